Source: an optimization exercise on an open RTL-to-GDS flow (aim: a short achievable clock period and few clock cycles). Production flows keep margins and buffers that such runs may drop.
The RTL was checked by simulation tests, not by an equivalence proof against the original design.
The runs stand in the order in which they began. Some may have run side by side, so a run need not build on the results above it, and the first need not be the original design.
Not every run is shown, and edits may drop behaviour that the tests do not exercise.
No activity file was given, so power comes from the tool's default toggle rates.

==> design.v <==
`timescale 1ns / 1ps
`timescale 1ns / 1ps
 `timescale 1ns / 1ps
module ALU(
    input wire [31:0] Operand1,
    input wire [31:0] Operand2,
    input wire [3:0] AluContrl,
    output reg [31:0] AluOut
    );    
	wire signed [31:0] Operand1_Signed = $signed(Operand1);
    wire signed [31:0] Operand2_Signed = $signed(Operand2);  
    always@(*)
	begin
		case(AluContrl)
			4'd0:
				begin
					AluOut <= Operand1 << (Operand2[4:0]);
				end
			4'd1:
				begin
					AluOut <= Operand1 >> (Operand2[4:0]);
				end
			4'd2:
				begin
					AluOut <= Operand1_Signed >>> (Operand2[4:0]);
				end
			4'd3:
				begin
					AluOut <= Operand1 + Operand2;
				end
			4'd4:
				begin
					AluOut <= Operand1 - Operand2;
				end
			4'd5:
				begin
					AluOut <= Operand1 ^ Operand2;
				end
			4'd6:
				begin
					AluOut <= Operand1 | Operand2;
				end
			4'd7:
				begin
					AluOut <= Operand1 & Operand2;
				end
			4'd8:
				begin
					AluOut <= Operand1_Signed < Operand2_Signed ? 32'b1:32'b0;
				end
			4'd9:
				begin
					AluOut <= Operand1 < Operand2 ? 32'b1:32'b0;
				end
			4'd10:
				begin
					AluOut <= {Operand2[31:12], 12'b0};
				end
			4'd11:
				begin
					AluOut <= Operand1 & (~Operand2);
				end
			default: AluOut <= 32'b0;
		endcase
	end
endmodule
`timescale 1ns / 1ps
 `timescale 1ns / 1ps
module BranchDecisionMaking(
    input wire [2:0] BranchTypeE,
    input wire [31:0] Operand1,Operand2,
    output reg BranchE
    );
	wire signed [31:0] Operand1_Signed = $signed(Operand1);
    wire signed [31:0] Operand2_Signed = $signed(Operand2);
	always@(*)
	begin
		case(BranchTypeE)
			3'd1: BranchE <= (Operand1 == Operand2) ? 1'b1 : 1'b0;
			3'd2: BranchE <= (Operand1 != Operand2) ? 1'b1 : 1'b0;
			3'd3: BranchE <= (Operand1_Signed < Operand2_Signed) ? 1'b1 : 1'b0;
			3'd4: BranchE <= (Operand1 < Operand2) ? 1'b1 : 1'b0;
			3'd5: BranchE <= (Operand1_Signed >= Operand2_Signed) ? 1'b1 : 1'b0;
			3'd6: BranchE <= (Operand1 >= Operand2) ? 1'b1 : 1'b0;
			default: BranchE <= 1'b0;
		endcase
	end
endmodule
module CSR_RegisterFile(
    input wire clk,
    input wire rst,
    input wire WE,
    input wire [4:0] A,
    input wire [4:0] B,
    input wire [31:0] WD,
    output wire [31:0] RD
    );
    reg [31:0] CSR[31:0];
    integer i;
    always@(posedge clk)
    begin
        if(rst)         for(i=0;i<32;i=i+1) CSR[i][31:0]<=32'b0;
        else if(WE)     CSR[B]<=WD;
    end
    assign RD = (WE && (B==A)) ? WD : CSR[A];
endmodule
`timescale 1ns / 1ps
 `timescale 1ns / 1ps
module ControlUnit(
    input wire [6:0] Op,
    input wire [2:0] Fn3,
    input wire [6:0] Fn7,
    output wire JalD,
    output wire JalrD,
    output reg [2:0] RegWriteD,
    output wire MemToRegD,
    output reg [3:0] MemWriteD,
    output wire LoadNpcD,
    output reg [1:0] RegReadD,
    output reg [2:0] BranchTypeD,
    output reg [3:0] AluContrlD,
    output wire [1:0] AluSrc2D,		 
    output wire AluSrc1D, 			 
	output wire ResultCtrlD,
	output reg [2:0] MuxcD,
    output reg [2:0] ImmType,
    output wire CSRWriteD,
    output wire CSRRead        
    ); 
	assign AluSrc1D = (Op == 7'b0010111) ? 1:0;	
	assign AluSrc2D = ((Op == 7'b0010011)&&(Fn3[1:0] == 2'b01)) ? (2'b01) : (((Op == 7'b0110011)||(Op == 7'b1100011)) ? 2'b00 : 2'b10);
	assign JalD = (Op == 7'b1101111) ? 1:0;
    assign JalrD = (Op == 7'b1100111) ? 1:0;
    assign MemToRegD = (Op == 7'b0000011) ? 1:0; 
	assign LoadNpcD = ((Op == 7'b1101111)||(Op == 7'b1100111)) ? 1:0;
	assign ResultCtrlD = (Op == 7'b1110011) ? 1:0;	 
	assign CSRWriteD = (Op == 7'b1110011) ? 1:0;
	assign CSRRead = (Op == 7'b1110011) ? 1:0;
	always@(*)
	begin
		RegWriteD <= 3'b0;
		MemWriteD <= 0;
		AluContrlD <= 4'd3;
		ImmType <= 3'd0;
		RegReadD <= 2'b00;
		BranchTypeD <= 3'd0;
		MuxcD <= 3'b000;
		case(Op)
			7'b0010011:	  
				begin
					RegWriteD <= 3'd3;
					MemWriteD <= 0;
					ImmType <= 3'd1;
					RegReadD <= 2'b10;
					BranchTypeD <= 3'd0;
					MuxcD <= 3'b000;
					case(Fn3)
						3'b000:	 
							AluContrlD <= 4'd3;
						3'b001:	 
							AluContrlD <= 4'd0;
						3'b010:	 
							AluContrlD <= 4'd8;
						3'b011:	 
							AluContrlD <= 4'd9;
						3'b100:	 
							AluContrlD <= 4'd5;
						3'b101:	 
							begin
								if(Fn7 == 7'b0)
									AluContrlD <= 4'd1;	
								else
									AluContrlD <= 4'd2;
							end
						3'b110:	 
							AluContrlD <= 4'd6;
						3'b111:	 
							AluContrlD <= 4'd7;
					endcase	
				end
			7'b0110011:	 
				begin
					RegWriteD <= 3'd3;
					MemWriteD <= 0;
					ImmType <= 3'd0;
					RegReadD <= 2'b11;
					BranchTypeD <= 3'd0;
					MuxcD <= 3'b000;
					case(Fn3)
						3'b000:	 
						  begin
							if(Fn7 == 7'b0)
								AluContrlD <= 4'd3;	
							else
								AluContrlD <= 4'd4;
						  end
						3'b001:	 
							AluContrlD <= 4'd0;
						3'b010:	 
							AluContrlD <= 4'd8;
						3'b011:	 
							AluContrlD <= 4'd9;
						3'b100:	 
							AluContrlD <= 4'd5;
						3'b101:	 
							begin
								if(Fn7 == 7'b0)
									AluContrlD <= 4'd1;
								else
									AluContrlD <= 4'd2;
							end
						3'b110:	 
							AluContrlD <= 4'd6;
						3'b111:	 
							AluContrlD <= 4'd7;
					endcase
				end
			7'b0110111:	 
				begin
					RegWriteD <= 3'd3;
					MemWriteD <= 0;
					AluContrlD <= 4'd10;
					ImmType <= 3'd4;
					RegReadD <= 2'b00;
					BranchTypeD <= 3'd0;
					MuxcD <= 3'b000;
				end
			7'b0010111:	 
				begin
					RegWriteD <= 3'd3;
					MemWriteD <= 0;
					AluContrlD <= 4'd3;
					ImmType <= 3'd4;	
					RegReadD <= 2'b00;
					BranchTypeD <= 3'd0;
					MuxcD <= 3'b000;
				end
			7'b1101111:	 
				begin
					RegWriteD <= 3'd3;
					MemWriteD <= 0;
					AluContrlD <= 4'd3;
					ImmType <= 3'd5;
					RegReadD <= 2'b00;
					BranchTypeD <= 3'd0;
					MuxcD <= 3'b000;
				end
			7'b1100111:  
				begin
					RegWriteD <= 3'd3;
					MemWriteD <= 0;
					AluContrlD <= 4'd3;
					ImmType <= 3'd1;
					RegReadD <= 2'b10;
					BranchTypeD <= 3'd0;
					MuxcD <= 3'b000;
				end
			7'b1100011:	 
				begin
				    RegWriteD <= 3'b0;
					MemWriteD <= 0;
					ImmType <= 3'd3;	
					RegReadD <= 2'b11;
					MuxcD <= 3'b000;
					case(Fn3)
						3'b000:	 
							BranchTypeD <= 3'd1;
						3'b001:	 
							BranchTypeD <= 3'd2;
						3'b100:	 
							BranchTypeD <= 3'd3;
						3'b101:	 
							BranchTypeD <= 3'd5;
						3'b110:	 
							BranchTypeD <= 3'd4;
						3'b111:	 
							BranchTypeD <= 3'd6;
						default:;
					endcase
				end
			7'b0000011:	 
				begin
					MemWriteD <= 0;
					AluContrlD <= 4'd3;
					ImmType <= 3'd1;
					RegReadD <= 2'b10;
					BranchTypeD <= 3'd0;
					MuxcD <= 3'b000;
					case(Fn3)
						3'b000:	 
							RegWriteD <= 3'd1;
						3'b001:	 
							RegWriteD <= 3'd2;
						3'b010:	 
							RegWriteD <= 3'd3;
						3'b100:  
							RegWriteD <= 3'd4;
						3'b101:  
							RegWriteD <= 3'd5;
						default:;
					endcase
				end
			7'b0100011:	 
				begin
					RegWriteD <= 3'b0;
					AluContrlD <= 4'd3;
					ImmType <= 3'd2; 
					RegReadD <= 2'b11;
					BranchTypeD <= 3'd0;
					MuxcD <= 3'b000;
					case(Fn3)
						3'b000:	 
							MemWriteD <= 4'b0001;
						3'b001:	 
							MemWriteD <= 4'b0011;
						3'b010:	 
							MemWriteD <= 4'b1111;
						default:;
					endcase
				end
			7'b1110011:	 
				begin
					RegWriteD <= 3'd3;
					ImmType <= 3'd6;
					MemWriteD <= 0;
					RegReadD <= 2'b10;
					BranchTypeD <= 3'd0;
					case(Fn3)
						3'b001:	 
							begin
								AluContrlD <= 4'd3;
								MuxcD <= 3'b001;
							end
						3'b010:	 
							begin
								AluContrlD <= 4'd6;
								MuxcD <= 3'b011;
							end
						3'b011:	 
							begin
								AluContrlD <= 4'd11;
								MuxcD <= 3'b011;
							end
						3'b101:	 
							begin
								AluContrlD <= 4'd3;
								MuxcD <= 3'b010;
							end
						3'b110:	 
							begin
								AluContrlD <= 4'd6;
								MuxcD <= 3'b100;
							end
						3'b111:	 
							begin
								AluContrlD <= 4'd11;
								MuxcD <= 3'b100;
							end
					endcase
				end
			default:	 
				begin
					RegWriteD <= 3'b0;
					MemWriteD <= 0;
					AluContrlD <= 4'd3;
					ImmType <= 3'd0;
					RegReadD <= 2'b00;
					BranchTypeD <= 3'd0;
					MuxcD <= 3'b000;
				end
		endcase
	end
endmodule
`timescale 1ns / 1ps
 `timescale 1ns / 1ps
module DataExt(
    input wire [31:0] IN,
    input wire [1:0] LoadedBytesSelect,
    input wire [2:0] RegWriteW,
    output reg [31:0] OUT
    );
    wire [31:0] IN_NA;
 	assign IN_NA = IN >> (LoadedBytesSelect * 32'h8);
	always@(*)
	begin
		case(RegWriteW)
			3'd1: OUT <= { {24{IN_NA[7]}}, IN_NA[7:0] };		
			3'd2: OUT <= { {16{IN_NA[15]}}, IN_NA[15:0] };
			3'd3: OUT <= IN;
			3'd4: OUT <= { 24'b0 , IN_NA[7:0] };
			3'd5: OUT <= { 16'b0 , IN_NA[15:0] };
			default: OUT <= 32'hxxxxxxxx;
		endcase
	end
endmodule
`timescale 1ns / 1ps
module EXSegReg(
    input wire clk,
    input wire en,
    input wire clear,
    input wire [31:0] PCD,
    output reg [31:0] PCE, 
    input wire [31:0] JalNPC,
    output reg [31:0] BrNPC, 
    input wire [31:0] ImmD,
    output reg [31:0] ImmE,
    input wire [4:0] RdD,
    output reg [4:0] RdE,
    input wire [4:0] Rs1D,
    output reg [4:0] Rs1E,
    input wire [4:0] Rs2D,
    output reg [4:0] Rs2E,
    input wire [31:0] RegOut1D,
    output reg [31:0] RegOut1E,
    input wire [31:0] RegOut2D,
    output reg [31:0] RegOut2E,
    input wire JalrD,
    output reg JalrE,
    input wire [2:0] RegWriteD,
    output reg [2:0] RegWriteE,
    input wire MemToRegD,
    output reg MemToRegE,
    input wire [3:0] MemWriteD,
    output reg [3:0] MemWriteE,
    input wire LoadNpcD,
    output reg LoadNpcE,
    input wire [1:0] RegReadD,
    output reg [1:0] RegReadE, 
    input wire [2:0] BranchTypeD,
    output reg [2:0] BranchTypeE,
    input wire [3:0] AluContrlD,
    output reg [3:0] AluContrlE,
    input wire AluSrc1D,
    output reg AluSrc1E,
    input wire [1:0] AluSrc2D,
    output reg [1:0] AluSrc2E,
    input wire [31:0] CSROutD,
	output reg [31:0] CSROutE,
	input wire [4:0] CSRD,
	output reg [4:0] CSRE,
	input wire ResultCtrlD,
	output reg ResultCtrlE,
	input wire [2:0] MuxcD,
	output reg [2:0] MuxcE,
	input wire CSRWriteD,
	output reg CSRWriteE
    );
    always@(posedge clk) begin
        if(en)
            if(clear)
                begin
                PCE<=32'b0; 
                BrNPC<=32'b0; 
                ImmE<=32'b0;
                RdE<=32'b0;
                Rs1E<=5'b0;
                Rs2E<=5'b0;
                RegOut1E<=32'b0;
                RegOut2E<=32'b0;
                JalrE<=1'b0;
                RegWriteE<=1'b0;
                MemToRegE<=1'b0;
                MemWriteE<=1'b0;
                LoadNpcE<=1'b0;
                RegReadE<=2'b00;
                BranchTypeE <= 3'b0;
                AluContrlE<=4'b0;
                AluSrc1E<=1'b0; 
                AluSrc2E<=2'b0; 
                CSROutE <= 32'b0;
                CSRE <= 5'b0;
                ResultCtrlE <= 1'b0;
                MuxcE <= 3'b0;  
                CSRWriteE <= 1'b0;  
            end else begin
                PCE<=PCD; 
                BrNPC<=JalNPC; 
                ImmE<=ImmD;
                RdE<=RdD;
                Rs1E<=Rs1D;
                Rs2E<=Rs2D;
                RegOut1E<=RegOut1D;
                RegOut2E<=RegOut2D;
                JalrE<=JalrD;
                RegWriteE<=RegWriteD;
                MemToRegE<=MemToRegD;
                MemWriteE<=MemWriteD;
                LoadNpcE<=LoadNpcD;
                RegReadE<=RegReadD;
                BranchTypeE <= BranchTypeD;
                AluContrlE<=AluContrlD;
                AluSrc1E<=AluSrc1D;
                AluSrc2E<=AluSrc2D; 
                CSROutE <= CSROutD;
                CSRE <= CSRD;
                ResultCtrlE <= ResultCtrlD;
                MuxcE <= MuxcD;   
                CSRWriteE <= CSRWriteD;     
            end
        end
endmodule
`timescale 1ns / 1ps
module HarzardUnit(
    input wire CpuRst, ICacheMiss, DCacheMiss, 
    input wire BranchE, JalrE, JalD, 
    input wire [4:0] Rs1D, Rs2D, Rs1E, Rs2E, RdE, RdM, RdW,
    input wire [1:0] RegReadE,
    input wire MemToRegE,
    input wire [2:0] RegWriteM, RegWriteW,
    output reg StallF, FlushF, StallD, FlushD, StallE, FlushE, StallM, FlushM, StallW, FlushW,
    output reg [1:0] Forward1E, Forward2E
    );
	always@(*)
	begin
		if(CpuRst)
			{StallF, FlushF, StallD, FlushD, StallE, FlushE, StallM, FlushM, StallW, FlushW} <= 10'b0101010101;
		else if(BranchE)
			{StallF, FlushF, StallD, FlushD, StallE, FlushE, StallM, FlushM, StallW, FlushW} <= 10'b0001010000;
		else if(JalrE)
			{StallF, FlushF, StallD, FlushD, StallE, FlushE, StallM, FlushM, StallW, FlushW} <= 10'b0001010000;
		else if(JalD)
			{StallF, FlushF, StallD, FlushD, StallE, FlushE, StallM, FlushM, StallW, FlushW} <= 10'b0001000000;
		else if( MemToRegE && ((RdE == Rs1D)||(RdE == Rs2D)))
			{StallF, FlushF, StallD, FlushD, StallE, FlushE, StallM, FlushM, StallW, FlushW} <= 10'b1010010000;
		else
			{StallF, FlushF, StallD, FlushD, StallE, FlushE, StallM, FlushM, StallW, FlushW} <= 10'b0000000000;
	end
	always@(*)		 
	begin
		if((RegReadE[1])&&(RegWriteM != 0)&&(RdM == Rs1E)&&(RdM != 0))
			Forward1E <= 2'b10;
		else if((RegReadE[1])&&(RegWriteW != 0)&&(RdW == Rs1E)&&(RdW != 0))
			Forward1E <= 2'b01;
		else
			Forward1E <= 2'b00;
	end
	always@(*)		 
	begin
		if((RegReadE[0])&&(RegWriteM != 0)&&(RdM == Rs2E)&&(RdM != 0))
			Forward2E <= 2'b10;
		else if((RegReadE[0])&&(RegWriteW != 0)&&(RdW == Rs2E)&&(RdW != 0))
			Forward2E <= 2'b01;
		else
			Forward2E <= 2'b00;
	end
endmodule
`timescale 1ns / 1ps
module IDSegReg(
    input wire clk,
    input wire clear,
    input wire en,
    input wire [31:0] RD_raw,
    output wire [31:0] RD,
    input wire [31:0] PCF,
    output reg [31:0] PCD 
    );
    always@(posedge clk)
        if(en)
            PCD <= clear ? 0: PCF;
    reg stall_ff;
    reg clear_ff;
    reg [31:0] RD_old;
    always @ (posedge clk)
    begin
        stall_ff<=~en;
        clear_ff<=clear;
        RD_old<=RD_raw;
    end    
    assign RD = stall_ff ? RD_old : (clear_ff ? 32'b0 : RD_raw );
endmodule
`timescale 1ns / 1ps
module IFSegReg(
    input wire clk,
    input wire en, clear,
    input wire [31:0] PC_In,
    output reg [31:0] PCF
    );
    always@(posedge clk)
        if(en) begin
            if(clear)
                PCF <= 0;
            else 
                PCF <= PC_In;
        end
endmodule
`timescale 1ns / 1ps
 `timescale 1ns / 1ps
module ImmOperandUnit(
    input wire [31:7] In,
    input wire [2:0] Type,
    output reg [31:0] Out
    );
    always@(*)
    begin
        case(Type)
            3'd1: Out <= { {21{In[31]}}, In[30:20] };
			3'd2: Out <= { {21{In[31]}}, In[30:25], In[11:7] };
			3'd3:	Out <= { {20{In[31]}}, In[7], In[30:25], In[11:8], 1'b0 };
			3'd4:	Out <= { In[31:12], 12'b0 };
			3'd5:	Out <= { {12{In[31]}}, In[19:12], In[20], In[30:21], 1'b0 };
			3'd6: Out <= { 27'b0, In[19:15] };
            default:Out<=32'hxxxxxxxx;
        endcase
    end
endmodule
`timescale 1ns / 1ps
module MEMSegReg(
    input wire clk,
    input wire en,
    input wire clear,
    input wire [31:0] AluOutE,
    output reg [31:0] AluOutM, 
    input wire [31:0] ForwardData2,
    output reg [31:0] StoreDataM, 
    input wire [4:0] RdE,
    output reg [4:0] RdM,
    input wire [31:0] PCE,
    output reg [31:0] PCM,
    input wire [2:0] RegWriteE,
    output reg [2:0] RegWriteM,
    input wire MemToRegE,
    output reg MemToRegM,
    input wire [3:0] MemWriteE,
    output reg [3:0] MemWriteM,
    input wire LoadNpcE,
    output reg LoadNpcM
    );
    always@(posedge clk)
        if(en) begin
            AluOutM    <= clear ?     0 : AluOutE;
            StoreDataM <= clear ?     0 : ForwardData2;
            RdM        <= clear ?  5'h0 : RdE;
            PCM        <= clear ?     0 : PCE;
            RegWriteM  <= clear ?  3'h0 : RegWriteE;
            MemToRegM  <= clear ?  1'b0 : MemToRegE;
            MemWriteM  <= clear ?  4'b0 : MemWriteE;
            LoadNpcM   <= clear ?     0 : LoadNpcE;
        end
endmodule
`timescale 1ns / 1ps
module NPC_Generator(
    input wire [31:0] PCF,JalrTarget, BranchTarget, JalTarget,
    input wire BranchE,JalD,JalrE,
    output reg [31:0] PC_In
    );
	always@(*)
	begin
		if(JalrE)
			PC_In <= JalrTarget;
		else if(BranchE)
			PC_In <= BranchTarget;
		else if(JalD)
			PC_In <= JalTarget;
		else
			PC_In <= PCF + 4;
	end
endmodule
`timescale 1ns / 1ps
module RegisterFile(
    input wire clk,
    input wire rst,
    input wire WE3,
    input wire [4:0] A1,
    input wire [4:0] A2,
    input wire [4:0] A3,
    input wire [31:0] WD3,
    output wire [31:0] RD1,
    output wire [31:0] RD2
    );
    reg [31:0] RegFile[31:1];
    integer i;
    always@(posedge clk)
    begin
        if(rst)                                 for(i=1;i<32;i=i+1) RegFile[i][31:0]<=32'b0;
        else if( (WE3==1'b1) && (A3!=5'b0) )    RegFile[A3]<=WD3;
    end
    assign RD1= (A1==5'b0)?32'b0:(((WE3==1'b1)&&(A3==A1))?WD3:RegFile[A1]);
    assign RD2= (A2==5'b0)?32'b0:(((WE3==1'b1)&&(A3==A2))?WD3:RegFile[A2]);
endmodule
`timescale 1ns / 1ps
module WBSegReg(
    input wire clk,
    input wire en,
    input wire clear,
    input wire [31:0] A,
    input wire [31:0] WD,
    input wire [3:0] WE,
    output wire [31:0] RD,
    output reg [1:0] LoadedBytesSelect,
    output wire [31:0] MemA,
    output wire [3:0] MemWE,
    output wire [31:0] MemWD,
    input wire [31:0] RD_raw,
    input wire [31:0] ResultM,
    output reg [31:0] ResultW, 
    input wire [4:0] RdM,
    output reg [4:0] RdW,
    input wire [2:0] RegWriteM,
    output reg [2:0] RegWriteW,
    input wire MemToRegM,
    output reg MemToRegW
    );
    always@(posedge clk)
        if(en) begin
            LoadedBytesSelect <= clear ? 2'b00 : A[1:0];
            RegWriteW         <= clear ?  1'b0 : RegWriteM;
            MemToRegW         <= clear ?  1'b0 : MemToRegM;
            ResultW           <= clear ?     0 : ResultM;
            RdW               <= clear ?  5'b0 : RdM;
        end
    assign MemA  = A;
    assign MemWE = WE << A[1:0];
    assign MemWD = WD << (A[1:0]*8);
    reg stall_ff;
    reg clear_ff;
    reg [31:0] RD_old;
    always @ (posedge clk)
    begin
        stall_ff<=~en;
        clear_ff<=clear;
        RD_old<=RD_raw;
    end    
    assign RD = stall_ff ? RD_old : (clear_ff ? 32'b0 : RD_raw );
endmodule
module mux4to2(
	input [31:0] s1,	 
	input [31:0] s2,	 
	input [31:0] s3,	 
	input [31:0] s4,	 
	input [2:0]   s,
	output reg [31:0] out1,
	output reg [31:0] out2
);
	always@(*)
	begin
		case(s)
			3'b000:	 
				begin
					out1 <= s1;
					out2 <= s2;
				end
			3'b001:	 
				begin
					out1 <= s1;
					out2 <= s4;
				end
			3'b010:	 
				begin
					out1 <= s2;
					out2 <= s4;
				end
			3'b011:	 
				begin
					out1 <= s3;
					out2 <= s1;
				end
			3'b100:	 
				begin
					out1 <= s3;
					out2 <= s2;
				end
			default:
				begin
					out1 <= s1;
					out2 <= s2;
				end
		endcase
	end
endmodule
`timescale 1ns / 1ps
module RV32Core(
    input wire CPU_CLK,
    input wire CPU_RST,
    output wire [31:0] CPU_InstRAM_A,
    input wire [31:0] CPU_InstRAM_RD,
    output wire [31:0] CPU_DataRAM_A,
    output wire [3:0] CPU_DataRAM_WE,
    output wire [31:0] CPU_DataRAM_WD,
    input wire [31:0] CPU_DataRAM_RD
    );
    wire StallF, FlushF, StallD, FlushD, StallE, FlushE, StallM, FlushM, StallW, FlushW;
    wire [31:0] PC_In;
    wire [31:0] PCF;
    wire [31:0] Instr, PCD;
    wire JalD, JalrD, LoadNpcD, MemToRegD, AluSrc1D;
    wire [2:0] RegWriteD;
    wire [3:0] MemWriteD;
    wire [1:0] RegReadD;
    wire [2:0] BranchTypeD;
    wire [3:0] AluContrlD;
    wire [1:0] AluSrc2D;
    wire [2:0] RegWriteW;
    wire [4:0] RdW;
    wire [31:0] RegWriteData;
    wire [31:0] DM_RD_Ext;
    wire [2:0] ImmType;
    wire [31:0] ImmD;
    wire [31:0] JalNPC;
    wire [31:0] BrNPC; 
    wire [31:0] ImmE;
    wire [6:0] OpCodeD, Funct7D;
    wire [2:0] Funct3D;
    wire [4:0] Rs1D, Rs2D, RdD;
    wire [4:0] Rs1E, Rs2E, RdE;
    wire [31:0] RegOut1D;
    wire [31:0] RegOut1E;
    wire [31:0] RegOut2D;
    wire [31:0] RegOut2E;
    wire JalrE;
    wire [2:0] RegWriteE;
    wire MemToRegE;
    wire [3:0] MemWriteE;
    wire LoadNpcE;
    wire [1:0] RegReadE;
    wire [2:0] BranchTypeE;
    wire [3:0] AluContrlE;
    wire AluSrc1E;
    wire [1:0] AluSrc2E;
    wire [31:0] Operand1;
    wire [31:0] Operand2;
    wire BranchE;
    wire [31:0] AluOutE;
    wire [31:0] AluOutM; 
    wire [31:0] ForwardData1;
    wire [31:0] ForwardData2;
    wire [31:0] PCE;
    wire [31:0] StoreDataM; 
    wire [4:0] RdM;
    wire [31:0] PCM;
    wire [2:0] RegWriteM;
    wire MemToRegM;
    wire [3:0] MemWriteM;
    wire LoadNpcM;
    wire [31:0] DM_RD;
    wire [31:0] ResultM;
    wire [31:0] ResultW;
    wire MemToRegW;
    wire [1:0] Forward1E;
    wire [1:0] Forward2E;
    wire [1:0] LoadedBytesSelect;
	wire [4:0] CSRD,CSRE;
	wire [2:0] MuxcD,MuxcE;
	wire CSRWriteD, CSRWriteE, CSRWriteEE;
	wire ResultCtrlD,ResultCtrlE;
	wire [31:0] CSROutD,CSROutE;
	wire [31:0] Operand01,Operand02;
	wire [31:0] AluOutEE;
	wire CSRRead,CSRRead0;
    assign {Funct7D, Rs2D, Rs1D, Funct3D, RdD, OpCodeD} = Instr;
    assign JalNPC=ImmD+PCD;
    assign ForwardData1 = Forward1E[1]?(AluOutM):( Forward1E[0]?RegWriteData:RegOut1E );
    assign Operand1 = AluSrc1E?PCE:ForwardData1;
    assign ForwardData2 = Forward2E[1]?(AluOutM):( Forward2E[0]?RegWriteData:RegOut2E );
    assign Operand2 = AluSrc2E[1]?(ImmE):( AluSrc2E[0]?Rs2E:ForwardData2 );
    assign ResultM = LoadNpcM ? (PCM+4) : AluOutM;
    assign RegWriteData = ~MemToRegW?ResultW:DM_RD_Ext;
    assign AluOutE = (ResultCtrlE)? CSROutE:AluOutEE;
    assign CSRRead0 = ((CSRRead && ((MuxcD == 3'b001)||(MuxcD == 3'b0101))&&(RdD == 5'b0))||(CSRRead == 0)) ? 0:1;
    assign CSRWriteEE = CSRWriteE?((((MuxcE == 3'b011)&&(Rs1E == 5'b0))||((MuxcE == 3'b100)&&(ImmE == 32'b0)))? 0 :1):0;
    assign CSRD = Rs2D;
    assign CPU_InstRAM_A = PCF;
    NPC_Generator NPC_Generator1(
        .PCF(PCF),
        .JalrTarget(AluOutE), 
        .BranchTarget(BrNPC), 
        .JalTarget(JalNPC),
        .BranchE(BranchE),
        .JalD(JalD),
        .JalrE(JalrE),
        .PC_In(PC_In)
    );
    IFSegReg IFSegReg1(
        .clk(CPU_CLK),
        .en(~StallF),
        .clear(FlushF), 
        .PC_In(PC_In),
        .PCF(PCF)
    );
    IDSegReg IDSegReg1(
        .clk(CPU_CLK),
        .clear(FlushD),
        .en(~StallD),
        .RD_raw(CPU_InstRAM_RD),
        .RD(Instr),
        .PCF(PCF),
        .PCD(PCD) 
    );
    ControlUnit ControlUnit1(
        .Op(OpCodeD),
        .Fn3(Funct3D),
        .Fn7(Funct7D),
        .JalD(JalD),
        .JalrD(JalrD),
        .RegWriteD(RegWriteD),
        .MemToRegD(MemToRegD),
        .MemWriteD(MemWriteD),
        .LoadNpcD(LoadNpcD),
        .RegReadD(RegReadD),
        .BranchTypeD(BranchTypeD),
        .AluContrlD(AluContrlD),
        .AluSrc1D(AluSrc1D),
        .AluSrc2D(AluSrc2D),
        .ImmType(ImmType),
		.ResultCtrlD(ResultCtrlD),
		.MuxcD(MuxcD),
		.CSRWriteD(CSRWriteD),
		.CSRRead(CSRRead)
    );
    ImmOperandUnit ImmOperandUnit1(
        .In(Instr[31:7]),
        .Type(ImmType),
        .Out(ImmD)
    );
    RegisterFile RegisterFile1(
        .clk(CPU_CLK),
        .rst(CPU_RST),
        .WE3(|RegWriteW),
        .A1(Rs1D),
        .A2(Rs2D),
        .A3(RdW),
        .WD3(RegWriteData),
        .RD1(RegOut1D),
        .RD2(RegOut2D)
    );
	CSR_RegisterFile CSR0(
		.clk(CPU_CLK),
        .rst(CPU_RST),
        .WE(CSRWriteEE),
        .A(Rs2D),
        .B(CSRE),
        .WD(AluOutEE),
        .RD(CSROutD)
	);
    EXSegReg EXSegReg1(
        .clk(CPU_CLK),
        .en(~StallE),
        .clear(FlushE),
        .PCD(PCD),
        .PCE(PCE), 
        .JalNPC(JalNPC),
        .BrNPC(BrNPC), 
        .ImmD(ImmD),
        .ImmE(ImmE),
        .RdD(RdD),
        .RdE(RdE),
        .Rs1D(Rs1D),
        .Rs1E(Rs1E),
        .Rs2D(Rs2D),
        .Rs2E(Rs2E),
        .RegOut1D(RegOut1D),
        .RegOut1E(RegOut1E),
        .RegOut2D(RegOut2D),
        .RegOut2E(RegOut2E),
        .JalrD(JalrD),
        .JalrE(JalrE),
        .RegWriteD(RegWriteD),
        .RegWriteE(RegWriteE),
        .MemToRegD(MemToRegD),
        .MemToRegE(MemToRegE),
        .MemWriteD(MemWriteD),
        .MemWriteE(MemWriteE),
        .LoadNpcD(LoadNpcD),
        .LoadNpcE(LoadNpcE),
        .RegReadD(RegReadD),
        .RegReadE(RegReadE),
        .BranchTypeD(BranchTypeD),
        .BranchTypeE(BranchTypeE),
        .AluContrlD(AluContrlD),
        .AluContrlE(AluContrlE),
        .AluSrc1D(AluSrc1D),
        .AluSrc1E(AluSrc1E),
        .AluSrc2D(AluSrc2D),
        .AluSrc2E(AluSrc2E),
		.CSROutD(CSROutD),
		.CSROutE(CSROutE),
		.CSRD(CSRD),
		.CSRE(CSRE),
		.ResultCtrlD(ResultCtrlD),
		.ResultCtrlE(ResultCtrlE),
		.MuxcD(MuxcD),
		.MuxcE(MuxcE),
		.CSRWriteD(CSRWriteD),
		.CSRWriteE(CSRWriteE)
    	);
	mux4to2 M0(
		.s1(Operand1),
		.s2(Operand2),
		.s3(CSROutE),
		.s4(32'b0),
		.s(MuxcE),
		.out1(Operand01),
		.out2(Operand02)
		);
    ALU ALU1(
        .Operand1(Operand01),
        .Operand2(Operand02),
        .AluContrl(AluContrlE),
        .AluOut(AluOutEE)
    	);
    BranchDecisionMaking BranchDecisionMaking1(
        .BranchTypeE(BranchTypeE),
        .Operand1(Operand1),
        .Operand2(Operand2),
        .BranchE(BranchE)
        );
    MEMSegReg MEMSegReg1(
        .clk(CPU_CLK),
        .en(~StallM),
        .clear(FlushM),
        .AluOutE(AluOutE),
        .AluOutM(AluOutM), 
        .ForwardData2(ForwardData2),
        .StoreDataM(StoreDataM), 
        .RdE(RdE),
        .RdM(RdM),
        .PCE(PCE),
        .PCM(PCM),
        .RegWriteE(RegWriteE),
        .RegWriteM(RegWriteM),
        .MemToRegE(MemToRegE),
        .MemToRegM(MemToRegM),
        .MemWriteE(MemWriteE),
        .MemWriteM(MemWriteM),
        .LoadNpcE(LoadNpcE),
        .LoadNpcM(LoadNpcM)
    );
    WBSegReg WBSegReg1(
        .clk(CPU_CLK),
        .en(~StallW),
        .clear(FlushW),
        .A(AluOutM),
        .WD(StoreDataM),
        .WE(MemWriteM),
        .RD(DM_RD),
        .LoadedBytesSelect(LoadedBytesSelect),
        .MemA(CPU_DataRAM_A),
        .MemWE(CPU_DataRAM_WE),
        .MemWD(CPU_DataRAM_WD),
        .RD_raw(CPU_DataRAM_RD),
        .ResultM(ResultM),
        .ResultW(ResultW), 
        .RdM(RdM),
        .RdW(RdW),
        .RegWriteM(RegWriteM),
        .RegWriteW(RegWriteW),
        .MemToRegM(MemToRegM),
        .MemToRegW(MemToRegW)
    );
    DataExt DataExt1(
        .IN(DM_RD),
        .LoadedBytesSelect(LoadedBytesSelect),
        .RegWriteW(RegWriteW),
        .OUT(DM_RD_Ext)
    );
    HarzardUnit HarzardUnit1(
        .CpuRst(CPU_RST),
        .BranchE(BranchE),
        .JalrE(JalrE),
        .JalD(JalD),
        .Rs1D(Rs1D),
        .Rs2D(Rs2D),
        .Rs1E(Rs1E),
        .Rs2E(Rs2E),
        .RegReadE(RegReadE),
        .MemToRegE(MemToRegE),
        .RdE(RdE),
        .RdM(RdM),
        .RegWriteM(RegWriteM),
        .RdW(RdW),
        .RegWriteW(RegWriteW),
        .ICacheMiss(1'b0),
        .DCacheMiss(1'b0),
        .StallF(StallF),
        .FlushF(FlushF),
        .StallD(StallD),
        .FlushD(FlushD),
        .StallE(StallE),
        .FlushE(FlushE),
        .StallM(StallM),
        .FlushM(FlushM),
        .StallW(StallW),
        .FlushW(FlushW),
        .Forward1E(Forward1E),
        .Forward2E(Forward2E)
    	);    
endmodule
==> run.sh <==
#!/bin/bash
# synth_recipe.tcl (not shown) runs the flow's synth.tcl, then flattens the netlist and writes it again
# the make line also repeats each setting of config.mk as NAME=value (left out here)
make -C /OpenROAD-flow-scripts/flow DESIGN_CONFIG=/design/flow/config.mk WORK_HOME=/design/flow/orfs CLKGATE_MAP_FILE= SYNTH_SCRIPT=/design/flow/synth_recipe.tcl finish
==> config.mk <==
export PLATFORM = sky130hd
export DESIGN_NAME = RV32Core
export DESIGN_NICKNAME = RV32Core
export VERILOG_FILES = /design/flow/design.v
export SDC_FILE = /design/flow/constraint.sdc
export NUM_CORES = 4
export LEC_CHECK = 0
export CAP_MARGIN = 20
export CORE_MARGIN = 2
export CORE_UTILIZATION = 45
export PLACE_DENSITY = 0.6
export SLEW_MARGIN = 20
==> constraint.sdc <==
create_clock -name core_clock -period 12.0 [get_ports {CPU_CLK}]
set_input_delay 2.4000 -clock core_clock [delete_from_list [all_inputs] [get_ports {CPU_CLK}]]
set_output_delay 2.4000 -clock core_clock [all_outputs]
set_load 0.01 [all_outputs]
==> results of run 1 <==
==> worst reg2reg max path: cells and delay by family (launching register included) <==
kind,cells,cell delay [ns]
AOI/OAI and AO/OA,11,4.26
adders and majority gates,1,0.43
DFF,1,0.90
muxes,1,0.36
buffers and inverters,3,1.12
and+or+nand+nor,6,1.51
==> cells by family (layout without fill, tap and decap cells) <==
kind of cell             Yosys count  after routing  share of synthesized area [%]
other                              1             54                        0.00273
XOR/XNOR                         169            169                           1.08
multiplexers                     152            152                           1.17
flip-flops                      2531           2531                           52.3
AND/OR/NAND/NOR                 8118           8118                           25.3
buffers and inverters           1613           1298                           4.81
adder cells (fa/ha/maj)          171            171                           1.58
AO/OA/AOI/OAI                   2507           2507                           13.7
==> power groups by stage <==
stage                     combinational [mW]  clock, mW  sequential, mW
final                                   3.68       8.62            10.1
after global routing                    3.79       8.96            10.1
after CTS                               3.52       8.64            10.1
after detailed placement                3.50          0            10.3
after global placement                  3.51          0            10.3
after floorplan                         2.01          0            10.1
==> layer usage <==
| layer | part of all wire [%] | global-route usage (%) | up-vias |
|---|---|---|---|
| met5 | 0.013 | 0 | - |
| met4 | 6.3 | 21.2 | 12 |
| met3 | 14 | 12.1 | 1610 |
| met2 | 41 | 55.3 | 8939 |
| met1 | 39 | 53.6 | 60200 |
| li1 | - | - | 53200 |
==> cells in the final DEF (no fill, tap or decap), drive strengths merged, types with 118 or more instances in the layout <==
cell type	count
and3	382
edfxtp	2112
xnor2	126
clkdlybuf4s50	164
ha	168
a21oi	368
o21ai	194
dfxtp	419
clkbuf	373
a211oi	422
nor2	2519
and2	124
inv	200
nand3	1057
a311oi	577
nand2	3446
mux2i	118
buf	433
a31oi	233
nor3	183
==> worst min path at each step <==
stage | startpoint | end | slack (ns) | cells past startpoint
after floorplan | EXSegReg1.LoadNpcE$_SDFF_PP0_ | MEMSegReg1.LoadNpcM$_SDFF_PP0_ | 0.41 | 1
after global placement | EXSegReg1.LoadNpcE$_SDFF_PP0_ | MEMSegReg1.LoadNpcM$_SDFF_PP0_ | 0.42 | 1
after detailed placement | EXSegReg1.MemWriteE[0]$_SDFF_PP0_ | MEMSegReg1.MemWriteM[0]$_SDFF_PP0_ | 0.42 | 1
after CTS | EXSegReg1.MemWriteE[0]$_SDFF_PP0_ | MEMSegReg1.MemWriteM[0]$_SDFF_PP0_ | 0.44 | 1
after global routing | EXSegReg1.LoadNpcE$_SDFF_PP0_ | MEMSegReg1.LoadNpcM$_SDFF_PP0_ | 0.45 | 1
final | EXSegReg1.LoadNpcE$_SDFF_PP0_ | MEMSegReg1.LoadNpcM$_SDFF_PP0_ | 0.43 | 1
==> stage by stage <==
stage | setup slack [ns] | total power [mW] | hold slack, ns | instance area, um^2 | utilization (%)
2_1_floorplan | 3.52 | 12.1 | 0.414 | 137000 | -
3_3_place_gp | 1.73 | 13.8 | 0.416 | 143000 | 47.0
3_5_place_dp | 1.60 | 13.8 | 0.424 | 143000 | 47.0
4_1_cts | 2.50 | 22.2 | 0.439 | 152000 | 50.0
5_1_grt | 2.26 | 22.9 | 0.453 | 152000 | 50.1
6_report | 2.34 | 22.4 | 0.433 | 152000 | 50.1
==> cell type report <==
type	count	share of cell area, %
sequential	2531	47.3
clock inverter	139	0.771
inverter	189	0.471
timing repair buffer	598	3.50
tap	3978	3.28
multi-input combinational	11100	39.5
clock buffer	372	5.15
antenna	22	0.0363
==> out/qor.csv, run 1 <==
stage,metric,value,unit
setup_path,Critical Path Sink,EXSegReg1.ImmE[10]$_SDFF_PP0_,
grt,first-pass GRT wire length,868000,um
detailed_routing,final wirelength,626000,um
clocking,clk sinks,2531,
detailed_routing,DR pass1 iterations,7,
setup_path,FF-to-FF setup slack,3.16,ns
sta,max-slew violations,0,
grt,initial antenna violation count,32,
logic_synthesis,Post-synth EDFFs,2112,
detailed_routing,1st-iter DRT viols,19600,
layout,biggest regs,"CSR0.CSR: 1024 flops, RegisterFile1.RegFile: 1024 flops",
clocking,TritonCTS Buffers,287,
logic_synthesis,Synth top area share,46.2,%
setup_path,Worst setup startpoint,CPU_DataRAM_RD[23],
setup_path,Critical Path Slowest Stage Cell,a31oi_2,
setup_path,RR Startpoint,WBSegReg1.RdW[2]$_SDFF_PP0_,
setup_path,CP endpoint kind,register,
logic_synthesis,Cell variety after synth,127,
detailed_routing,Via density,6.53,
placement,placed insts,18400,
clocking,CTS-repair resized insts,0,
power_and_ir_drop,Internal,15.5,mW
sta,RSZ-0062 raised after global routing,no,
sta,fmax,0.104,GHz
detailed_routing,antenna-violating nets left,0,
logic_synthesis,"top cells by area, synth","edfxtp_1, nand2_1, nor2_1, dfxtp_1, nand3_1",
floorplanning,Ports,166,
detailed_routing,DR WL/cell,33.0,um
logic_synthesis,Yosys reg bits,2531,
logic_synthesis,sequential-to-total area share from yosys stat,52.3,%
clocking,"Clk pin slew, worst setup/hold paths",0.06,ns
sta,final hold viol count,0,
logic_synthesis,YS warnings,15,
layout,"Area growth, synth to finish",10.6,%
floorplanning,row cnt,202,
grt,vias in the first global route,112000,
clocking,post-CTS setup repair buffer count,0,
flow_run,Max Cap Viol,0,
placement,post-DP HPWL,395000,um
grt,global route overflow,0,
logic_synthesis,synth cell count leaders,"nand2_1, nor2_1, edfxtp_1, clkbuf_1, nand3_1",
power_and_ir_drop,Switching Share,30.7,%
clocking,TritonCTS clock tree,done,
logic_synthesis,"Top FF cell, synth",edfxtp_1,
setup_path,Slowest Stage Delay on Critical Path,1.06,ns
power_and_ir_drop,Worst VDD drop,0.000107,V
floorplanning,Initial Utilization,45.3,%
setup_path,CP Class,primary input to register,
sta,Slew headroom,10.1,%
setup_path,worst path arrival time,10.48,ns
layout,footprint of the multi-input gates,0.0599,mm^2
layout,"non-filler cells, final",19000,
power_and_ir_drop,share of power burned in registers,45.1,%
clocking,worst skew pair latency,0.96,ns
detailed_routing,drt drc,0,
detailed_routing,via count,124000,
setup_path,Crit path depth,25,
setup_path,Worst Reg-to-Reg Cells,22,
sta,worst slew pin tran,1.34,ns
logic_synthesis,Mean Syn Cell Area,8.99,um^2
logic_synthesis,"count leader, synth",nand2_1,
clocking,Post-CTS Hold Fix Bufs,0,
power_and_ir_drop,Lkg Pwr,54.4,nW
power_and_ir_drop,Clk pwr share,38.5,%
clocking,Clk Tree Root Cell,clkbuf_16,
clocking,Clock Tree Buf Depth,4,
floorplanning,die height,556,um
setup_path,Worst Setup Start Kind,primary input,
floorplanning,die area,0.309,mm^2
placement,port bufs,165,
logic_synthesis,dominant cell type by area after synthesis,edfxtp_1,
logic_synthesis,Mapped Area,0.137,mm^2
setup_path,worst-path fanout max,61,
grt,Total GRT Usage,39.2,%
layout,layout cell share with drive strength beyond 1,8.25,%
setup_path,worst path required time,12.82,ns
setup_path,cell family with most CP delay,compound AO/OA/AOI/OAI gates,
sta,Max Clock Skew,0.0973,ns
power_and_ir_drop,PD cells,148,mW/mm^2
setup_path,Worst R2R End,CSR0.CSR[11][9]$_SDFFCE_PN0P_,
power_and_ir_drop,switching power of the nets,6.87,mW
outcome,status,finished clean,
setup_path,CP bufs+invs,3,
floorplanning,chip width,556,um
sta,min cycle time layout,9.66,ns
sta,"Period Utilization, post-route",80.5,%
setup_path,CP dominant cell by count,nor2_1,
logic_synthesis,async set-reset flop share out of synthesis,0,%
logic_synthesis,post-synthesis instance total,15300,
clocking,H-tree level count,5,
power_and_ir_drop,combinational share of power,16.4,%
grt,largest net degree at the start of global routing,131,
layout,Final nets,15000,
min_path,Hold Path Class,register to register,
layout,Register Area,0.0718,mm^2
sta,setup violators final,0,
sta,Final TNS setup,0,ns
placement,GP Congestion,1.06,
floorplanning,CORE AREA,0.303,mm^2
layout,fill count,28000,
Testbench counts, summed over its fixed seeds: cycles 788,903.
==> run 2: changes to the inputs <==
==> design.v (replaced) <==
`timescale 1ns / 1ps
module RV32Core(
    input wire CPU_CLK,
    input wire CPU_RST,
    output wire [31:0] CPU_InstRAM_A,
    input wire [31:0] CPU_InstRAM_RD,
    output wire [31:0] CPU_DataRAM_A,
    output wire [3:0] CPU_DataRAM_WE,
    output wire [31:0] CPU_DataRAM_WD,
    input wire [31:0] CPU_DataRAM_RD
    );
    localparam IB = 5;               
    localparam NB = 1 << IB;
    localparam TW = 8;               
    localparam TL = IB + 2;          
    wire clk = CPU_CLK;
    wire rst = CPU_RST;
    integer i;
    function [31:0] ksadd;
        input [31:0] a, b;
        input        cin;
        reg   [31:0] g, p, gn, pn, p0;
        integer k, d;
        begin
            p0 = a ^ b;
            g  = a & b;
            p  = p0;
            g[0] = g[0] | (p0[0] & cin);
            for (d = 1; d < 32; d = d * 2) begin
                gn = g;
                pn = p;
                for (k = d; k < 32; k = k + 1) begin
                    gn[k] = g[k] | (p[k] & g[k-d]);
                    pn[k] = p[k] & p[k-d];
                end
                g = gn;
                p = pn;
            end
            ksadd = p0 ^ {g[30:0], cin};
        end
    endfunction
    function ksltu;
        input [31:0] a, b;
        reg   [31:0] g, p, gn, pn;
        integer k, d;
        begin
            g = a & ~b;
            p = ~(a ^ b);
            g[0] = g[0] | p[0];
            for (d = 1; d < 32; d = d * 2) begin
                gn = g;
                pn = p;
                for (k = d; k < 32; k = k + 1) begin
                    gn[k] = g[k] | (p[k] & g[k-d]);
                    pn[k] = p[k] & p[k-d];
                end
                g = gn;
                p = pn;
            end
            ksltu = ~g[31];
        end
    endfunction
    reg  [31:0] pcF;
    reg              btb_v   [0:NB-1];
    reg  [TW-1:0]    btb_tag [0:NB-1];
    reg  [29:0]      btb_tgt [0:NB-1];
    reg  [1:0]       btb_ctr [0:NB-1];
    reg  [1:0]       btb_typ [0:NB-1];   
    reg  [29:0]      ras [0:7];
    reg  [2:0]       rasSp;
    reg              rwE;                
    reg  [2:0]       rwIdx;
    reg  [29:0]      rwVal;
    reg         ivI, svI;
    reg  [31:0] pcI, skidI;
    reg  [29:0] ptgtI;
    reg         predI, hitI;
    reg  [1:0]  ctrI;
    reg  [2:0]  spI;
    reg         pushI, popI;
    reg         vD;
    reg  [31:0] IR, pcD;
    reg  [29:0] ptgtD;
    reg         predD, hitD;
    reg  [1:0]  ctrD;
    reg  [2:0]  spD;
    reg         pushD, popD;
    reg  [31:0] pcE, pc4E, tgtE, constE, aRegE, bRegE, sRegE;
    reg  [2:0]  fAE, fBE, fSE;           
    reg  [29:0] ptgtE;
    reg  [4:0]  rdE, csrIdxE, zimmE;
    reg  [2:0]  f3E;
    reg         wrE, ldE, stE, brE, jalE, jalrE, csrWeE, lateE;
    reg         subE, sAddE, sSllE, sSrlE, sSraE, sSltE, sSltuE, sXorE, sOrE, sAndE, sConstE, sCsrE;
    reg         predE, hitE;
    reg  [1:0]  ctrE;
    reg         lsAE, lsBE;              
    reg         lbrE;                    
    reg  [2:0]  spE;
    reg         pushE, popE;
    reg  [31:0] resM, wdM, redirM, capAM, capBM;
    reg  [31:0] memA;                    
    reg  [3:0]  weM;
    reg  [4:0]  rdM;
    reg  [2:0]  f3M;
    reg         wrM, ldM, misM, lateM, lsAM, lsBM;
    reg  [9:0]  lopM;
    reg         lbrM, predM, tgtOkM, hitM;
    reg  [1:0]  ctrM;
    reg  [31:0] tgtM, pc4M, pcM;
    reg             buWe;
    reg  [IB-1:0]   buIdx;
    reg  [TW-1:0]   buTag;
    reg  [29:0]     buTgt;
    reg  [1:0]      buCtr;
    reg  [31:0] resW, capAW, capBW;
    reg  [4:0]  rdW;
    reg  [2:0]  f3W;
    reg  [1:0]  offW;
    reg         wrW, ldW, lateW, lsAW, lsBW;
    reg  [9:0]  lopW;
    reg         lbrW, predW, tgtOkW, hitW;
    reg  [1:0]  ctrW;
    reg  [31:0] tgtW, pc4W, pcW;
    reg         misX;
    reg  [31:0] redirX;
    reg         brM, misB, jrM;
    reg  [31:0] redirB;
    reg  [29:0] ptgtM;
    reg  [2:0]  spM, spW, spRecM, spRecB, spRecX;
    reg         pushRecM;
    reg  [29:0] pushValM;
    reg  [1:0]  buTyp;
    reg  [31:0] resX;
    reg  [4:0]  rdX;
    reg         wrX;
    reg  [31:0] RF  [1:31];
    reg  [31:0] CSR [0:31];
    wire [IB-1:0] idxF   = pcF[TL-1:2];
    wire          hitF   = btb_v[idxF] && (btb_tag[idxF] == pcF[TL+TW-1:TL]);
    wire [1:0]    ctrF   = btb_ctr[idxF];
    wire          predF  = hitF && ctrF[1];
    wire [1:0]    typF   = btb_typ[idxF];
    wire [29:0]   rasTop = (rwE && rwIdx == rasSp) ? rwVal : ras[rasSp];
    wire [29:0]   ptgtF  = typF[0] ? rasTop : btb_tgt[idxF];
    wire [31:0]   pc4F   = pcF + 32'd4;
    wire [31:0]   npcF   = predF ? {ptgtF, 2'b00} : pc4F;
    wire          pushF  = predF && typF[1];
    wire          popF   = predF && typF[0];
    wire [2:0]    spF    = pushF ? rasSp + 3'd1 : (popF ? rasSp - 3'd1 : rasSp);
    assign CPU_InstRAM_A = pcF;
    wire [31:0] instrI = svI ? skidI : CPU_InstRAM_RD;
    wire [6:0] opD  = IR[6:0];
    wire [4:0] rdD  = IR[11:7];
    wire [2:0] f3D  = IR[14:12];
    wire [4:0] rs1D = IR[19:15];
    wire [4:0] rs2D = IR[24:20];
    wire isLUI   = opD == 7'b0110111;
    wire isAUIPC = opD == 7'b0010111;
    wire isJAL   = opD == 7'b1101111;
    wire isJALR  = opD == 7'b1100111;
    wire isBR    = opD == 7'b1100011;
    wire isLD    = opD == 7'b0000011;
    wire isST    = opD == 7'b0100011;
    wire isOPI   = opD == 7'b0010011;
    wire isOP    = opD == 7'b0110011;
    wire isSYS   = opD == 7'b1110011;
    wire isCSR   = isSYS && (f3D[1:0] != 2'b00);
    wire ldOk    = (f3D == 3'd0) || (f3D == 3'd1) || (f3D == 3'd2) || (f3D == 3'd4) || (f3D == 3'd5);
    wire stOk    = (f3D == 3'd0) || (f3D == 3'd1) || (f3D == 3'd2);
    wire useRs1  = isOP || isOPI || isLD || isST || isBR || isJALR || (isCSR && !f3D[2]);
    wire useRs2  = isOP || isST || isBR;
    wire bIsRs2  = isOP || isBR;
    wire writesRd = isLUI || isAUIPC || isJAL || isJALR || isOP || isOPI || isCSR || (isLD && ldOk);
    wire wrD      = writesRd && (rdD != 5'd0);
    wire [31:0] immI = {{21{IR[31]}}, IR[30:20]};
    wire [31:0] immS = {{21{IR[31]}}, IR[30:25], IR[11:7]};
    wire [31:0] immB = {{20{IR[31]}}, IR[7], IR[30:25], IR[11:8], 1'b0};
    wire [31:0] immU = {IR[31:12], 12'b0};
    wire [31:0] immJ = {{12{IR[31]}}, IR[19:12], IR[20], IR[30:21], 1'b0};
    wire [31:0] immPc = isAUIPC ? immU : (isJAL ? immJ : immB);
    wire [31:0] tgtD  = ksadd(pcD, immPc, 1'b0);
    wire [31:0] pc4D  = pcD + 32'd4;
    wire [31:0] constD = isLUI ? immU : (isAUIPC ? tgtD : pc4D);
    wire [31:0] immAlu = isST ? immS : immI;
    wire opAlu   = isOP || isOPI;
    wire fnAdd   = opAlu && (f3D == 3'd0);
    wire fnSub   = isOP && (f3D == 3'd0) && IR[30];
    wire fnSll   = opAlu && (f3D == 3'd1);
    wire fnSlt   = opAlu && (f3D == 3'd2);
    wire fnSltu  = opAlu && (f3D == 3'd3);
    wire fnXor   = opAlu && (f3D == 3'd4);
    wire fnSrl   = opAlu && (f3D == 3'd5) && !IR[30];
    wire fnSra   = opAlu && (f3D == 3'd5) && IR[30];
    wire fnOr    = opAlu && (f3D == 3'd6);
    wire fnAnd   = opAlu && (f3D == 3'd7);
    wire fnConst = isLUI || isAUIPC || isJAL || isJALR;
    wire [31:0] rf1 = (rs1D == 5'd0) ? 32'd0 : ((wrX && rdX == rs1D) ? resX : RF[rs1D]);
    wire [31:0] rf2 = (rs2D == 5'd0) ? 32'd0 : ((wrX && rdX == rs2D) ? resX : RF[rs2D]);
    wire m1E = wrE && (rdE == rs1D);
    wire m1M = wrM && (rdM == rs1D);
    wire m1W = wrW && (rdW == rs1D);
    wire m2E = wrE && (rdE == rs2D);
    wire m2M = wrM && (rdM == rs2D);
    wire m2W = wrW && (rdW == rs2D);
    wire [2:0] f1D = m1E ? 3'b001 : (m1M ? 3'b010 : (m1W ? 3'b100 : 3'b000));
    wire [2:0] f2D = m2E ? 3'b001 : (m2M ? 3'b010 : (m2W ? 3'b100 : 3'b000));
    wire slowE  = ldE || lateE;
    wire slowM  = ldM || lateM;
    wire late1  = m1E && useRs1 && slowE;
    wire late2  = m2E && useRs2 && slowE;
    wire wait1  = !m1E && m1M && useRs1 && slowM;
    wire wait2  = !m2E && m2M && useRs2 && slowM;
    wire lateD  = (late1 || late2) && opAlu;
    wire lbrD   = (late1 || late2) && isBR;
    wire stall  = vD && (((late1 || late2) && !opAlu && !isBR) || wait1 || wait2 ||
                         (isST && lbrE) || (isCSR && (brE || jalrE || lbrE || lbrM)));
    wire [31:0] A = ({32{fAE[0]}} & resM) | ({32{fAE[1]}} & resW) | ({32{fAE[2]}} & resX) |
                    ({32{fAE == 3'b000}} & aRegE);
    wire [31:0] B = ({32{fBE[0]}} & resM) | ({32{fBE[1]}} & resW) | ({32{fBE[2]}} & resX) |
                    ({32{fBE == 3'b000}} & bRegE);
    wire [31:0] S = ({32{fSE[0]}} & resM) | ({32{fSE[1]}} & resW) | ({32{fSE[2]}} & resX) |
                    ({32{fSE == 3'b000}} & sRegE);
    wire        tgtOkE = (ptgtE == tgtE[31:2]) && (tgtE[1:0] == 2'b00);
    wire [31:0] sum  = ksadd(A, subE ? ~B : B, subE);
    wire        eq   = (A == B);
    wire        ltu  = ksltu(A, B);
    wire        lt   = ltu ^ A[31] ^ B[31];
    wire [31:0] sll  = A << B[4:0];
    wire [31:0] srl  = A >> B[4:0];
    wire [31:0] sra  = $signed(A) >>> B[4:0];
    wire [31:0] csrOld = CSR[csrIdxE];
    wire [31:0] csrSrc = f3E[2] ? {27'd0, zimmE} : A;
    wire [31:0] resE =
        ({32{sAddE}}   & sum) |
        ({32{sSllE}}   & sll) |
        ({32{sSrlE}}   & srl) |
        ({32{sSraE}}   & sra) |
        ({32{sSltE}}   & {31'd0, lt}) |
        ({32{sSltuE}}  & {31'd0, ltu}) |
        ({32{sXorE}}   & (A ^ B)) |
        ({32{sOrE}}    & (A | B)) |
        ({32{sAndE}}   & (A & B)) |
        ({32{sConstE}} & constE) |
        ({32{sCsrE}}   & csrOld);
    wire        killE   = misM || misB || misX;
    wire        misE    = !killE && (jalE ? !(predE && tgtOkE) : (jalrE ? !predE : (predE && !brE && !lbrE)));
    wire        callE   = jalE && (rdE == 5'd1 || rdE == 5'd5);
    wire        retE    = jalrE && (rdE == 5'd0) && (zimmE == 5'd1 || zimmE == 5'd5);
    wire [31:0] redirE  = jalE ? tgtE : (jalrE ? {sum[31:1], 1'b0} : pc4E);
    wire        eqM  = (capAM == capBM);
    wire        ltuM = ksltu(capAM, capBM);
    wire        ltM  = ltuM ^ capAM[31] ^ capBM[31];
    reg         condM;
    always @(*) begin
        case (f3M)
            3'b000: condM = eqM;
            3'b001: condM = !eqM;
            3'b100: condM = ltM;
            3'b101: condM = !ltM;
            3'b110: condM = ltuM;
            3'b111: condM = !ltuM;
            default: condM = 1'b0;
        endcase
    end
    wire        takenB = brM && condM;
    wire        jrBad  = (redirM[31:2] != ptgtM) || (redirM[1:0] != 2'b00);
    wire        misBc  = !misB && !misX && ((brM && (predM ? (!tgtOkM || !takenB) : takenB)) ||
                                            (jrM && jrBad));
    wire [31:0] redirBc = jrM ? redirM : (!predM ? tgtM : (tgtOkM ? pc4M : pcM));
    wire [3:0]  maskE = (f3E[1:0] == 2'b00) ? 4'b0001 : ((f3E[1:0] == 2'b01) ? 4'b0011 : 4'b1111);
    wire [3:0]  weE   = (stE && !killE) ? (maskE << sum[1:0]) : 4'b0000;
    wire [31:0] wdE   = S << {sum[1:0], 3'b000};
    wire [9:0]  lopE = {sAndE, sOrE, sXorE, sSltuE, sSltE, sSraE, sSrlE, sSllE, sAddE, subE};
    wire [31:0] ldSh = CPU_DataRAM_RD >> {offW, 3'b000};
    reg  [31:0] ldExt;
    always @(*) begin
        case (f3W)
            3'd0:    ldExt = {{24{ldSh[7]}}, ldSh[7:0]};
            3'd1:    ldExt = {{16{ldSh[15]}}, ldSh[15:0]};
            3'd4:    ldExt = {24'd0, ldSh[7:0]};
            3'd5:    ldExt = {16'd0, ldSh[15:0]};
            default: ldExt = CPU_DataRAM_RD;
        endcase
    end
    wire [31:0] LA   = lsAW ? resX : capAW;
    wire [31:0] LB   = lsBW ? resX : capBW;
    wire [31:0] lSum = ksadd(LA, lopW[0] ? ~LB : LB, lopW[0]);
    wire        lLtu = ksltu(LA, LB);
    wire        lLt  = lLtu ^ LA[31] ^ LB[31];
    wire [31:0] lSll = LA << LB[4:0];
    wire [31:0] lSrl = LA >> LB[4:0];
    wire [31:0] lSra = $signed(LA) >>> LB[4:0];
    wire [31:0] lateRes =
        ({32{lopW[1]}} & lSum) |
        ({32{lopW[2]}} & lSll) |
        ({32{lopW[3]}} & lSrl) |
        ({32{lopW[4]}} & lSra) |
        ({32{lopW[5]}} & {31'd0, lLt}) |
        ({32{lopW[6]}} & {31'd0, lLtu}) |
        ({32{lopW[7]}} & (LA ^ LB)) |
        ({32{lopW[8]}} & (LA | LB)) |
        ({32{lopW[9]}} & (LA & LB));
    wire [31:0] wdataW = ldW ? ldExt : (lateW ? lateRes : resW);
    wire        lEq = (LA == LB);
    reg         condL;
    always @(*) begin
        case (f3W)
            3'b000: condL = lEq;
            3'b001: condL = !lEq;
            3'b100: condL = lLt;
            3'b101: condL = !lLt;
            3'b110: condL = lLtu;
            3'b111: condL = !lLtu;
            default: condL = 1'b0;
        endcase
    end
    wire        takenL = lbrW && condL;
    wire        misL   = lbrW && !misX && (predW ? (!takenL || !tgtOkW) : takenL);
    wire [31:0] redirL = !predW ? tgtW : (tgtOkW ? pc4W : pcW);
    assign CPU_DataRAM_A  = memA;
    assign CPU_DataRAM_WE = (misB || misX) ? 4'b0000 : weM;
    assign CPU_DataRAM_WD = wdM;
    wire goD = vD && !stall && !killE;    
    always @(posedge clk) begin
        if (rst) begin
            pcF <= 32'd0;
            ivI <= 1'b0;
            svI <= 1'b0;
        end else if (misX) begin
            pcF <= redirX;
            ivI <= 1'b0;
            svI <= 1'b0;
        end else if (misB) begin
            pcF <= redirB;
            ivI <= 1'b0;
            svI <= 1'b0;
        end else if (misM) begin
            pcF <= redirM;
            ivI <= 1'b0;
            svI <= 1'b0;
        end else if (stall) begin
            if (ivI)
                svI <= 1'b1;
        end else begin
            pcF   <= npcF;
            ivI   <= 1'b1;
            svI   <= 1'b0;
        end
        if (!stall) begin
            pcI   <= pcF;
            ptgtI <= ptgtF;
            predI <= predF;
            hitI  <= hitF;
            ctrI  <= ctrF;
            spI   <= spF;
            pushI <= pushF;
            popI  <= popF;
        end
    end
    always @(posedge clk) begin
        if (rst)
            rasSp <= 3'd0;
        else if (misX)
            rasSp <= spRecX;
        else if (misB)
            rasSp <= spRecB;
        else if (misM)
            rasSp <= spRecM;
        else if (!stall)
            rasSp <= spF;
        rwE   <= !rst && !misX && !misB && (misM ? pushRecM : (!stall && pushF));
        rwIdx <= misM ? spRecM : spF;
        rwVal <= misM ? pushValM : pc4F[31:2];
        if (rwE)
            ras[rwIdx] <= rwVal;
    end
    always @(posedge clk)
        if (stall && !svI)
            skidI <= CPU_InstRAM_RD;
    always @(posedge clk) begin
        if (rst || killE)
            vD <= 1'b0;
        else if (!stall)
            vD <= ivI;
        if (!stall) begin
            IR    <= instrI;
            pcD   <= pcI;
            ptgtD <= ptgtI;
            predD <= predI;
            hitD  <= hitI;
            ctrD  <= ctrI;
            spD   <= spI;
            pushD <= pushI;
            popD  <= popI;
        end
    end
    always @(posedge clk) begin
        pcE     <= pcD;
        pc4E    <= pc4D;
        tgtE    <= tgtD;
        ptgtE   <= ptgtD;
        constE  <= constD;
        aRegE   <= rf1;
        bRegE   <= bIsRs2 ? rf2 : immAlu;
        sRegE   <= rf2;
        fAE     <= f1D;
        fBE     <= bIsRs2 ? f2D : 3'b000;
        fSE     <= f2D;
        rdE     <= rdD;
        csrIdxE <= IR[24:20];
        zimmE   <= rs1D;
        f3E     <= f3D;
        subE    <= fnSub;
        sAddE   <= fnAdd || isLD || isST;
        sSllE   <= fnSll;
        sSrlE   <= fnSrl;
        sSraE   <= fnSra;
        sSltE   <= fnSlt;
        sSltuE  <= fnSltu;
        sXorE   <= fnXor;
        sOrE    <= fnOr;
        sAndE   <= fnAnd;
        sConstE <= fnConst;
        sCsrE   <= isCSR;
        hitE    <= hitD;
        ctrE    <= ctrD;
        spE     <= spD;
        pushE   <= pushD;
        popE    <= popD;
        lsAE    <= late1;
        lsBE    <= late2;
        if (rst || !goD) begin
            wrE    <= 1'b0;
            ldE    <= 1'b0;
            stE    <= 1'b0;
            brE    <= 1'b0;
            jalE   <= 1'b0;
            jalrE  <= 1'b0;
            csrWeE <= 1'b0;
            predE  <= 1'b0;
            lateE  <= 1'b0;
            lbrE   <= 1'b0;
        end else begin
            wrE    <= wrD;
            ldE    <= isLD && ldOk;
            stE    <= isST && stOk;
            brE    <= isBR && !lbrD;
            jalE   <= isJAL;
            jalrE  <= isJALR;
            csrWeE <= isCSR && ((f3D[1:0] == 2'b01) || (rs1D != 5'd0));
            predE  <= predD;
            lateE  <= lateD;
            lbrE   <= lbrD;
        end
    end
    always @(posedge clk) begin
        if (rst) begin
            for (i = 0; i < 32; i = i + 1) CSR[i] <= 32'd0;
        end else if (csrWeE && !killE) begin
            for (i = 0; i < 32; i = i + 1)
                if (csrIdxE == i)
                    CSR[i] <= (f3E[1:0] == 2'b01) ? csrSrc :
                              ((f3E[1:0] == 2'b10) ? (CSR[i] | csrSrc) : (CSR[i] & ~csrSrc));
        end
    end
    always @(posedge clk) begin
        resM   <= resE;
        wdM    <= wdE;
        rdM    <= rdE;
        f3M    <= f3E;
        redirM <= redirE;
        capAM  <= A;
        capBM  <= B;
        lsAM   <= lsAE;
        lsBM   <= lsBE;
        lopM   <= lopE;
        predM  <= predE;
        tgtOkM <= tgtOkE;
        hitM   <= hitE;
        ctrM   <= ctrE;
        tgtM   <= tgtE;
        pc4M   <= pc4E;
        pcM    <= pcE;
        redirB <= redirBc;
        memA   <= sum;
        ptgtM  <= ptgtE;
        spM    <= spE;
        spRecB <= spM;
        spRecM <= (callE && !pushE) ? spE + 3'd1 : ((retE && !popE) ? spE - 3'd1 : spE);
        pushRecM <= callE && !pushE;
        pushValM <= pc4E[31:2];
        if (rst) begin
            weM   <= 4'b0000;
            wrM   <= 1'b0;
            ldM   <= 1'b0;
            misM  <= 1'b0;
            lateM <= 1'b0;
            lbrM  <= 1'b0;
            brM   <= 1'b0;
            jrM   <= 1'b0;
            misB  <= 1'b0;
        end else begin
            weM   <= weE;
            wrM   <= wrE && !killE;
            ldM   <= ldE && !killE;
            misM  <= misE;
            lateM <= lateE && !killE;
            lbrM  <= lbrE && !killE;
            brM   <= brE && !killE;
            jrM   <= jalrE && predE && !killE;
            misB  <= misBc;
        end
    end
    wire [1:0]  ctrIncW = (ctrW == 2'b11) ? 2'b11 : ctrW + 2'd1;
    wire [1:0]  ctrDecW = (ctrW == 2'b00) ? 2'b00 : ctrW - 2'd1;
    wire [1:0]  ctrIncM = (ctrM == 2'b11) ? 2'b11 : ctrM + 2'd1;
    wire [1:0]  ctrDecM = (ctrM == 2'b00) ? 2'b00 : ctrM - 2'd1;
    always @(posedge clk) begin
        if (lbrW) begin
            buIdx <= pcW[TL-1:2];
            buTag <= pcW[TL+TW-1:TL];
            buTgt <= tgtW[31:2];
            buCtr <= hitW ? (takenL ? ctrIncW : ctrDecW) : 2'b11;
            buTyp <= 2'b00;
        end else if (brM) begin
            buIdx <= pcM[TL-1:2];
            buTag <= pcM[TL+TW-1:TL];
            buTgt <= tgtM[31:2];
            buCtr <= hitM ? (takenB ? ctrIncM : ctrDecM) : 2'b11;
            buTyp <= 2'b00;
        end else begin
            buIdx <= pcE[TL-1:2];
            buTag <= pcE[TL+TW-1:TL];
            buTgt <= tgtE[31:2];
            buCtr <= 2'b11;
            buTyp <= {callE, retE};
        end
        if (rst)
            buWe <= 1'b0;
        else if (lbrW)
            buWe <= !misX && (hitW || takenL);
        else if (brM)
            buWe <= !misB && !misX && (hitM || takenB);
        else
            buWe <= !killE && (jalE || retE);
    end
    always @(posedge clk) begin
        if (rst) begin
            for (i = 0; i < NB; i = i + 1) btb_v[i] <= 1'b0;
        end else if (buWe) begin
            btb_v[buIdx] <= 1'b1;
        end
        if (buWe) begin
            btb_tag[buIdx] <= buTag;
            btb_tgt[buIdx] <= buTgt;
            btb_ctr[buIdx] <= buCtr;
            btb_typ[buIdx] <= buTyp;
        end
    end
    always @(posedge clk) begin
        resW  <= resM;
        rdW   <= rdM;
        f3W   <= f3M;
        offW  <= resM[1:0];
        capAW <= capAM;
        capBW <= capBM;
        lsAW  <= lsAM;
        lsBW  <= lsBM;
        lopW  <= lopM;
        predW  <= predM;
        tgtOkW <= tgtOkM;
        hitW   <= hitM;
        ctrW   <= ctrM;
        tgtW   <= tgtM;
        pc4W   <= pc4M;
        pcW    <= pcM;
        spW    <= spM;
        spRecX <= spW;
        redirX <= redirL;
        if (rst) begin
            wrW   <= 1'b0;
            ldW   <= 1'b0;
            lateW <= 1'b0;
            lbrW  <= 1'b0;
            misX  <= 1'b0;
        end else begin
            wrW   <= wrM && !misB && !misX;
            ldW   <= ldM && !misB && !misX;
            lateW <= lateM && !misB && !misX;
            lbrW  <= lbrM && !misB && !misX;
            misX  <= misL;
        end
    end
    always @(posedge clk) begin
        resX <= wdataW;
        rdX  <= rdW;
        if (rst)
            wrX <= 1'b0;
        else
            wrX <= wrW && !misX;
    end
    always @(posedge clk) begin
        if (rst) begin
            for (i = 1; i < 32; i = i + 1) RF[i] <= 32'd0;
        end else if (wrX) begin
            RF[rdX] <= resX;
        end
    end
endmodule
==> flow/run.sh (new file) <==
#!/bin/bash
set -euo pipefail
export SETUP_SLACK_MARGIN=${SETUP_SLACK_MARGIN_OVERRIDE:-8.0}
bash standard.sh > standard.log 2>&1
==> standard.sh (new file) <==
#!/bin/bash
# synth_recipe.tcl (not shown) runs the flow's synth.tcl, then flattens the netlist and writes it again
# the make line also repeats each setting of config.mk as NAME=value (left out here)
make -C /OpenROAD-flow-scripts/flow DESIGN_CONFIG=/design/flow/config.mk WORK_HOME=/design/flow/orfs CLKGATE_MAP_FILE= SYNTH_SCRIPT=/design/flow/synth_recipe.tcl "${@:-finish}"
--- a/config.mk
+++ b/config.mk
@@ -5,8 +5,9 @@
 export SDC_FILE = /design/flow/constraint.sdc
 export NUM_CORES = 4
 export LEC_CHECK = 0
+export ABC_CLOCK_PERIOD_IN_PS = 3500
 export CAP_MARGIN = 20
 export CORE_MARGIN = 2
-export CORE_UTILIZATION = 45
-export PLACE_DENSITY = 0.6
+export CORE_UTILIZATION = 50
+export PLACE_DENSITY = 0.62
 export SLEW_MARGIN = 20
removed: run.sh
==> run 2 against run 1 <==
Net effect: power up 80%; largest cell class unchanged; sequential share of layout area up 2.9 points; global-route usage down 1.2 points.
==> out/qor.csv, run 2 <==
stage,metric,value,unit,change
logic_synthesis,dominant cell type by area after synthesis,edfxtp_1,,
logic_synthesis,sequential-to-total area share from yosys stat,57.7,%,+5.4 points
setup_path,cell family with most CP delay,flip-flops,,
setup_path,Crit path depth,4,,-84%
grt,vias in the first global route,155000,,+38%
layout,"Area growth, synth to finish",15.3,%,
setup_path,CP bufs+invs,2,,-1
sta,RSZ-0062 raised after global routing,yes,,
layout,Final nets,18200,,+21%
detailed_routing,final wirelength,888000,um,+42%
setup_path,"Critical Path, Cell by Cell","nor2_4, buf_12, and2_4, buf_6",,
placement,GP Congestion,1.00,,-6.0%
outcome,status,finished clean,,
sta,setup violators final,0,,unchanged
clocking,TritonCTS clock tree,done,,
setup_path,Slowest Stage Delay on Critical Path,0.36,ns,-0.70 ns
detailed_routing,DR WL/cell,36.8,um,+11%
layout,layout cell share with drive strength beyond 1,20.9,%,+13 points
logic_synthesis,Cell variety after synth,101,,-20%
sta,fmax,0.226,GHz,+120%
power_and_ir_drop,PD cells,157,mW/mm^2,+6.6%
sta,min cycle time layout,4.42,ns,-5.24 ns
detailed_routing,drt drc,0,,unchanged
clocking,clk sinks,5004,,+98%
detailed_routing,1st-iter DRT viols,30600,,+56%
sta,max-slew violations,0,,unchanged
clocking,"Clk pin slew, worst setup/hold paths",0.06,ns,about the same
logic_synthesis,Post-synth EDFFs,2814,,+33%
logic_synthesis,YS warnings,2,,-13
grt,first-pass GRT wire length,1210000,um,+40%
flow_run,Max Cap Viol,0,,unchanged
min_path,Worst Hold Depth,0,,-1
detailed_routing,DR pass1 iterations,12,,+5
sta,Hold WS,0.319,ns,-0.115 ns
sta,final hold viol count,0,,unchanged
grt,global route overflow,0,,unchanged
floorplanning,CORE AREA,0.442,mm^2,+46%
floorplanning,Ports,166,,unchanged
setup_path,worst-path fanout max,5,,-92%
logic_synthesis,async set-reset flop share out of synthesis,0,%,unchanged
layout,"non-filler cells, final",24200,,+27%
floorplanning,die height,671,um,+21%
placement,placed insts,22800,,+23%
setup_path,Worst Reg-to-Reg Cells,14,,-36%
clocking,Post-CTS Hold Fix Bufs,0,,unchanged
sta,Slew headroom,16.3,%,+6.2 points
grt,initial antenna violation count,81,,+150%
logic_synthesis,Yosys reg bits,5004,,+98%
clocking,TritonCTS Buffers,532,,+85%
detailed_routing,antenna-violating nets left,0,,unchanged
sta,Max Clock Skew,0.0729,ns,-0.0244 ns
layout,"commonest non-fill, non-tap cell in the layout",edfxtp_1,,
clocking,worst skew pair latency,1.12,ns,+0.16 ns
grt,largest net degree at the start of global routing,210,,+60%
layout,post-route cell area,0.257,mm^2,+69%
logic_synthesis,post-synthesis instance total,17900,,+17%
logic_synthesis,Synth top area share,38.0,%,-8.2 points
detailed_routing,via count,167000,,+35%
sta,"Period Utilization, post-route",36.9,%,-44 points
layout,fin util,58.0,%,+7.9 points
floorplanning,chip width,671,um,+21%
floorplanning,Initial Utilization,50.3,%,+5.0 points
sta,Final TNS setup,0,ns,unchanged
floorplanning,die area,0.450,mm^2,+46%
logic_synthesis,synth cell count leaders,"edfxtp_1, dfxtp_1, o21ai_0, a21oi_1, clkbuf_1",,
logic_synthesis,Mean Syn Cell Area,12.5,um^2,+39%
setup_path,worst path arrival time,2.02,ns,-8.46 ns
grt,Total GRT Usage,38.0,%,-1.2 points
logic_synthesis,"top cells by area, synth","edfxtp_1, dfxtp_1, mux4_2, o21ai_0, a21oi_1",,
placement,post-DP HPWL,519000,um,+32%
detailed_routing,Via density,6.90,,+5.7%
logic_synthesis,"Top FF cell, synth",edfxtp_1,,
clocking,Clock Tree Buf Depth,4,,unchanged
placement,port bufs,165,,unchanged
logic_synthesis,"count leader, synth",edfxtp_1,,
setup_path,CP Class,register to output port,,
clocking,Clk Tree Root Cell,clkbuf_16,,
power_and_ir_drop,Lkg Pwr,88.2,nW,+62%
placement,placed cell area,0.231,mm^2,+62%
setup_path,CP endpoint kind,output port,,
power_and_ir_drop,Worst VDD drop,0.000161,V,+51%
layout,"commonest non-fill, non-tap cells in the layout","edfxtp_1, dfxtp_1, a21oi_1",,
logic_synthesis,Mapped Area,0.222,mm^2,+62%
floorplanning,row cnt,244,,+21%
setup_path,worst path required time,9.60,ns,-3.22 ns
setup_path,Worst Setup Start Kind,register,,
min_path,Hold Path Class,register to register,,
sta,worst slew pin tran,1.25,ns,-0.0819 ns
setup_path,Critical Path Slowest Stage Cell,dfxtp_4,,
clocking,H-tree level count,6,,+1
run 2: cell count changes after synthesis, sizes merged, moves of 223 or more:
cell	delta
dfxtp	+1771
edfxtp	+702
a21oi	+1028
nand2	-2641
nor2	-1813
clkbuf	+223
a311oi	-563
mux2i	+477
o21ai	+1248
mux4	+1095
and3	-341
and2	+951
run 2: final cells by class:
class	instances	area (um^2)
fillers	35300	186000
clock inverters	204	2120
repair buffers	1018	10600
inverters	273	1130
flip-flops and latches	5004	129000
multi-input cells	10900	91000
diodes	56	140
well taps	5904	7390
clock buffers	765	15400
run 2: report_power, final:
part	total [mW]	switching, mW	internal, mW
clock	16.7	7.12	9.60
combinational	4.50	2.86	1.64
sequential	19.2	0.607	18.5
run 2: path summary, 6_finish.rpt:
kind	startpoint	to	slack, ns
max	misX$_SDFF_PP0_	CPU_DataRAM_WE[1]	7.58
min	pcE[20]$_DFF_P_	pcM[20]$_DFF_P_	0.32
max reg2reg	lsAW$_DFF_P_	buCtr[0]$_DFF_P_	7.78
min reg2reg	pcE[20]$_DFF_P_	pcM[20]$_DFF_P_	0.32
run 2: layer usage:
layer / vias to the layer above / track usage (%) / share of wire, %
li1: 67700 / - / -
met1: 83400 / 50.8 / 36
met2: 12800 / 54.2 / 42
met3: 2950 / 11.1 / 14
met4: 32 / 24.4 / 8.1
met5: - / 0.128 / 0.037
run 2: logic make-up (layout without fill, tap and decap cells):
| group | count (synthesis) | after routing | share of synthesized area (%) |
|---|---|---|---|
| buffers and inverters | 1907 | 2260 | 3.34 |
| adder cells (fa/ha/maj) | 325 | 325 | 1.84 |
| AO/OA/AOI/OAI | 4448 | 4448 | 12.3 |
| flip-flops | 5004 | 5004 | 57.7 |
| multiplexers | 1814 | 1814 | 14.4 |
| AND/OR/NAND/NOR | 4048 | 4051 | 9.17 |
| other | 0 | 56 | 0 |
| XOR/XNOR | 308 | 308 | 1.22 |
run 2: repair_timing:
action | in CTS | in global routing
cloned | 32 | 16
buffers inserted | 173 | 144
setup endpoints to repair | 1904 | 1440
pin swaps | 87 | 158
gates resized for setup | 1178 | 316
run 2: stage by stage:
| stage | setup WS, ns | power [mW] |
|---|---|---|
| final | 7.58 | 40.4 |
| after global routing | 7.58 | 41.2 |
| after CTS | 7.55 | 39.9 |
| after detailed placement | 5.64 | 23.2 |
| after global placement | 5.61 | 23.2 |
| after floorplan | 7.72 | 21.4 |
run 2: worst register-to-register path: stages (launching register included):
cell and delay, ns:
dfxtp_4 0.43, buf_12 0.19, mux2i_2 0.39, ha_4 0.27, or4_4 0.53, nor2_4 0.20
and4_4 0.27, nor4b_4 0.24, o211a_1 0.26, a2111oi_4 0.07, buf_4 0.20, nand3_1 0.10
o2111ai_2 0.45, nand4_1 0.33, o221a_2 0.21
Testbench counts for the RTL of run 2, summed over its fixed seeds: cycles 699,231.
==> run 3: changes to the inputs <==
--- a/design.v
+++ b/design.v
@@ -124,6 +124,7 @@
     reg  [31:0] tgtW, pc4W, pcW;
     reg         misX;
     reg  [31:0] redirX;
+    reg         dropWe;                  
     reg         brM, misB, jrM;
     reg  [31:0] redirB;
     reg  [29:0] ptgtM;
@@ -319,7 +320,7 @@
     wire        misL   = lbrW && !misX && (predW ? (!takenL || !tgtOkW) : takenL);
     wire [31:0] redirL = !predW ? tgtW : (tgtOkW ? pc4W : pcW);
     assign CPU_DataRAM_A  = memA;
-    assign CPU_DataRAM_WE = (misB || misX) ? 4'b0000 : weM;
+    assign CPU_DataRAM_WE = dropWe ? 4'b0000 : weM;
     assign CPU_DataRAM_WD = wdM;
     wire goD = vD && !stall && !killE;    
     always @(posedge clk) begin
@@ -591,6 +592,7 @@
             lbrW  <= lbrM && !misB && !misX;
             misX  <= misL;
         end
+        dropWe <= !rst && (misBc || misL);
     end
     always @(posedge clk) begin
         resX <= wdataW;
--- a/config.mk
+++ b/config.mk
@@ -8,6 +8,6 @@
 export ABC_CLOCK_PERIOD_IN_PS = 3500
 export CAP_MARGIN = 20
 export CORE_MARGIN = 2
-export CORE_UTILIZATION = 50
-export PLACE_DENSITY = 0.62
+export CORE_UTILIZATION = 60
+export PLACE_DENSITY = 0.7
 export SLEW_MARGIN = 20
==> run 3 against run 2 <==
Net effect: still clean on timing, DRC and antenna; clock skew shrank 0.026 ns; worst hold slack gained 0.0051 ns; maximum frequency grew 0.34%; sequential power is essentially flat; global-route usage grew 7.8 points.
==> out/qor.csv, run 3 <==
stage,metric,value,unit,change
outcome,status,finished clean,,
clocking,Clk Tree Root Cell,clkbuf_16,,
setup_path,Worst Setup Start Kind,register,,
floorplanning,row cnt,223,,-8.6%
detailed_routing,final wirelength,891000,um,+0.29%
setup_path,cell family with most CP delay,flip-flops,,
setup_path,Worst Reg-to-Reg Cells,8,,-6
grt,global route overflow,0,,unchanged
sta,max-slew violations,0,,unchanged
power_and_ir_drop,Worst VDD drop,0.000179,V,+11%
floorplanning,die height,613,um,-8.7%
grt,Total GRT Usage,45.8,%,+7.8 points
logic_synthesis,async set-reset flop share out of synthesis,0,%,unchanged
clocking,TritonCTS clock tree,done,,
placement,port bufs,165,,unchanged
min_path,Hold Path Class,register to register,,
floorplanning,die area,0.375,mm^2,-17%
power_and_ir_drop,Lkg Pwr,88.6,nW,+0.48%
logic_synthesis,synth cell count leaders,"edfxtp_1, dfxtp_1, o21ai_0, a21oi_1, clkbuf_1",,
sta,fmax,0.227,GHz,+0.34%
logic_synthesis,dominant cell type by area after synthesis,edfxtp_1,,
logic_synthesis,post-synthesis mux area share,13.9,%,-0.51 points
sta,final hold viol count,0,,unchanged
logic_synthesis,Post-synth EDFFs,2814,,unchanged
setup_path,worst path arrival time,2.01,ns,about the same
logic_synthesis,largest family of logic cells by synthesized area,multiplexers,,
detailed_routing,DR WL/cell,37.9,um,+3.1%
setup_path,CP endpoint kind,output port,,
logic_synthesis,area share of fa/ha/maj cells after synthesis,1.86,%,+0.019 points
logic_synthesis,YS warnings,2,,unchanged
layout,Final nets,18400,,+1.3%
sta,Max Clock Skew,0.0466,ns,-0.0263 ns
logic_synthesis,"Top FF cell, synth",edfxtp_1,,
setup_path,RR Startpoint,csrIdxE[0]$_DFF_P_,,
logic_synthesis,Mapped Area,0.222,mm^2,about the same
layout,"commonest non-fill, non-tap cells in the layout","edfxtp_1, dfxtp_1, a21oi_1",,
setup_path,worst path required time,9.60,ns,about the same
detailed_routing,drt drc,0,,unchanged
grt,initial antenna violation count,104,,+28%
power_and_ir_drop,power consumption,40.3,mW,-0.22%
clocking,TritonCTS Buffers,527,,-0.94%
detailed_routing,antenna-violating nets left,0,,unchanged
setup_path,CP Class,register to output port,,
floorplanning,Initial Utilization,60.3,%,+10 points
layout,"commonest non-fill, non-tap cell in the layout",edfxtp_1,,
logic_synthesis,"top cells by area, synth","edfxtp_1, dfxtp_1, mux4_2, o21ai_0, a21oi_1",,
logic_synthesis,Synth top area share,38.0,%,about the same
layout,"Area growth, synth to finish",15.8,%,
logic_synthesis,fraction of the mapped netlist area in compound gates,12.4,%,+0.095 points
layout,Register Area,0.129,mm^2,about the same
setup_path,worst-path fanout max,4,,-1
layout,fill count,25500,,-28%
sta,"Period Utilization, post-route",36.7,%,-0.13 points
power_and_ir_drop,PD cells,156,mW/mm^2,-0.58%
floorplanning,Ports,166,,unchanged
clocking,"Clk pin slew, worst setup/hold paths",0.07,ns,about the same
min_path,hold path endpoint,pcM[29]$_DFF_P_,,
detailed_routing,via count,170000,,+1.9%
logic_synthesis,Post-Synth Simple-Gate Area,9.48,%,+0.31 points
clocking,Post-CTS Hold Fix Bufs,0,,unchanged
sta,Slew headroom,0.794,%,-16 points
setup_path,Worst setup startpoint,dropWe$_DFF_P_,,
setup_path,Slowest Stage Delay on Critical Path,0.41,ns,+0.05 ns
clocking,clk sinks,5005,,+0.020%
detailed_routing,1st-iter DRT viols,30900,,+0.95%
floorplanning,chip width,613,um,-8.7%
layout,footprint of the multi-input gates,0.0916,mm^2,+0.67%
clocking,worst skew pair latency,1.09,ns,-0.03 ns
sta,worst slew pin tran,1.49,ns,+0.233 ns
grt,vias in the first global route,157000,,+1.5%
setup_path,FF-to-FF setup slack,7.67,ns,-0.11 ns
min_path,Worst Hold Depth,0,,unchanged
clocking,H-tree level count,6,,unchanged
logic_synthesis,sequential-to-total area share from yosys stat,57.7,%,about the same
detailed_routing,Via density,7.23,,+4.8%
logic_synthesis,post-synthesis instance total,18000,,+0.73%
logic_synthesis,Mean Syn Cell Area,12.4,um^2,-0.79%
setup_path,CP bufs+invs,1,,-1
clocking,Clock Tree Buf Depth,4,,unchanged
logic_synthesis,post-synthesis xor/xnor area fraction,1.27,%,+0.053 points
grt,first-pass GRT wire length,1210000,um,-0.42%
logic_synthesis,"count leader, synth",edfxtp_1,,
layout,fin util,69.8,%,+12 points
layout,post-route cell area,0.257,mm^2,+0.37%
layout,layout cell share with drive strength beyond 1,21.6,%,+0.75 points
flow_run,Max Cap Viol,0,,unchanged
min_path,Worst Hold Launch,pcE[29]$_DFF_P_,,
sta,RSZ-0062 raised after global routing,yes,,
floorplanning,CORE AREA,0.369,mm^2,-17%
sta,setup violators final,0,,unchanged
placement,post-DP HPWL,513000,um,-1.3%
detailed_routing,DR pass1 iterations,15,,+3
sta,min cycle time layout,4.41,ns,-0.0151 ns
logic_synthesis,Yosys reg bits,5005,,+0.020%
setup_path,Critical Path Slowest Stage Cell,dfxtp_4,,
placement,placed cell area,0.229,mm^2,-0.58%
placement,GP Congestion,1.04,,+4.2%
sta,Final TNS setup,0,ns,unchanged
setup_path,"Critical Path, Cell by Cell","nor2b_4, buf_6",,
grt,largest net degree at the start of global routing,200,,-4.8%
logic_synthesis,Cell variety after synth,94,,-6.9%
-- run 3: worst max-delay path by stage --
stage	to	cells after the start
floorplan	RF[28][0]$_SDFFCE_PN0P_	7
global placement	register	6
detailed placement	register	6
CTS	CPU_DataRAM_WE[2]	2
global route	CPU_DataRAM_WE[1]	2
finish	CPU_DataRAM_WE[1]	2
-- run 3: final cells by class --
cell class / count / share of cell area [%]
flip-flops and latches: 5005 / 50.0
clock buffers: 759 / 5.88
repair buffers: 1140 / 4.74
diodes: 119 / 0.116
multi-input cells: 11100 / 35.6
inverters: 253 / 0.418
clock inverters: 197 / 0.835
well taps: 4950 / 2.41
-- run 3: metrics by stage --
stage	hold WS (ns)	worst slack, ns	cells
2_1_floorplan	0.310	7.74	18000
3_5_place_dp	0.312	5.40	21900
3_3_place_gp	0.310	5.39	21900
6_report	0.324	7.59	23500
5_1_grt	0.326	7.60	23400
4_1_cts	0.325	7.64	23200
-- run 3: worst register-to-register path, stage by stage (launching register included) --
cell and delay [ns]:
dfxtp_1 0.31, buf_4 0.31, nor2b_1 0.31, nand2_1 0.28, nor2_4 0.82, buf_4 0.67, and2_2 1.14, nand3_1 0.21
a21oi_1 0.18
-- run 3: cells by family (layout without fill, tap and decap cells) --
group                    count (synthesis)  after routing
AO/OA/AOI/OAI                         4499           4499
XOR/XNOR                               322            322
adder cells (fa/ha/maj)                329            329
buffers and inverters                 1906           2349
flip-flops                            5005           5005
multiplexers                          1706           1706
other                                    0            119
AND/OR/NAND/NOR                       4218           4236
-- run 3: timing repair --
action / in CTS / in global routing
setup endpoints to repair: 2754 / 1255
gates cloned: 52 / 26
setup buffers: 239 / 185
pin swaps: 136 / 226
resized for setup: 1299 / 362
-- run 3: where the power goes --
group	internal, mW	switching (mW)
logic	1.69	2.93
clock network	9.39	7.18
registers	18.5	0.565
-- run 3: routing by layer --
metal  track usage [%]  up-vias  share of wire [%]
li1                  -    68300                  -
met1              59.3    83200                 34
met2              63.6    14600                 41
met3              15.4     3789                 15
met4              35.4       62                9.9
met5             0.103        -              0.063
Testbench counts for the RTL of run 3, summed over its fixed seeds: cycles 699,231.

-- static timing again, ports no longer ideal --
No port has a modelled driver above. Below, the same layouts with a new extraction and two added sets of constraints. Step 1: set_driving_cell puts a clkbuf_16 on CPU_CLK and a buf_2 on each other input, an assumption about the parent block. Step 2 adds t to the input delays and takes it off the output delays; t is the mean of the earliest and latest rising clock arrival at the registers after step 1. Input paths then give back, and output paths get back, about the clock's delay inside the block. Three values: ideal, step 1, step 2; two values: the first two.
run | t, ns | setup slack, ns | worst setup path after step 2
run 1 | 1.018 | 2.342 / 2.427 / 1.409 | input to register
run 2 | 1.181 | 7.578 / 7.476 / 6.832 | input to register
run 3 | 1.199 | 7.593 / 7.465 / 6.626 | input to register
After both steps setup and hold are still met in every run listed. For run 3, which loses most, drivers alone change the setup slack by -0.128 ns; drivers and shift together by -0.967 ns.
